Source: an optimization exercise on an open RTL-to-GDS flow (aim: small area and a short achievable clock period). Production flows keep margins and buffers that such runs may drop. RTL that was checked went through simulation tests only; none was proved equivalent to the original. Runs are listed by start time; runs that overlapped did not see each other's results, and the first one shown may already differ from the original design. The series may have gaps, and a smaller design here may also do less where the tests do not look. Only the layout flow was run in run 3; the RTL was not checked for function there. Power figures rest on the tool's default switching activity, not on a simulated workload.

`flow/design.v`:
```
`timescale 1ns / 1ps
module full_adder
(
    input logic a,b,c,
    output logic cr, s
);
always_comb begin
    s= a^b^c;
    cr= (a&b)| c&(a^b);
end
endmodule
`timescale 1ns / 1ps
module MUX
(
    input logic a,b,s,
    output logic o
);
always_comb begin
    case(s)
        1'b0: o=a;
        1'b1: o=b;
    endcase
end
endmodule
`timescale 1ns / 1ps
module adder_module
(
    input logic [31:0] A_i,
    input logic [31:0] B_i,
    input logic Sel_i, 
    output logic [31:0] Sum_o,
    output logic C_o,
    output logic Overflow
);
logic [31:0] C_I;
logic [31:0] C_O;
integer i;
genvar j;
logic [31:0] n1;
logic [31:0] n2;
logic [31:0] B;
logic [32:0] full;
generate 
    for (j=0; j<=31; j=j+1) begin
        full_adder uut (.a(A_i[j]), .b(B[j]), .c(C_I[j]), .cr(n1[j]), .s(n2[j]));
    end
endgenerate
always_comb begin
    if(Sel_i == 0)
    C_I[0]= 0;
    else 
    C_I[0]=1;
    for(i=0;i<=31;i=i+1) begin
        B[i] = B_i[i] ^ Sel_i;
    end
    C_O = n1;
    for(i=0;i<=30;i=i+1) begin
        C_I[i+1] = C_O[i];
    end
    Sum_o = n2;
    C_o = C_O[31];
    Overflow = C_O[31] ^ C_O[30];
    full= {C_o, Sum_o};
end
endmodule
`timescale 1ns / 1ps
module core_adder
(
    input logic [31:0] a_i,b_i,
    output logic [31:0] sum 
);
genvar j;
logic [31:0] C_I;
logic [31:0] C_O;
integer i;
logic [31:0] n1;
logic [31:0] n2;
logic [31:0] B;
generate 
    for (j=0; j<=31; j=j+1)  begin
        full_adder uut (.a(a_i[j]), .b(b_i[j]), .c(C_I[j]), .cr(n1[j]), .s(n2[j]));
    end
endgenerate
always_comb begin
    C_I[0]=0;
    C_O = n1;
    for(i=0;i<=30;i=i+1) begin
        C_I[i+1] = C_O[i];
    end
    sum = n2;
end
endmodule
`timescale 1ns / 1ps
module logic_unit
(
    input logic [31:0] A,B, 
    input logic [1:0] logic_op, 
    output logic [31:0] o
);
integer i;
logic [31:0] o1,o2,o3;
always_comb begin
    for(i=0; i<32; i=i+1) begin
        o1[i] = A[i] ^ B[i];
        o2[i] = A[i] | B[i];
        o3[i] = A[i] & B[i];  
    end
    case(logic_op)
        2'b00: o=o3;
        2'b01: o=o2;
        2'b10: o=o1;
        default  : o=0;
    endcase
end
endmodule
`timescale 1ns / 1ps
module Comparison_Unit
(
    input logic [31:0] A,B,
    input logic [1:0] cmp_op,
    output logic [31:0] o 
);
logic [31:0] f0;
logic f1 ,f3,f4;
logic sign;
integer i,j;
logic t;
always_comb begin
    t=0;
    f1=0;
    f3=0;
    f4=0;
    for(i=0; i<=31; i=i+1) begin
        f0[i] = A[i] ^B[i];
    end
    if((A[31]==1 && B[31] ==1) || (A[31]==0 && B[31]==0))
    sign =1;  
    else
    sign =0; 
    if(sign==0) begin
        if(A[31])
        f3=0;  
        else
        f3=1; 
    end
    if(sign==1) begin
        if(A[31])
        f4=1;  
        else 
        f4=0; 
    end
    for(j=0;j<=31;j=j+1) begin
        if(f0[31-j]==1 && t==0) begin  
           if(A[31-j]) begin
               f1=1;  
               t=1;
           end
           else begin  
               f1=0;
               t=1;
           end 
        end
    end
    case (cmp_op)
        2'b11: o = !(|(f0));  
        2'b01: o =((!sign)&&(!f3) || (sign)&&(!f1)&&(!f4) || (sign)&&f4&&(!f1))  && (|(f0)) ;  
        2'b10: o = !f1 && (|(f0));  
        default: o = 0;
    endcase
end
endmodule
`timescale 1ns / 1ps
module Barrel_shift
(
    input logic [31:0] A,B,
    input logic [1:0] shifter_op,
    output logic [31:0] o
);
genvar i;
logic [31:0] A_16,B_16, A_8,B_8, A_4,B_4, A_2,B_2, A_1,B_1;
logic [31:0] n1,n2,n3,n4,n5;
logic sign_bit;
logic [15:0] sign_mem;
integer j;
logic [31:0] B0;
always_comb begin
    B0= { {27{1'b0}} , B[4:0]  };
    sign_bit=0; sign_mem=0; j=0;
    A_16=0; B_16=0; A_8=0; B_8=0; A_4=0; B_4=0; A_2=0; B_2=0; A_1=0; B_1=0;
    if(shifter_op == 2'b00) begin  
       A_16=  {16'b0,A[31:16]};
       B_16=  {16'b0,B0[31:16]};
       A_8=  {8'b0,n1[31:8]};
       B_8=  {8'b0,n1[31:8]};
       A_4=  {4'b0,n2[31:4]};
       B_4=  {4'b0,n2[31:4]};
       A_2=  {2'b0,n3[31:2]};
       B_2=  {2'b0,n3[31:2]};
       A_1=  {1'b0,n4[31:1]};
       B_1=  {1'b0,n4[31:1]};
    end
    if(shifter_op == 2'b10) begin  
        A_16=  {A[15:0],16'b0};
        B_16=  {B0[15:0],16'b0};
        A_8=  {n1[23:0],8'b0};
        B_8=  {n1[23:0],8'b0};
        A_4=  {n2[27:0],4'b0};
        B_4=  {n2[27:0],4'b0};
        A_2=  {n3[29:0],2'b0};
        B_2=  {n3[29:0],2'b0};
        A_1=  {n4[30:0],1'b0};
        B_1=  {n4[30:0],1'b0};
    end
    if(shifter_op == 2'b01) begin  
       sign_bit=A[31];
       for (j=0;j<16;j=j+1)
       sign_mem[j] = sign_bit;
       A_16=  {sign_mem,A[31:16]};
       B_16=  {sign_mem,B0[31:16]};
       A_8=  {sign_mem[7:0],n1[31:8]};
       B_8=  {sign_mem[7:0],n1[31:8]};
       A_4=  {sign_mem[3:0],n2[31:4]};
       B_4=  {sign_mem[3:0],n2[31:4]};
       A_2=  {sign_mem[1:0],n3[31:2]};
       B_2=  {sign_mem[1:0],n3[31:2]};
       A_1=  {sign_mem[0],n4[31:1]};
       B_1=  {sign_mem[0],n4[31:1]};
    end
    o=n5;
end
generate 
    for(i=0; i<32; i=i+1) begin
        MUX bit_16 (.a(A[31-i]), .b(A_16[31-i]),.s(B0[4]) , .o(n1[31-i]) );
        MUX bit_8 (.a(n1[31-i]), .b(A_8[31-i]), .s(B0[3]) , .o(n2[31-i]) );
        MUX bit_4 (.a(n2[31-i]), .b(A_4[31-i]), .s(B0[2]) , .o(n3[31-i]) );
        MUX bit_2 (.a(n3[31-i]), .b(A_2[31-i]), .s(B0[1]) , .o(n4[31-i]) );
        MUX bit_1 (.a(n4[31-i]), .b(A_1[31-i]), .s(B0[0]) , .o(n5[31-i]) );
    end
endgenerate
endmodule
`timescale 1ns / 1ps
module Count_Unit
(
    input logic [31:0] A,  
    input logic  [1:0] op,  
    output logic [31:0] out
);
logic [31:0] counter; 
logic stop;
always_comb begin
counter = 0; 
stop = 0;
    case(op)
        2'b00 : for (int i = 31; i>=0; i=i-1) begin
                    if(A[i] == 0 && !stop) counter = counter + 1;    
                    else stop = 1;
                end
        2'b01 : for (int i = 0; i<=31; i=i+1) begin                  
                    if(A[i] == 0 && !stop) counter = counter + 1;           
                    else stop = 1;
                end
        2'b10 : for (int i = 0; i<=31; i=i+1)                        
                if(A[i] == 1) counter = counter + 1;  
        default: counter = 0;
    endcase
    out = counter;
end
endmodule
`timescale 1ns / 1ps
module ALU
(
    input logic [31:0] A,B,
    input logic [3:0] op,
    output logic [31:0] F,
    output logic C,Ov, Zero 
);
logic [31:0] o1,o2,o3,o4,o5;
logic n2,n3;
logic [32:0] full;
adder_module u0 (.A_i(A), .B_i(B), .Sel_i(op[0]), .Sum_o(o1), .C_o(n2), .Overflow(n3));
logic_unit u1 (.A(A), .B(B), .logic_op({op[3],op[0]}), .o(o2));
Comparison_Unit u2 (.A(A), .B(B) , .cmp_op({op[3],op[0]}), .o(o3));
Barrel_shift u3 (.A(A), .B(B), .shifter_op({op[3],op[0]}), .o(o4));
Count_Unit u4 ( .A(A), .op(B[1:0]), .out(o5));
always_comb begin
    C=n2;
    Ov=n3;
    case(op[2:1]) 
        2'b00 : F=o1;
        2'b01 : F=o2;
        2'b10 : F=o3;
        2'b11 : if(op != 4'b1111) F=o4;
                else F=o5;  
    endcase
    Zero  = F[0];
    full ={C,F};
end
endmodule
`timescale 1ns / 1ps
module Extend
(
    input logic [31:7] Instr, 
    input logic [2:0] ImmSrc, 
    output logic [31:0] ImmExt
);
always_comb  begin
    case(ImmSrc)
        3'b000: ImmExt = {{20{Instr[31]}}, Instr[31:20]};   
        3'b001: ImmExt = {{20{Instr[31]}}, Instr[31:25], Instr[11:7]};  
        3'b010: ImmExt = {{20{Instr[31]}}, Instr[7], Instr[30:25], Instr[11:8], 1'b0};  
        3'b011: ImmExt = {{12{Instr[31]}}, Instr[19:12], Instr[20], Instr[30:21], 1'b0};  
        3'b100: ImmExt = {Instr[31:12], {12{1'b0}} };  
        default: ImmExt = 32'h0;
    endcase
end
endmodule
`timescale 1ns / 1ps
module PC
(
    input logic [31:0] PCNext,
    input logic  CLK, 
    input logic reset,
    output logic [31:0] PC
);
always_ff @(posedge CLK or negedge reset)
begin
    if(!reset) 
    PC<=32'h8000_0000;   
    else
    PC<=PCNext;
end    
endmodule
`timescale 1ns / 1ps
module Register_File
(
    input logic [4:0] A1,A2,A3,
    input logic clk, WE3,reset,
    input logic [31:0] WD3, 
    output logic [31:0] RD1,RD2
);
logic [31:1][31:0] file;  
always_ff @(posedge clk or negedge reset ) begin
    if(!reset) begin
        file <= '0;    
    end
    else
    if(WE3 && (A3 != 5'b00000))  file[A3] <= WD3;
end
always_comb  begin
    RD1= (A1 == 5'b00000) ? 32'd0 : file[A1];
    RD2= (A2 == 5'b00000) ? 32'd0 : file[A2];
end
endmodule
`timescale 1ns / 1ps
module Datapath
(
    input logic PCSrc,MemWrite, ALUSrc ,RegWrite, clk, rstn_i,
    input logic [3:0] ALUControl,
    input logic [1:0] ResultSrc, TargetSrc,
    input logic [2:0] ImmSrc,
    input logic [31:0] imem_rdata_i,
    input logic [31:0] dmem_rdata_i,
    output logic [31:0] Instr,
    output logic [31:0] pc_o,
    output logic [4:0] reg_addr_o,
    output logic [31:0] reg_data_o,
    output logic [31:0] mem_addr_o,
    output logic [31:0] mem_wdata_o,
    output logic [3:0]  mem_we_o,
    output logic Zero
);
logic [31:0] pc, instr, Result, SrcA, rd2, immext, PCTarget, four, PCPlus4, PCNext, SrcB, ALUResult, ReadData, Target;             
logic[31:0] srcb, pcnext, result,target;
logic [19:15] a1;
logic [24:20] a2;
logic [11:7] a3;
logic z;
assign four =32'h4;
assign a1 = instr[19:15];
assign a2 = instr[24:20];
assign a3 = instr[11:7];
assign pc_o = pc;
assign reg_addr_o = a3;
assign reg_data_o = Result;
assign mem_addr_o = ALUResult;
assign mem_wdata_o = rd2;
assign instr = imem_rdata_i;   
Register_File d1(.A1(a1) , .A2(a2), .A3(a3), .clk(clk), .WE3(RegWrite), .WD3(Result), .RD1(SrcA), .RD2(rd2), .reset(rstn_i));  
Extend d2 (.Instr(instr[31:7]), .ImmSrc(ImmSrc), .ImmExt(immext));      
PC d3 (.PCNext(PCNext), .CLK(clk), .PC(pc), .reset(rstn_i)); 
ALU d4 (.A(SrcA), .B(SrcB), .F(ALUResult), .Zero(z),.op(ALUControl)); 
always_comb begin
    case(instr[14:12])
        3'b000: ReadData = { {24{dmem_rdata_i[7]}} ,  dmem_rdata_i[7:0] };     
        3'b001: ReadData = { {16{dmem_rdata_i[15]}} , dmem_rdata_i[15:0] };    
        3'b010: ReadData = dmem_rdata_i;                                       
        3'b100: ReadData = { {24{1'b0}} , dmem_rdata_i[7:0] };                 
        3'b101: ReadData = { {16{1'b0}} , dmem_rdata_i[15:0] };                
        default: ReadData = 32'h0;
    endcase
    case(instr[14:12])
        3'b000: mem_we_o = {3'b000, MemWrite};    
        3'b001: mem_we_o = {2'b00, {2{MemWrite}}};  
        3'b010: mem_we_o = {4{MemWrite}};         
        default: mem_we_o = 4'b0000;
    endcase
end
core_adder adder0 (.a_i(Target), .b_i(immext), .sum(PCTarget));
core_adder adder1 (.a_i(pc), .b_i(four), .sum(PCPlus4));        
assign SrcB = srcb;        
assign PCNext = pcnext;
assign Result = result;        
assign Target = target;
always_comb begin 
    Instr = instr;      
    Zero = z;
    case(PCSrc) 
        1'b0 : pcnext = PCPlus4;
        1'b1 : pcnext = PCTarget; 
    endcase
    case(ALUSrc)
        1'b0 : srcb = rd2;
        1'b1 : srcb = immext;
    endcase             
    case(ResultSrc)
        2'b00: result = ALUResult;           
        2'b01: result = ReadData;
        2'b10: result = PCPlus4;    
        2'b11: result = PCTarget;                  
    endcase         
    case(TargetSrc)
        2'b00: target = 32'h0;
        2'b01: target = pc;
        2'b10: target =SrcA;
        default: target = 32'h0;
    endcase
end
endmodule
`timescale 1ns / 1ps
module Main_Decoder
(
    input logic [6:0] op ,
    output logic Branch,Jump,MemWrite,ALUSrc,RegWrite,
    output logic [1:0] ResultSrc,ALUOp,TargetSrc,
    output logic [2:0] ImmSrc
);
logic [13:0] controls;
always_comb begin
    case(op)
        7'b0000011: controls = 14'b1_000_1_0_01_0_00_0_01;  
        7'b0100011: controls = 14'b0_001_1_1_00_0_00_0_01;  
        7'b0110011: controls = 14'b1_000_0_0_00_0_10_0_01;  
        7'b1100011: controls = 14'b0_010_0_0_00_1_01_0_01;  
        7'b0010011: controls = 14'b1_000_1_0_00_0_10_0_01;  
        7'b0010111: controls = 14'b1_100_0_0_11_0_00_0_01;  
        7'b0110111: controls = 14'b1_100_0_0_11_0_00_0_00;  
        7'b1101111: controls = 14'b1_011_0_0_10_0_00_1_01;  
        7'b1100111: controls = 14'b1_000_1_0_10_0_00_1_10;  
        default:    controls = 14'b0_000_0_0_00_0_00_0_00;  
    endcase
    {RegWrite, ImmSrc, ALUSrc, MemWrite,
    ResultSrc, Branch, ALUOp, Jump , TargetSrc} = controls;
end
endmodule
`timescale 1ns / 1ps
module ALU_dec
(
    input logic opb5,
    input logic [2:0] funct3,
    input logic funct7b5,
    input logic [1:0] ALUOp,
    output logic [3:0] ALUControl
);
logic RtypeSub;
assign RtypeSub = funct7b5 & opb5;  
always_comb begin
    case(ALUOp)
        2'b00: ALUControl = 4'b0000;  
        2'b01: case(funct3)  
                   3'b000: ALUControl = 4'b1101;   
                   3'b001: ALUControl = 4'b1101;
                   3'b100: ALUControl = 4'b0101;   
                   3'b101: ALUControl = 4'b0101; 
                   3'b110: ALUControl = 4'b1100;   
                   3'b111: ALUControl = 4'b1100;
                   default: ALUControl = 4'b0000;
               endcase
        default: case(funct3)  
                     3'b000: if (RtypeSub) ALUControl = 4'b0001;  
                             else ALUControl = 4'b0000;  
                     3'b001: if (!funct7b5) ALUControl = 4'b1110;  
                             else ALUControl = 4'b1111;  
                     3'b010: ALUControl = 4'b0101;  
                     3'b011: ALUControl = 4'b1100;  
                     3'b100: ALUControl = 4'b1010;  
                     3'b110: ALUControl = 4'b0011;  
                     3'b111: ALUControl = 4'b0010;  
                     3'b101: if (funct7b5) ALUControl = 4'b0111;  
                             else ALUControl = 4'b0110;
                     default: ALUControl = 4'b0000;  
                 endcase
    endcase
end
endmodule
`timescale 1ns / 1ps
module Control_Unit
(
    input  logic [6:0] op,
    input  logic [14:12] funct3,
    input  logic funct7, Zero,
    output logic PCSrc, MemWrite, ALUSrc, RegWrite,
    output logic [1:0] ResultSrc, TargetSrc,
    output logic [2:0] ImmSrc,
    output logic [3:0] ALUControl
);
logic Branch0, Jump0,  MemWrite0, ALUSrc0, RegWrite0;
logic [1:0] ResultSrc0, ALUOp0,TargetSrc0;
logic [2:0] ImmSrc0;
logic [3:0] ALUControl0;
logic flag;
Main_Decoder m_dec (.op(op), .Branch(Branch0), .Jump(Jump0), .MemWrite(MemWrite0),
 .ALUSrc(ALUSrc0), .RegWrite(RegWrite0)
, .ResultSrc(ResultSrc0), .ImmSrc(ImmSrc0), .ALUOp(ALUOp0), .TargetSrc(TargetSrc0) );
ALU_dec alu_dec (.opb5(op[5]), .funct3(funct3), .funct7b5(funct7), .ALUOp(ALUOp0),
 .ALUControl(ALUControl0));
always_comb begin
    case (funct3[12])
        1'b0: flag = Zero;
        1'b1: flag = ~Zero;
    endcase
    PCSrc= (flag & Branch0) | Jump0;
    MemWrite= MemWrite0;
    ALUSrc= ALUSrc0;
    RegWrite= RegWrite0;
    ResultSrc= ResultSrc0; 
    ImmSrc= ImmSrc0;
    TargetSrc = TargetSrc0;
    ALUControl = ALUControl0;
end
endmodule
`timescale 1ns / 1ps
module riscv_singlecycle
(
    input  logic        clk_i,          
    input  logic        rstn_i,         
    output logic [31:0] imem_addr_o,    
    input  logic [31:0] imem_rdata_i,   
    output logic [31:0] dmem_addr_o,    
    output logic [31:0] dmem_wdata_o,   
    output logic [3:0]  dmem_we_o,      
    input  logic [31:0] dmem_rdata_i,   
    output logic        rd_we_o,        
    output logic [4:0]  rd_addr_o,      
    output logic [31:0] rd_data_o       
);
logic PCSrc1,MemWrite1, ALUSrc1 ,RegWrite1;
logic [3:0] ALUControl1;
logic [2:0] ImmSrc1;
logic [1:0] ResultSrc1, TargetSrc1;
logic zero1;
logic [31:0] Instr1;
Datapath datapath (.PCSrc(PCSrc1), .MemWrite(MemWrite1), .ALUSrc(ALUSrc1), .RegWrite(RegWrite1),
 .clk(clk_i), .TargetSrc(TargetSrc1), .ALUControl(ALUControl1)
, .ImmSrc(ImmSrc1), .ResultSrc(ResultSrc1), .Zero(zero1), .Instr(Instr1),
.imem_rdata_i(imem_rdata_i), .dmem_rdata_i(dmem_rdata_i), .rstn_i(rstn_i), .pc_o(imem_addr_o),
.reg_addr_o(rd_addr_o), .reg_data_o(rd_data_o), .mem_addr_o(dmem_addr_o),
.mem_wdata_o(dmem_wdata_o), .mem_we_o(dmem_we_o) );
Control_Unit ctrl (.op(Instr1[6:0]) , .funct3(Instr1[14:12]), .funct7(Instr1[30]), .Zero(zero1), .PCSrc(PCSrc1),
.MemWrite(MemWrite1), .ALUSrc(ALUSrc1), .RegWrite(RegWrite1), .ResultSrc(ResultSrc1),
 .ImmSrc(ImmSrc1), .ALUControl(ALUControl1),
 .TargetSrc(TargetSrc1) );
assign rd_we_o = RegWrite1;
endmodule
```
`flow/run.sh`:
```
#!/bin/bash
# synth_recipe.tcl (not shown) runs the flow's synth.tcl, then flattens the netlist and writes it again
# the make line also repeats each setting of config.mk as NAME=value (left out here)
make -C /OpenROAD-flow-scripts/flow DESIGN_CONFIG=/design/flow/config.mk WORK_HOME=/design/flow/orfs CLKGATE_MAP_FILE= SYNTH_SCRIPT=/design/flow/synth_recipe.tcl finish
```
`flow/config.mk`:
```
export PLATFORM = sky130hd
export DESIGN_NAME = riscv_singlecycle
export DESIGN_NICKNAME = riscv_singlecycle
export VERILOG_FILES = /design/flow/design.v
export SDC_FILE = /design/flow/constraint.sdc
export NUM_CORES = 4
export LEC_CHECK = 0
export CAP_MARGIN = 20
export CORE_MARGIN = 2
export CORE_UTILIZATION = 40
export SLEW_MARGIN = 20
```
`flow/constraint.sdc`:
```
create_clock -name core_clock -period 40.0 [get_ports {clk_i}]
set_input_delay 8.0000 -clock core_clock [delete_from_list [all_inputs] [get_ports {clk_i}]]
set_output_delay 8.0000 -clock core_clock [all_outputs]
set_load 0.01 [all_outputs]
```
==> flow_summary.ini, run 1 <==
[synthesis]
postSynth.asyncResetShare_pct = 100
synth.area.mux_share_pct = 18.1
synth-compound-area-share_pct = 18.6
yosysWarnings = 16
synth_ff_type = dfrtp_1
yosysUniqueCellTypes = 131
avgSynthCellArea_um2 = 9.15
ys_seq_elements = 1024
synth_nets = 9048
synth_xor_xnor_area_share_pct = 4.95
synthCells = 8714
netlist_area_um2 = 79800
synth-simple-area-share_pct = 15.9
synth_top_family_by_area = compound AO/OA/AOI/OAI gates
yosys.area_share.adder_pct = 4.88
yosysSeqAreaShare_pct = 32.1
synth-edff-count = 0

[power]
intPower_uw = 2390
ir_drop_mv = 0.0414
switchingPower_uw = 1650
pwr-share-clk_pct = 26.2
comb_power_share_pct = 45.3
powerDensity_nw_per_um2 = 45.3
switching_share_pct = 40.8
leakage_uw = 0.0366
share_seq_of_total_power_pct = 28.5
total_power_uw = 4030

[critical_path]
cp-start-kind = input port
r2r_start = datapath.d1.file[129]
path_max_fanout = 12
path_class = input port to primary output
critical_path.slowest_cell = nor4b_2
crit_top_cell = ha_1
r2r_slack_ns = 17.74
startpoint = imem_rdata_i[16]
worstPathRequired_ns = 32.00
reg2regPathDepth = 107
reg2reg_to = datapath.d1.file[168]
arrival_ns = 30.93
slowest_delay_ns = 0.75
end_kind = primary output

[floorplan]
fp-row-count = 163
design.core.area_um2 = 198000
ios = 204
die_w_um = 451
initial_utilization_pct = 40.3
die_area_um2 = 203000
die_h_um = 451

[place]
placed_cells = 11100
place_hpwl_um = 231000
numPortBuffers = 203
gp_congestion = 0.992

[global_routing]
antenna_found_initial = 17
track_usage_pct = 32.2
grt_max_degree = 170
overflow = 0
grt_pass1_vias = 69700
grt_pass1_wl_um = 487000

[layout]
drive_above_1_share_pct = 16.6
fin_cells = 11300
fill_cells = 19100
area_growth_pct = 11.6
layout.nets = 8933
utilization_pct = 45.0

[detailed_routing]
drtIter0Drc = 8527
antenna_left = 0
wl_um = 335000
remaining_drc_errors = 0
vias = 72500
wire_per_inst_um = 29.5
routed_via_density = 6.39
drt_first_pass_iters = 9

[status]
status = complete, no violations

[sta]
worstMarginPinSlew_ns = 1.29
finalHoldViolations = 0
slew_headroom_pct = 13.3
setup_tns_ns = 0
slew_violations = 0
hold_slack_ns = 0.495
max_freq_mhz = 25.7
setup_viol = 0
fin_worst_skew_ns = 0.0593
period_share_pct = 97.3
finalCriticalPeriod_ns = 38.93

[hold_path]
hold_depth = 2
hold_path_end = datapath.d1.file[20]
hold_path.startpoint = datapath.d1.file[20]
holdCritPathClass = flop to flop

[clocking]
cts_max_path_buffers = 3
clock_latency_ns = 0.76
cts_max_level = 3
ctsHoldBuffers = 0
cts_tree = built
path_clk_slew_ns = 0.06
cts_made_buffers = 111
root_buffer = clkbuf_16
clock-sinks = 1024

[flow_run]
cap_violations = 0
worst max-delay path by stage:
stage / cells after the start / to / slack (ns)
final: 109 / dmem_addr_o[6] / 1.07
after global routing: 112 / rd_data_o[5] / -0.04
after CTS: 113 / rd_data_o[8] / 0.003
after detailed placement: 114 / rd_data_o[8] / -0.24
after global placement: 114 / rd_data_o[8] / -0.07
after floorplan: 124 / rd_data_o[8] / 0.68
sequential cells by signal, indices dropped and copies added, names as in the netlist:
register          flops
datapath.d3.PC       32
datapath.d1.file    992
repair_timing:
| action | CTS | global route |
|---|---|---|
| setup buffers | 0 | 30 |
| cloned | 0 | 3 |
| pin swaps | 1 | 19 |
| setup endpoints to repair | 7 | 18 |
| resized for setup | 2 | 63 |
metrics by stage:
step	setup WS, ns	instance area (um2)
6_report	1.07	89000
5_1_grt	-0.0399	89000
4_1_cts	0.00342	88300
3_5_place_dp	-0.238	84600
3_3_place_gp	-0.0738	84600
2_1_floorplan	0.678	79800
cells in the mapped netlist (all sizes together) (60+ instances only):
library cell / number / area, um2
nor2: 513 / 1930
fa: 60 / 1200
and3: 69 / 432
mux2i: 163 / 1660
inv: 238 / 893
buf: 248 / 1550
o22ai: 70 / 438
xor2: 109 / 985
nand3: 177 / 911
ha: 208 / 2600
a21oi: 324 / 1650
mux2: 141 / 1590
nand2: 1549 / 5830
o21ai: 1220 / 6130
nor3: 170 / 886
a31oi: 80 / 519
clkbuf: 508 / 1910
xnor2: 216 / 2030
mux4: 494 / 11200
a211oi: 77 / 583
dfrtp: 1023 / 25600
cell usage in the layout (no fill, tap or decap), types with 56 or more instances in the layout:
cell type	instances
nand3_1	175
mux2i_1	154
xnor2_1	193
nor2_1	501
mux4_2	479
inv_1	223
xor2_1	102
a21o_1	57
a21oi_1	305
a31oi_1	69
nor3_1	145
buf_4	306
clkdlybuf4s50_1	196
o21ai_0	1135
dfrtp_1	1023
o211ai_1	56
mux2_2	139
and3_1	69
a211oi_1	74
nand2_1	1514
o21ai_1	64
ha_1	204
fa_1	60
clkbuf_16	115
logic make-up after synthesis:
| kind of cell | Yosys count |
|---|---|
| compound gates | 2388 |
| xor+xnor | 366 |
| fa+ha+maj | 277 |
| buf+inv | 1001 |
| flops | 1024 |
| mux | 798 |
| simple gates | 2860 |
power groups by stage:
stage          sequential [uW]  clock, uW  combinational (uW)
5_1_grt                   1160       1110                1960
3_3_place_gp              1160          0                1730
6_report                  1150       1060                1830
4_1_cts                   1150       1070                1760
3_5_place_dp              1170          0                1750
2_1_floorplan             1150          0                1190
area by class of cell:
cell class / instances / area, um2 / area share [%]
multi-input combinational: 6689 / 50700 / 57.0
inverter: 244 / 917 / 1.03
clock inverter: 33 / 377 / 0.423
antenna: 12 / 30.0 / 0.0337
tap: 2640 / 3300 / 3.71
clock buffer: 169 / 3300 / 3.70
timing repair buffer: 529 / 4750 / 5.34
sequential: 1024 / 25600 / 28.8
per-layer routing:
| layer | wire [um] | vias up | part of all wire [%] | GRT usage, % |
|---|---|---|---|---|
| met3 | 34700 | 910 | 10 | 7.88 |
| met5 | 123 | - | 0.037 | 0 |
| met1 | 129000 | 36200 | 38 | 41.4 |
| met4 | 21200 | 18 | 6.3 | 17.5 |
| met2 | 150000 | 3832 | 45 | 50.0 |
| li1 | - | 31500 | - | - |
critical path, delay by kind of cell:
kind | cells | cell delay, ns
simple gates | 29 | 4.57
mux | 8 | 2.03
compound gates | 29 | 4.78
fa+ha+maj | 30 | 9.06
buf+inv | 13 | 2.47
==> inputs of run 2 (changes only) <==
==> flow/design.v (replaced) <==
module aoi222
(
    input  logic a1, b1, a2, b2, a3, b3,
    output logic y
);
assign y = ~((a1 & b1) | (a2 & b2) | (a3 & b3));
endmodule
module nand2g
(
    input  logic a, b,
    output logic y
);
assign y = ~(a & b);
endmodule
module nand4g
(
    input  logic a, b, c, d,
    output logic y
);
assign y = ~(a & b & c & d);
endmodule
module nand3g
(
    input  logic a, b, c,
    output logic y
);
assign y = ~(a & b & c);
endmodule
module or3g
(
    input  logic a, b, c,
    output logic y
);
assign y = a | b | c;
endmodule
module aoi22
(
    input  logic a1, b1, a2, b2,
    output logic y
);
assign y = ~((a1 & b1) | (a2 & b2));
endmodule
module oai21
(
    input  logic a1, a2, b1,
    output logic y
);
assign y = ~((a1 | a2) & b1);
endmodule
module xor2g
(
    input  logic a, b,
    output logic y
);
assign y = a ^ b;
endmodule
module adder_module
(
    input  logic [31:0] pc,
    input  logic [12:1] off,
    output logic [31:0] target
);
logic [13:1] c;
logic [18:0] hi, hi_inc, hi_dec;
logic [19:0] ai, ad;
always_comb begin
    target[0] = pc[0];
    c[1] = 1'b0;
    for (int i = 1; i < 13; i++) begin
        target[i] = pc[i] ^ off[i] ^ c[i];
        c[i+1]    = (pc[i] & off[i]) | (c[i] & (pc[i] ^ off[i]));
    end
    hi = pc[31:13];
    ai[0] = 1'b1;
    ad[0] = 1'b1;
    for (int i = 0; i < 19; i++) begin
        hi_inc[i] = hi[i] ^ ai[i];
        hi_dec[i] = hi[i] ^ ad[i];
        ai[i+1] = ai[i] & hi[i];
        ad[i+1] = ad[i] & ~hi[i];
    end
    case ({c[13], off[12]})
        2'b10:   target[31:13] = hi_inc;
        2'b01:   target[31:13] = hi_dec;
        default: target[31:13] = hi;
    endcase
end
endmodule
module Barrel_shift
(
    input  logic [31:0] X,
    input  logic [4:0]  shamt,
    input  logic        fill,
    output logic [31:0] o
);
logic [31:0] s0, s1, s2, s3, s4;
always_comb begin
    s0 = shamt[0] ? {fill, X[31:1]}          : X;
    s1 = shamt[1] ? {{2{fill}}, s0[31:2]}    : s0;
    s2 = shamt[2] ? {{4{fill}}, s1[31:4]}    : s1;
    s3 = shamt[3] ? {{8{fill}}, s2[31:8]}    : s2;
    s4 = shamt[4] ? {{16{fill}}, s3[31:16]}  : s3;
    o  = s4;
end
endmodule
module Count_Unit
(
    input  logic [31:0] X,
    input  logic [31:0] A,
    input  logic        pop,
    output logic [5:0]  out
);
logic [15:0]      v1;  logic [15:0][0:0] p1;
logic [7:0]       v2;  logic [7:0][1:0]  p2;
logic [3:0]       v3;  logic [3:0][2:0]  p3;
logic [1:0]       v4;  logic [1:0][3:0]  p4;
logic             v5;  logic [4:0]       p5;
logic [5:0]       tz;
logic [7:0][2:0]  c1;
logic [3:0][3:0]  c2;
logic [1:0][4:0]  c3;
logic [5:0]       c4;
genvar k;
generate
    for (k = 0; k < 8; k++) begin : q4
        pop4 p (.x(A[4*k+3:4*k]), .c(c1[k]));
    end
    for (k = 0; k < 4; k++) begin : a3
        cla_add #(.N(3)) s (.a(c1[2*k]), .b(c1[2*k+1]), .s(c2[k]));
    end
    for (k = 0; k < 2; k++) begin : a4
        cla_add #(.N(4)) s (.a(c2[2*k]), .b(c2[2*k+1]), .s(c3[k]));
    end
endgenerate
cla_add #(.N(5)) a5 (.a(c3[0]), .b(c3[1]), .s(c4));
always_comb begin
    for (int i = 0; i < 16; i++) begin
        v1[i] = X[2*i] | X[2*i+1];
        p1[i] = ~X[2*i];
    end
    for (int i = 0; i < 8; i++) begin
        v2[i] = v1[2*i] | v1[2*i+1];
        p2[i] = v1[2*i] ? {1'b0, p1[2*i]} : {1'b1, p1[2*i+1]};
    end
    for (int i = 0; i < 4; i++) begin
        v3[i] = v2[2*i] | v2[2*i+1];
        p3[i] = v2[2*i] ? {1'b0, p2[2*i]} : {1'b1, p2[2*i+1]};
    end
    for (int i = 0; i < 2; i++) begin
        v4[i] = v3[2*i] | v3[2*i+1];
        p4[i] = v3[2*i] ? {1'b0, p3[2*i]} : {1'b1, p3[2*i+1]};
    end
    v5 = v4[0] | v4[1];
    p5 = v4[0] ? {1'b0, p4[0]} : {1'b1, p4[1]};
    tz = {~v5, p5 & {5{v5}}};
    out = pop ? c4 : tz;
end
endmodule
module pop4
(
    input  logic [3:0] x,
    output logic [2:0] c
);
logic x1, x2, n1, n2, nx;
xor2g e1 (.a(x[0]), .b(x[1]), .y(x1));
xor2g e2 (.a(x[2]), .b(x[3]), .y(x2));
xor2g e3 (.a(x1), .b(x2), .y(c[0]));
assign n1 = x[0] & x[1];
assign n2 = x[2] & x[3];
xor2g e4 (.a(n1), .b(n2), .y(nx));
assign c[1] = nx | (x1 & x2);
assign c[2] = n1 & n2;
endmodule
module cla_add
#(
    parameter N = 4
)
(
    input  logic [N-1:0] a, b,
    output logic [N:0]   s
);
logic [N-1:0] p, g;
logic [N:0]   c;
genvar i;
generate
    for (i = 0; i < N; i++) begin : bit_g
        xor2g hp (.a(a[i]), .b(b[i]), .y(p[i]));
        xor2g hs (.a(p[i]), .b(c[i]), .y(s[i]));
    end
endgenerate
assign g = a & b;
always_comb begin
    c[0] = 1'b0;
    for (int j = 0; j < N; j++) c[j+1] = g[j] | (p[j] & c[j]);
end
assign s[N] = c[N];
endmodule
module ALU
(
    input  logic [31:0] A, B,
    input  logic        sub,       
    input  logic        rev,       
    input  logic        arith,     
    input  logic        pop,       
    input  logic        s_sum, s_sl, s_sr, s_cnt, s_slt, s_sltu, s_xor, s_or, s_and,
    output logic [31:0] Sum,
    output logic        Ltu, Lt, Eq,
    output logic [31:0] F
);
logic [33:0] s;
logic [31:0] x, ar, sh;
logic [5:0]  cnt;
assign s   = {1'b0, A, 1'b1} + {1'b0, B ^ {32{sub}}, sub};
assign Sum = s[32:1];
assign Ltu = ~s[33];
assign Lt  = (A[31] ^ B[31]) ? A[31] : Ltu;
assign x   = A ^ B;
assign Eq  = ~|x;
always_comb for (int i = 0; i < 32; i++) ar[i] = rev ? A[31-i] : A[i];
Barrel_shift shifter (.X(ar), .shamt(B[4:0]), .fill(arith & A[31]), .o(sh));
Count_Unit   counter (.X(ar), .A(A), .pop(pop), .out(cnt));
always_comb begin
    for (int i = 0; i < 32; i++)
        F[i] = (s_sum & Sum[i]) | (s_sl & sh[31-i]) | (s_sr & sh[i]) |
               (s_xor & x[i]) | (s_or & (A[i] | B[i])) | (s_and & A[i] & B[i]);
    F[0]   = F[0] | (s_slt & Lt) | (s_sltu & Ltu);
    F[5:0] = F[5:0] | ({6{s_cnt}} & cnt);
end
endmodule
module Extend
(
    input  logic [31:0] Instr,
    output logic [31:0] ImmExt
);
logic b6, b5, b4, b3, b2;
assign {b6, b5, b4, b3, b2} = Instr[6:2];
always_comb begin
    if (b4 & b2 & ~b6)                            
        ImmExt = {Instr[31:12], 12'b0};
    else if (b3)                                  
        ImmExt = {{12{Instr[31]}}, Instr[19:12], Instr[20], Instr[30:21], 1'b0};
    else if (b5 & ~b4 & ~b6)                      
        ImmExt = {{20{Instr[31]}}, Instr[31:25], Instr[11:7]};
    else                                          
        ImmExt = {{20{Instr[31]}}, Instr[31:20]};
end
endmodule
module PC
(
    input  logic        CLK,
    input  logic        reset,
    input  logic [31:0] PCNext,
    output logic [31:0] PC
);
always_ff @(posedge CLK or negedge reset) begin
    if (!reset) PC <= 32'h8000_0000;
    else        PC <= PCNext;
end
endmodule
module Register_File
(
    input  logic        clk,
    input  logic        reset,
    input  logic [4:0]  A1, A2, A3,
    input  logic        WE3,
    input  logic [31:0] WD3,
    input  logic        use1,      
    input  logic        pcsel,     
    input  logic [31:0] PC,
    output logic [31:0] RD1, RD2
);
logic [31:1][31:0] file;
logic [31:1]       valid;
logic [31:1]       wsel, sel1, sel2;
logic [3:0] lo1, lo2, low;
logic [7:0] hi1, hi2, hiw;
always_comb begin
    for (int j = 0; j < 4; j++) begin
        lo1[j] = (A1[1:0] == 2'(j));
        lo2[j] = (A2[1:0] == 2'(j));
        low[j] = (A3[1:0] == 2'(j));
    end
    for (int k = 0; k < 8; k++) begin
        hi1[k] = use1 && (A1[4:2] == 3'(k));
        hi2[k] = (A2[4:2] == 3'(k));
        hiw[k] = WE3 && (A3[4:2] == 3'(k));
    end
    for (int i = 1; i < 32; i++) begin
        wsel[i] = hiw[i/4] && low[i%4];
        sel1[i] = valid[i] && hi1[i/4] && lo1[i%4];
        sel2[i] = valid[i] && hi2[i/4] && lo2[i%4];
    end
end
always_ff @(posedge clk or negedge reset) begin
    if (!reset) valid <= '0;
    else        valid <= valid | wsel;
end
logic [31:1][31:0] nxt, hold_n;
logic [31:1]       wsel_n;
logic [31:0]       wd_n;
assign wsel_n = ~wsel;
assign wd_n   = ~WD3;
genvar r, b;
generate
    for (r = 1; r < 32; r++) begin : wr
        for (b = 0; b < 32; b++) begin : wb
            nand2g h (.a(wsel_n[r]), .b(file[r][b]), .y(hold_n[r][b]));
            oai21  m (.a1(wsel_n[r]), .a2(wd_n[b]), .b1(hold_n[r][b]), .y(nxt[r][b]));
        end
    end
endgenerate
always_ff @(posedge clk) file <= nxt;
RF_read #(.EXTRA(1)) rp1 (.sel(sel1), .file(file), .xsel(pcsel), .x(PC), .rd(RD1));
RF_read #(.EXTRA(0)) rp2 (.sel(sel2), .file(file), .xsel(1'b0), .x(32'b0), .rd(RD2));
endmodule
module RF_read
#(
    parameter EXTRA = 0
)
(
    input  logic [31:1]       sel,
    input  logic [31:1][31:0] file,
    input  logic              xsel,
    input  logic [31:0]       x,
    output logic [31:0]       rd
);
genvar b, g;
generate
    for (b = 0; b < 32; b++) begin : bit_g
        logic [10:0] t;      
        logic [2:0]  u;
        for (g = 0; g < 10; g++) begin : grp
            aoi222 c (.a1(sel[3*g+1]), .b1(file[3*g+1][b]),
                      .a2(sel[3*g+2]), .b2(file[3*g+2][b]),
                      .a3(sel[3*g+3]), .b3(file[3*g+3][b]), .y(t[g]));
        end
        if (EXTRA) begin : gx
            aoi22 c31 (.a1(sel[31]), .b1(file[31][b]), .a2(xsel), .b2(x[b]), .y(t[10]));
        end else begin : g1
            nand2g c31 (.a(sel[31]), .b(file[31][b]), .y(t[10]));
        end
        nand4g n0 (.a(t[0]), .b(t[1]), .c(t[2]), .d(t[3]), .y(u[0]));
        nand4g n1 (.a(t[4]), .b(t[5]), .c(t[6]), .d(t[7]), .y(u[1]));
        nand3g n2 (.a(t[8]), .b(t[9]), .c(t[10]), .y(u[2]));
        or3g   o  (.a(u[0]), .b(u[1]), .c(u[2]), .y(rd[b]));
    end
endgenerate
endmodule
module riscv_singlecycle
(
    input  logic        clk_i,          
    input  logic        rstn_i,         
    output logic [31:0] imem_addr_o,    
    input  logic [31:0] imem_rdata_i,   
    output logic [31:0] dmem_addr_o,    
    output logic [31:0] dmem_wdata_o,   
    output logic [3:0]  dmem_we_o,      
    input  logic [31:0] dmem_rdata_i,   
    output logic        rd_we_o,        
    output logic [4:0]  rd_addr_o,      
    output logic [31:0] rd_data_o       
);
logic [31:0] instr, pc, pc_next, pc4, btgt, imm, rs1, rs2, srcb, sum, alu_f, ldata, result;
logic [2:0]  f3;
logic b6, b5, b4, b3, b2, i30;
logic is_alu, is_op, is_branch, is_jump, is_jal, is_store, is_load, is_upper, is_auipc;
logic reg_write, use_rs2, sub, ltu, lt, eq, taken, f3is0, f3is1;
assign instr = imem_rdata_i;
assign f3  = instr[14:12];
assign i30 = instr[30];
assign {b6, b5, b4, b3, b2} = instr[6:2];
assign is_alu    = ~b6 &  b4 & ~b2;             
assign is_op     = ~b6 &  b5 & b4 & ~b2;        
assign is_branch =  b6 & ~b2;
assign is_jump   =  b6 &  b2;                   
assign is_jal    =  b3;
assign is_store  = ~b6 &  b5 & ~b4;
assign is_load   = ~b6 & ~b5 & ~b4;
assign is_upper  = ~b6 &  b4 & b2;              
assign is_auipc  = is_upper & ~b5;
assign reg_write = ~(is_store | is_branch);
assign use_rs2   = is_op | is_branch;
assign f3is0     = (f3 == 3'b000);
assign f3is1     = (f3 == 3'b001);
assign sub = is_branch | (is_alu & ((f3[1] & ~f3[2]) | (f3is0 & i30 & b5)));
Extend imm_gen (.Instr(instr), .ImmExt(imm));
PC pc_reg (.CLK(clk_i), .reset(rstn_i), .PCNext(pc_next), .PC(pc));
Register_File rf (.clk(clk_i), .reset(rstn_i), .A1(instr[19:15]), .A2(instr[24:20]), .A3(instr[11:7]),
    .WE3(reg_write), .WD3(result), .use1(~(is_upper | is_jal)), .pcsel(is_auipc | is_jal), .PC(pc),
    .RD1(rs1), .RD2(rs2));
assign srcb = use_rs2 ? rs2 : imm;
ALU alu (.A(rs1), .B(srcb), .sub(sub),
    .rev(~f3[2] & ~(i30 & instr[20])), .arith(i30), .pop(instr[21]),
    .s_sum(is_upper | (is_alu & f3is0)),
    .s_sl(is_alu & f3is1 & ~i30), .s_sr(is_alu & (f3 == 3'b101)), .s_cnt(is_alu & f3is1 & i30),
    .s_slt(is_alu & (f3 == 3'b010)), .s_sltu(is_alu & (f3 == 3'b011)),
    .s_xor(is_alu & (f3 == 3'b100)), .s_or(is_alu & (f3 == 3'b110)), .s_and(is_alu & (f3 == 3'b111)),
    .Sum(sum), .Ltu(ltu), .Lt(lt), .Eq(eq), .F(alu_f));
adder_module btgt_add (.pc(pc), .off({instr[31], instr[7], instr[30:25], instr[11:8]}), .target(btgt));
assign pc4 = {pc[31:2] + 30'd1, pc[1:0]};
always_comb begin
    ldata[7:0]   = dmem_rdata_i[7:0];
    ldata[15:8]  = (f3[1:0] == 2'b00) ? {8{~f3[2] & dmem_rdata_i[7]}} : dmem_rdata_i[15:8];
    ldata[31:16] = f3[1] ? dmem_rdata_i[31:16] :
                   {16{~f3[2] & (f3[0] ? dmem_rdata_i[15] : dmem_rdata_i[7])}};
end
always_comb begin
    case (f3[2:1])
        2'b00:   taken = eq ^ f3[0];
        2'b10:   taken = lt ^ f3[0];
        default: taken = ltu ^ f3[0];
    endcase
end
assign result = alu_f | ({32{is_load}} & ldata) | ({32{is_jump}} & pc4);
always_comb begin
    if (is_jump)                  pc_next = sum;      
    else if (is_branch & taken)   pc_next = btgt;
    else                          pc_next = pc4;
end
assign imem_addr_o  = pc;
assign dmem_addr_o  = sum;
assign dmem_wdata_o = rs2;
assign dmem_we_o    = {{2{is_store & f3[1]}}, is_store & (f3[1] | f3[0]), is_store};
assign rd_we_o      = reg_write;
assign rd_addr_o    = instr[11:7];
assign rd_data_o    = result;
endmodule
--- a/flow/config.mk
+++ b/flow/config.mk
@@ -7,5 +7,7 @@
 export LEC_CHECK = 0
 export CAP_MARGIN = 20
 export CORE_MARGIN = 2
-export CORE_UTILIZATION = 40
+export CORE_UTILIZATION = 45
 export SLEW_MARGIN = 20
+export SYNTH_HIERARCHICAL = 1
+export SYNTH_MINIMUM_KEEP_SIZE = 0
==> flow_summary.ini, run 2 <==
[status]
status = complete, no violations

[clocking]
ctsHoldBuffers = 0
clock_latency_ns = 0.75
path_clk_slew_ns = 0.05
cts_max_path_buffers = 3
clock-sinks = 1055
cts_max_level = 3
cts_resized = 0
root_buffer = clkbuf_16
post_cts_buffers = 0
cts_tree = built
cts_made_buffers = 111

[synthesis]
yosysWarnings = 17
synthCells = 5952
synth_nets = 6099
avgSynthCellArea_um2 = 8.74
netlist_area_um2 = 52000

[sta]
slew_violations = 0
finalCriticalPeriod_ns = 25.97
setup_viol = 0
setup_tns_ns = 0
period_share_pct = 64.9
slew_headroom_pct = 17.1
worstMarginPinSlew_ns = 1.24
finalHoldViolations = 0
fin_worst_skew_ns = 0.0511
max_freq_mhz = 38.5
worst_slack_ns = 14.03
rsz0062_at_grt = no

[critical_path]
worstPathRequired_ns = 32.00
crit_family = simple AND/OR/NAND/NOR gates
critical_path.slowest_cell = and3_2
reg2regPathDepth = 21
r2r_slack_ns = 31.50
reg2reg_to = pc_reg.PC[22]
crit_buf_inv = 3
end_kind = primary output
slowest_delay_ns = 1.07
path_max_fanout = 32
crit_top_cell = xor2_1
cp-start-kind = input port
path_class = input port to primary output
r2r_start = rf.valid[22]
arrival_ns = 17.97

[power]
ir_drop_mv = 0.0799
switchingPower_uw = 1820
comb_power_share_pct = 38.7
intPower_uw = 2570
powerDensity_nw_per_um2 = 72.6
pwr-share-clk_pct = 23.7
total_power_uw = 4390
switching_share_pct = 41.5
leakage_uw = 0.0228
share_seq_of_total_power_pct = 37.7

[floorplan]
die_area_um2 = 118000
die_h_um = 344
design.core.area_um2 = 115000
ios = 204
die_w_um = 344
fp-row-count = 124
initial_utilization_pct = 45.4

[hold_path]
hold_path.startpoint = rf.file[422]
holdCritPathClass = flop to flop
hold_path_end = rf.file[422]
hold_depth = 2

[flow_run]
cap_violations = 0

[global_routing]
grt_pass1_wl_um = 354000
overflow = 0
antenna_found_initial = 36
track_usage_pct = 41.2
grt_max_degree = 65
grt_pass1_vias = 49100

[detailed_routing]
wl_um = 254000
routed_via_density = 6.91
antenna_left = 0
vias = 54600
remaining_drc_errors = 0
drt_first_pass_iters = 13
drtIter0Drc = 10300
wire_per_inst_um = 32.1

[layout]
top_regs = rf.file (992), pc_reg.PC (32), rf.valid (31)
fill_cells = 11100
multi_input_area_um2 = 29600
final_common_cell = nand2_1
drive_above_1_share_pct = 9.52
largest_reg_flops = 992
top_register = rf.file
layout.nets = 6443
layout_common_cells = nand2_1, o21ai_1, dfxtp_1
utilization_pct = 52.8
area_growth_pct = 16.2
seq_area_um2 = 21400

[place]
place_hpwl_um = 164000
pre_cts_ws_ns = 14.57
gp_congestion = 1.03
numPortBuffers = 201
-- run 2: final cells by class --
cell class	instances	area share, %
multi-input cells	4629	49.0
clock inverters	31	0.474
inverters	128	0.795
diodes	13	0.0538
clock buffers	173	5.62
well taps	1512	3.13
repair buffers	371	5.45
flip-flops and latches	1055	35.5
-- run 2: per-stage QoR --
stage	instance area, um2	hold WS (ns)	std cells
3_5_place_dp	56700	0.451	7694
3_3_place_gp	56700	0.444	7694
5_1_grt	60400	0.477	7899
2_1_floorplan	52000	0.433	5952
6_report	60400	0.462	7912
4_1_cts	60400	0.462	7898
-- run 2: power groups by stage --
stage | combinational [uW] | clock [uW] | sequential (uW)
after global routing | 1800 | 1090 | 1680
after global placement | 1620 | 0 | 1640
final | 1700 | 1040 | 1650
after floorplan | 1020 | 0 | 1580
after CTS | 1650 | 1040 | 1630
after detailed placement | 1640 | 0 | 1650
-- run 2: worst max path at each step --
stage	startpoint	to	slack, ns	depth (start not counted)
final	imem_rdata_i[2]	rd_data_o[4]	14.03	27
after global routing	imem_rdata_i[2]	rd_data_o[4]	13.98	27
after CTS	imem_rdata_i[2]	rd_data_o[4]	14.53	27
after detailed placement	imem_rdata_i[2]	rd_data_o[4]	14.57	27
after global placement	imem_rdata_i[2]	rd_data_o[4]	14.61	27
after floorplan	imem_rdata_i[2]	rd_data_o[4]	17.78	24
-- run 2: worst min-delay path: cells and delay by family (launching register included) --
kind / cells / cell delay (ns)
flops: 1 / 0.32
simple gates: 1 / 0.05
compound gates: 1 / 0.05
-- run 2: per-layer routing --
layer	share of wire, %	up-vias	global-route usage, %	routed length [um]
li1	-	24300	-	-
met5	0.060	-	0	151
met2	42	3641	61.3	107000
met4	8.0	18	28.7	20400
met3	12	902	10.5	31000
met1	38	25700	52.1	95300
==> inputs of run 3 (changes only) <==
--- a/flow/design.v
+++ b/flow/design.v
@@ -57,34 +57,10 @@
 module adder_module
 (
     input  logic [31:0] pc,
-    input  logic [12:1] off,
+    input  logic [31:0] off,
     output logic [31:0] target
 );
-logic [13:1] c;
-logic [18:0] hi, hi_inc, hi_dec;
-logic [19:0] ai, ad;
-always_comb begin
-    target[0] = pc[0];
-    c[1] = 1'b0;
-    for (int i = 1; i < 13; i++) begin
-        target[i] = pc[i] ^ off[i] ^ c[i];
-        c[i+1]    = (pc[i] & off[i]) | (c[i] & (pc[i] ^ off[i]));
-    end
-    hi = pc[31:13];
-    ai[0] = 1'b1;
-    ad[0] = 1'b1;
-    for (int i = 0; i < 19; i++) begin
-        hi_inc[i] = hi[i] ^ ai[i];
-        hi_dec[i] = hi[i] ^ ad[i];
-        ai[i+1] = ai[i] & hi[i];
-        ad[i+1] = ad[i] & ~hi[i];
-    end
-    case ({c[13], off[12]})
-        2'b10:   target[31:13] = hi_inc;
-        2'b01:   target[31:13] = hi_dec;
-        default: target[31:13] = hi;
-    endcase
-end
+assign target = pc + off;
 endmodule
 module Barrel_shift
 (
@@ -203,6 +179,7 @@
     input  logic        arith,     
     input  logic        pop,       
     input  logic        s_sum, s_sl, s_sr, s_cnt, s_slt, s_sltu, s_xor, s_or, s_and,
+    input  logic [31:0] E,         
     output logic [31:0] Sum,
     output logic        Ltu, Lt, Eq,
     output logic [31:0] F
@@ -222,7 +199,7 @@
 always_comb begin
     for (int i = 0; i < 32; i++)
         F[i] = (s_sum & Sum[i]) | (s_sl & sh[31-i]) | (s_sr & sh[i]) |
-               (s_xor & x[i]) | (s_or & (A[i] | B[i])) | (s_and & A[i] & B[i]);
+               (s_xor & x[i]) | (s_or & (A[i] | B[i])) | (s_and & A[i] & B[i]) | E[i];
     F[0]   = F[0] | (s_slt & Lt) | (s_sltu & Ltu);
     F[5:0] = F[5:0] | ({6{s_cnt}} & cnt);
 end
@@ -230,19 +207,22 @@
 module Extend
 (
     input  logic [31:0] Instr,
-    output logic [31:0] ImmExt
+    output logic [31:0] ImmExt,
+    output logic [31:0] PcImm
 );
 logic b6, b5, b4, b3, b2;
 assign {b6, b5, b4, b3, b2} = Instr[6:2];
 always_comb begin
-    if (b4 & b2 & ~b6)                            
-        ImmExt = {Instr[31:12], 12'b0};
-    else if (b3)                                  
-        ImmExt = {{12{Instr[31]}}, Instr[19:12], Instr[20], Instr[30:21], 1'b0};
-    else if (b5 & ~b4 & ~b6)                      
+    if (b5 & ~b4 & ~b6)                           
         ImmExt = {{20{Instr[31]}}, Instr[31:25], Instr[11:7]};
     else                                          
         ImmExt = {{20{Instr[31]}}, Instr[31:20]};
+    if (~b6)                                      
+        PcImm = {Instr[31:12], 12'b0};
+    else if (b3)                                  
+        PcImm = {{12{Instr[31]}}, Instr[19:12], Instr[20], Instr[30:21], 1'b0};
+    else                                          
+        PcImm = {{20{Instr[31]}}, Instr[7], Instr[30:25], Instr[11:8], 1'b0};
 end
 endmodule
 module PC
@@ -264,9 +244,6 @@
     input  logic [4:0]  A1, A2, A3,
     input  logic        WE3,
     input  logic [31:0] WD3,
-    input  logic        use1,      
-    input  logic        pcsel,     
-    input  logic [31:0] PC,
     output logic [31:0] RD1, RD2
 );
 logic [31:1][31:0] file;
@@ -281,7 +258,7 @@
         low[j] = (A3[1:0] == 2'(j));
     end
     for (int k = 0; k < 8; k++) begin
-        hi1[k] = use1 && (A1[4:2] == 3'(k));
+        hi1[k] = (A1[4:2] == 3'(k));
         hi2[k] = (A2[4:2] == 3'(k));
         hiw[k] = WE3 && (A3[4:2] == 3'(k));
     end
@@ -310,7 +287,7 @@
     end
 endgenerate
 always_ff @(posedge clk) file <= nxt;
-RF_read #(.EXTRA(1)) rp1 (.sel(sel1), .file(file), .xsel(pcsel), .x(PC), .rd(RD1));
+RF_read #(.EXTRA(0)) rp1 (.sel(sel1), .file(file), .xsel(1'b0), .x(32'b0), .rd(RD1));
 RF_read #(.EXTRA(0)) rp2 (.sel(sel2), .file(file), .xsel(1'b0), .x(32'b0), .rd(RD2));
 endmodule
 module RF_read
@@ -360,7 +337,7 @@
     output logic [4:0]  rd_addr_o,      
     output logic [31:0] rd_data_o       
 );
-logic [31:0] instr, pc, pc_next, pc4, btgt, imm, rs1, rs2, srcb, sum, alu_f, ldata, result;
+logic [31:0] instr, pc, pc_next, pc4, ptgt, pimm, early, imm, rs1, rs2, srcb, sum, alu_f, ldata, result;
 logic [2:0]  f3;
 logic b6, b5, b4, b3, b2, i30;
 logic is_alu, is_op, is_branch, is_jump, is_jal, is_store, is_load, is_upper, is_auipc;
@@ -383,20 +360,20 @@
 assign f3is0     = (f3 == 3'b000);
 assign f3is1     = (f3 == 3'b001);
 assign sub = is_branch | (is_alu & ((f3[1] & ~f3[2]) | (f3is0 & i30 & b5)));
-Extend imm_gen (.Instr(instr), .ImmExt(imm));
+Extend imm_gen (.Instr(instr), .ImmExt(imm), .PcImm(pimm));
 PC pc_reg (.CLK(clk_i), .reset(rstn_i), .PCNext(pc_next), .PC(pc));
 Register_File rf (.clk(clk_i), .reset(rstn_i), .A1(instr[19:15]), .A2(instr[24:20]), .A3(instr[11:7]),
-    .WE3(reg_write), .WD3(result), .use1(~(is_upper | is_jal)), .pcsel(is_auipc | is_jal), .PC(pc),
-    .RD1(rs1), .RD2(rs2));
+    .WE3(reg_write), .WD3(result), .RD1(rs1), .RD2(rs2));
 assign srcb = use_rs2 ? rs2 : imm;
 ALU alu (.A(rs1), .B(srcb), .sub(sub),
     .rev(~f3[2] & ~(i30 & instr[20])), .arith(i30), .pop(instr[21]),
-    .s_sum(is_upper | (is_alu & f3is0)),
+    .s_sum(is_alu & f3is0),
     .s_sl(is_alu & f3is1 & ~i30), .s_sr(is_alu & (f3 == 3'b101)), .s_cnt(is_alu & f3is1 & i30),
     .s_slt(is_alu & (f3 == 3'b010)), .s_sltu(is_alu & (f3 == 3'b011)),
     .s_xor(is_alu & (f3 == 3'b100)), .s_or(is_alu & (f3 == 3'b110)), .s_and(is_alu & (f3 == 3'b111)),
+    .E(early),
     .Sum(sum), .Ltu(ltu), .Lt(lt), .Eq(eq), .F(alu_f));
-adder_module btgt_add (.pc(pc), .off({instr[31], instr[7], instr[30:25], instr[11:8]}), .target(btgt));
+adder_module pc_add (.pc(pc), .off(pimm), .target(ptgt));
 assign pc4 = {pc[31:2] + 30'd1, pc[1:0]};
 always_comb begin
     ldata[7:0]   = dmem_rdata_i[7:0];
@@ -411,10 +388,12 @@
         default: taken = ltu ^ f3[0];
     endcase
 end
-assign result = alu_f | ({32{is_load}} & ldata) | ({32{is_jump}} & pc4);
+assign early  = ({32{is_load}} & ldata) | ({32{is_jump}} & pc4) |
+                ({32{is_upper}} & (is_auipc ? ptgt : pimm));
+assign result = alu_f;
 always_comb begin
-    if (is_jump)                  pc_next = sum;      
-    else if (is_branch & taken)   pc_next = btgt;
+    if (is_jump & ~is_jal)                 pc_next = sum;      
+    else if (is_jal | (is_branch & taken)) pc_next = ptgt;     
     else                          pc_next = pc4;
 end
 assign imem_addr_o  = pc;
==> flow/flow/run.sh (new file) <==
#!/bin/bash
# Layout flow: the standard ORFS flow (standard.sh, all steps) with
# these changes to how the layout is built:
#  - the port buffers are buf_2 cells rather than the default pick, a slow
#    delay cell (timing repair may size them up);
#  - timing repair (floorplan, CTS and global-route steps) aims at a setup
#    slack margin, so the critical paths get sized and buffered although the
#    40 ns clock is met by a wide margin;
#  - clock tree: larger sink clusters and no dummy loads, which needs far
#    fewer clock buffers (flip-flop clock slew stays under the limit).
# Each tool's full output is in orfs/logs/...; this script's in standard.log.
set -euo pipefail
MARGIN=$(cat flow/margin.txt)
bash standard.sh \
    "BUFFER_PORTS_ARGS=-buffer_cell sky130_fd_sc_hd__buf_2" \
    "SETUP_SLACK_MARGIN=${MARGIN}" \
    "CTS_ARGS=-sink_clustering_enable -repair_clock_nets -dont_use_dummy_load -sink_clustering_size 30 -sink_clustering_max_diameter 80" \
    finish > standard.log 2>&1
==> flow/flow/margin.txt (new file) <==
18.5
==> flow/standard.sh (new file) <==
#!/bin/bash
# synth_recipe.tcl (not shown) runs the flow's synth.tcl, then flattens the netlist and writes it again
# the make line also repeats each setting of config.mk as NAME=value (left out here)
make -C /OpenROAD-flow-scripts/flow DESIGN_CONFIG=/design/flow/config.mk WORK_HOME=/design/flow/orfs CLKGATE_MAP_FILE= SYNTH_SCRIPT=/design/flow/synth_recipe.tcl "${@:-finish}"
--- a/flow/config.mk
+++ b/flow/config.mk
@@ -7,7 +7,8 @@
 export LEC_CHECK = 0
 export CAP_MARGIN = 20
 export CORE_MARGIN = 2
-export CORE_UTILIZATION = 45
+export CORE_UTILIZATION = 40
+export PLACE_DENSITY = 0.5
 export SLEW_MARGIN = 20
 export SYNTH_HIERARCHICAL = 1
 export SYNTH_MINIMUM_KEEP_SIZE = 0
removed: flow/run.sh
==> flow_summary.ini, run 3 <==
[status]
status = complete, no violations

[layout]
top_regs = rf.file (992), pc_reg.PC (32), rf.valid (31)
area_growth_pct = 16.3
top_register = rf.file
layout_common_cells = nand2_1, o21ai_1, dfxtp_1
final_common_cell = nand2_1
layout.nets = 6711
fin_area_um2 = 61600
drive_above_1_share_pct = 15.6
largest_reg_flops = 992

[global_routing]
grt_max_degree = 65
grt_pass1_wl_um = 377000
grt_pass1_vias = 49700
track_usage_pct = 38.5
overflow = 0
antenna_found_initial = 12

[floorplan]
die_h_um = 368
design.core.area_um2 = 131000
fp-row-count = 133
initial_utilization_pct = 40.3
die_area_um2 = 135000
ios = 204
die_w_um = 368

[place]
dpl_cell_area_um2 = 56700
gp_congestion = 1.04
place_hpwl_um = 169000
numPortBuffers = 201

[synthesis]
synth_nets = 6312
netlist_area_um2 = 53000
synthCells = 6146
yosysWarnings = 16
avgSynthCellArea_um2 = 8.62

[clocking]
clock-sinks = 1055
root_buffer = clkbuf_16
cts_made_buffers = 56
cts_tree = built
cts_max_level = 2
ctsHoldBuffers = 0
clock_latency_ns = 0.74
cts_max_path_buffers = 3
path_clk_slew_ns = 0.07

[critical_path]
slowest_delay_ns = 0.85
cp-start-kind = input port
arrival_ns = 13.85
path_max_fanout = 9
startpoint = imem_rdata_i[19]
critical_path.slowest_cell = a222oi_1
worstPathRequired_ns = 32.00
path_cells = buf_12, and3b_2, and3_4, buf_12, buf_16, a222oi_1, nand4_1, or3_4, buf_4, buf_6, nand2_1, o21ai_1, buf_4, mux4_2, a32o_2, a221oi_4, o221ai_4, a222oi_1, o2111ai_2, a21oi_2, nand3_4, buf_6
r2r_start = rf.valid[10]
crit_path_end = rd_data_o[28]
r2r_slack_ns = 32.74
reg2reg_to = pc_reg.PC[28]
end_kind = primary output
reg2regPathDepth = 23
path_class = input port to primary output

[power]
total_power_uw = 3680
comb_power_share_pct = 41.2
intPower_uw = 2150
powerDensity_nw_per_um2 = 59.7
leakage_uw = 0.0236
switchingPower_uw = 1530
pwr-share-clk_pct = 16.5
ir_drop_mv = 0.0489
share_seq_of_total_power_pct = 42.3
switching_share_pct = 41.6

[hold_path]
holdCritPathClass = flop to flop

[detailed_routing]
drt_first_pass_iters = 11
wire_per_inst_um = 33.4
drtIter0Drc = 10000
antenna_left = 0
vias = 55500
remaining_drc_errors = 0
wl_um = 277000
routed_via_density = 6.69

[sta]
finalHoldViolations = 0
setup_tns_ns = 0
slew_headroom_pct = 23.7
setup_viol = 0
slew_violations = 0
finalCriticalPeriod_ns = 21.85
max_freq_mhz = 45.8
period_share_pct = 54.6
worstMarginPinSlew_ns = 1.13
rsz0062_at_grt = yes
fin_worst_skew_ns = 0.113

[flow_run]
cap_violations = 0
[run 3: routing by layer]
layer | routed length, um | share of wire, % | track usage, %
met5 | 11 | 0.0040 | 0
met2 | 117000 | 42 | 57.5
met1 | 108000 | 39 | 49.8
met3 | 30100 | 11 | 8.98
met4 | 21800 | 7.9 | 24.9
[run 3: final cells by class]
class | count | area, um2
flip-flops and latches | 1055 | 21400
repair buffers | 509 | 4310
multi-input cells | 4761 | 31700
diodes | 6 | 15.0
fillers | 13200 | 69800
well taps | 1755 | 2200
clock buffers | 56 | 1400
inverters | 162 | 617
[run 3: power by group through the flow]
stage	logic [uW]	clock network, uW	registers (uW)
global placement	1260	0	1550
detailed placement	1270	0	1560
global route	1620	654	1590
floorplan	809	0	1510
CTS	1390	620	1540
finish	1510	608	1560
[run 3: worst min path at each step]
stage	startpoint	endpoint	slack (ns)	cells after the start
3_3_place_gp	rf.valid[19]	rf.valid[19]	0.44	1
6_report	rf.file[433]	rf.file[433]	0.46	2
2_1_floorplan	rf.valid[10]	rf.valid[10]	0.43	1
3_5_place_dp	rf.valid[21]	rf.valid[21]	0.45	1
4_1_cts	rf.file[530]	rf.file[530]	0.46	2
5_1_grt	rf.valid[19]	rf.valid[19]	0.48	1
[run 3: worst max-delay path, delay by kind of cell]
family	cells	cell delay (ns)
compound gates	8	2.65
buf+inv	7	1.03
mux	1	0.49
simple gates	6	1.65
[run 3: through the flow]
step                setup WS (ns)  util [%]  hold WS, ns  cells
floorplan                   19.35         -        0.433   6146
global placement            16.48      43.1        0.444   8082
detailed placement          16.43      43.1        0.449   8084
CTS                         18.42      46.0        0.464   8250
global route                18.23      46.9        0.480   8298
finish                      18.15      46.9        0.462   8304
[run 3: what timing repair did]
item	in CTS	in global routing
buffers inserted	96	39
cloned	14	8
pin swaps	208	133
gates resized for setup	299	141
setup endpoints to repair	59	33
==> inputs of run 4 (changes only) <==
--- a/flow/design.v
+++ b/flow/design.v
@@ -54,6 +54,13 @@
 );
 assign y = a ^ b;
 endmodule
+module and2g
+(
+    input  logic a, b,
+    output logic y
+);
+assign y = a & b;
+endmodule
 module adder_module
 (
     input  logic [31:0] pc,
@@ -83,15 +90,14 @@
 (
     input  logic [31:0] X,
     input  logic [31:0] A,
-    input  logic        pop,
-    output logic [5:0]  out
+    output logic [5:0]  pop,       
+    output logic [5:0]  tz         
 );
 logic [15:0]      v1;  logic [15:0][0:0] p1;
 logic [7:0]       v2;  logic [7:0][1:0]  p2;
 logic [3:0]       v3;  logic [3:0][2:0]  p3;
 logic [1:0]       v4;  logic [1:0][3:0]  p4;
 logic             v5;  logic [4:0]       p5;
-logic [5:0]       tz;
 logic [7:0][2:0]  c1;
 logic [3:0][3:0]  c2;
 logic [1:0][4:0]  c3;
@@ -109,6 +115,7 @@
     end
 endgenerate
 cla_add #(.N(5)) a5 (.a(c3[0]), .b(c3[1]), .s(c4));
+assign pop = c4;
 always_comb begin
     for (int i = 0; i < 16; i++) begin
         v1[i] = X[2*i] | X[2*i+1];
@@ -129,7 +136,6 @@
     v5 = v4[0] | v4[1];
     p5 = v4[0] ? {1'b0, p4[0]} : {1'b1, p4[1]};
     tz = {~v5, p5 & {5{v5}}};
-    out = pop ? c4 : tz;
 end
 endmodule
 module pop4
@@ -161,7 +167,11 @@
 generate
     for (i = 0; i < N; i++) begin : bit_g
         xor2g hp (.a(a[i]), .b(b[i]), .y(p[i]));
-        xor2g hs (.a(p[i]), .b(c[i]), .y(s[i]));
+        if (i == 0) begin : l
+            assign s[i] = p[i];
+        end else begin : h
+            xor2g hs (.a(p[i]), .b(c[i]), .y(s[i]));
+        end
     end
 endgenerate
 assign g = a & b;
@@ -177,8 +187,7 @@
     input  logic        sub,       
     input  logic        rev,       
     input  logic        arith,     
-    input  logic        pop,       
-    input  logic        s_sum, s_sl, s_sr, s_cnt, s_slt, s_sltu, s_xor, s_or, s_and,
+    input  logic        s_sum, s_sl, s_sr, s_pop, s_tz, s_slt, s_sltu, s_xor, s_or, s_and,
     input  logic [31:0] E,         
     output logic [31:0] Sum,
     output logic        Ltu, Lt, Eq,
@@ -186,7 +195,9 @@
 );
 logic [33:0] s;
 logic [31:0] x, ar, sh;
-logic [5:0]  cnt;
+logic [5:0]  pc, tz;
+logic [31:0] En, t1, t2, t3;
+logic        t4, t5;
 assign s   = {1'b0, A, 1'b1} + {1'b0, B ^ {32{sub}}, sub};
 assign Sum = s[32:1];
 assign Ltu = ~s[33];
@@ -195,14 +206,30 @@
 assign Eq  = ~|x;
 always_comb for (int i = 0; i < 32; i++) ar[i] = rev ? A[31-i] : A[i];
 Barrel_shift shifter (.X(ar), .shamt(B[4:0]), .fill(arith & A[31]), .o(sh));
-Count_Unit   counter (.X(ar), .A(A), .pop(pop), .out(cnt));
-always_comb begin
-    for (int i = 0; i < 32; i++)
-        F[i] = (s_sum & Sum[i]) | (s_sl & sh[31-i]) | (s_sr & sh[i]) |
-               (s_xor & x[i]) | (s_or & (A[i] | B[i])) | (s_and & A[i] & B[i]) | E[i];
-    F[0]   = F[0] | (s_slt & Lt) | (s_sltu & Ltu);
-    F[5:0] = F[5:0] | ({6{s_cnt}} & cnt);
-end
+Count_Unit   counter (.X(ar), .A(A), .pop(pc), .tz(tz));
+assign En = ~E;
+genvar i;
+generate
+    for (i = 0; i < 32; i++) begin : f
+        logic o, n;
+        assign o = A[i] | B[i];
+        assign n = A[i] & B[i];
+        aoi222 g1 (.a1(s_sum), .b1(Sum[i]), .a2(s_sl), .b2(sh[31-i]), .a3(s_sr), .b3(sh[i]), .y(t1[i]));
+        aoi222 g2 (.a1(s_xor), .b1(x[i]), .a2(s_or), .b2(o), .a3(s_and), .b3(n), .y(t2[i]));
+        if (i == 0) begin : b0
+            aoi22 g3 (.a1(s_pop), .b1(pc[i]), .a2(s_tz), .b2(tz[i]), .y(t3[i]));
+            aoi22 g4 (.a1(s_slt), .b1(Lt), .a2(s_sltu), .b2(Ltu), .y(t4));
+            and2g g5 (.a(t4), .b(En[i]), .y(t5));
+            nand4g g (.a(t1[i]), .b(t2[i]), .c(t3[i]), .d(t5), .y(F[i]));
+        end else if (i < 6) begin : bc
+            aoi22 g3 (.a1(s_pop), .b1(pc[i]), .a2(s_tz), .b2(tz[i]), .y(t3[i]));
+            nand4g g (.a(t1[i]), .b(t2[i]), .c(t3[i]), .d(En[i]), .y(F[i]));
+        end else begin : bo
+            assign t3[i] = 1'b1;
+            nand3g g (.a(t1[i]), .b(t2[i]), .c(En[i]), .y(F[i]));
+        end
+    end
+endgenerate
 endmodule
 module Extend
 (
@@ -366,9 +393,9 @@
     .WE3(reg_write), .WD3(result), .RD1(rs1), .RD2(rs2));
 assign srcb = use_rs2 ? rs2 : imm;
 ALU alu (.A(rs1), .B(srcb), .sub(sub),
-    .rev(~f3[2] & ~(i30 & instr[20])), .arith(i30), .pop(instr[21]),
+    .rev(~f3[2] & ~(i30 & instr[20])), .arith(i30),
     .s_sum(is_alu & f3is0),
-    .s_sl(is_alu & f3is1 & ~i30), .s_sr(is_alu & (f3 == 3'b101)), .s_cnt(is_alu & f3is1 & i30),
+    .s_sl(is_alu & f3is1 & ~i30), .s_sr(is_alu & (f3 == 3'b101)), .s_pop(is_alu & f3is1 & i30 & instr[21]), .s_tz(is_alu & f3is1 & i30 & ~instr[21]),
     .s_slt(is_alu & (f3 == 3'b010)), .s_sltu(is_alu & (f3 == 3'b011)),
     .s_xor(is_alu & (f3 == 3'b100)), .s_or(is_alu & (f3 == 3'b110)), .s_and(is_alu & (f3 == 3'b111)),
     .E(early),
==> flow_summary.ini, run 4 <==
[global_routing]
grt_pass1_vias = 49100
overflow = 0
track_usage_pct = 38.5
grt_max_degree = 65
grt_pass1_wl_um = 377000
antenna_found_initial = 8

[sta]
fin_worst_skew_ns = 0.128
setup_tns_ns = 0
finalCriticalPeriod_ns = 21.83
max_freq_mhz = 45.8
slew_violations = 0
worstMarginPinSlew_ns = 1.06
slew_headroom_pct = 28.5
period_share_pct = 54.6
worst_slack_ns = 18.17
finalHoldViolations = 0
rsz0062_at_grt = yes
setup_viol = 0

[clocking]
clock_latency_ns = 0.74
path_clk_slew_ns = 0.08
clock-sinks = 1055
cts_max_path_buffers = 3
cts_made_buffers = 58
cts_max_level = 2
cts_tree = built
ctsHoldBuffers = 0
root_buffer = clkbuf_16

[synthesis]
yosysWarnings = 16
synthCells = 6080
avgSynthCellArea_um2 = 8.75
synth_nets = 6275
netlist_area_um2 = 53200

[layout]
area_growth_pct = 18.8
drive_above_1_share_pct = 16.7
top_register = rf.file
largest_reg_flops = 992
layout_common_cells = nand2_1, o21ai_1, dfxtp_1
final_common_cell = nand2_1
layout.nets = 6748
top_regs = rf.file (992), pc_reg.PC (32), rf.valid (31)

[floorplan]
design.core.area_um2 = 132000
initial_utilization_pct = 40.4
ios = 204
die_h_um = 369
die_area_um2 = 136000
fp-row-count = 133
die_w_um = 369

[place]
place_hpwl_um = 167000
gp_congestion = 1.00
numPortBuffers = 201
pre_cts_ws_ns = 16.43

[critical_path]
path_max_fanout = 16
path_class = input port to primary output
worstPathRequired_ns = 32.00
cp-start-kind = input port
end_kind = primary output
arrival_ns = 13.83

[power]
powerDensity_nw_per_um2 = 58.9
leakage_uw = 0.0246
ir_drop_mv = 0.0544

[detailed_routing]
wl_um = 280000
routed_via_density = 6.72
drtIter0Drc = 11200
drt_first_pass_iters = 12
vias = 55800
antenna_left = 0
wire_per_inst_um = 33.6
remaining_drc_errors = 0

[status]
status = complete, no violations

[flow_run]
cap_violations = 0

[hold_path]
holdCritPathClass = flop to flop
run 4: through the flow:
stage	area [um2]	power, uW	util, %	hold slack, ns	cells
finish	63200	3720	47.9	0.465	8312
global route	63200	3890	47.9	0.478	8306
CTS	61600	3610	46.7	0.466	8227
floorplan	53200	2400	-	0.433	6080
global placement	56900	2880	43.2	0.443	8038
detailed placement	56900	2900	43.2	0.449	8038
run 4: worst paths after layout:
check / slack (ns) / start / cells past startpoint / end
max: 18.17 / imem_rdata_i[24] / 22 / rd_data_o[20]
min: 0.47 / rf.valid[31] / 1 / rf.valid[31]
max reg2reg: 33.00 / rf.valid[19] / 22 / pc_reg.PC[20]
min reg2reg: 0.47 / rf.valid[31] / 1 / rf.valid[31]
max in group asynchronous: 31.52 / rstn_i / 2 / rf.valid[2]
min in group asynchronous: 7.26 / rstn_i / 1 / pc_reg.PC[11]
run 4: area by class of cell:
type,instances,area (um2)
clock buffer,58,1450
sequential,1055,21400
timing repair buffer,567,5430
multi-input combinational,4656,31900
fill,13100,68600
tap,1755,2200
antenna,6,15.0
inverter,215,807
run 4: report_power, final:
part / internal [uW] / leakage, uW / switching [uW]
Sequential: 1340 / 0.00888 / 234
Combinational: 566 / 0.0150 / 966
Clock: 257 / 0.000715 / 363
Total: 2160 / 0.0246 / 1560
run 4: repair_timing:
item	CTS	global route
setup endpoints to repair	60	26
buffers inserted	104	67
gates resized for setup	357	152
pin swaps	212	190
gates cloned	27	12
run 4: worst max-delay path, cell delays in order:
cell	delay, ns
buf_16	0.13
nor3b_4	0.21
and3_4	0.26
buf_12	0.19
a222oi_1	0.34
nand4_1	0.31
or3_4	0.54
mux2_4	0.32
buf_12	0.14
xor2_1	0.13
ha_1	0.38
a21oi_4	0.22
o221ai_4	0.16
a21oi_4	0.28
o31a_1	0.30
o211ai_1	0.16
a221oi_2	0.33
xnor2_2	0.15
a222oi_1	0.74
nand3_2	0.17
buf_8	0.20
buf_6	0.13
run 4: metal layers:
metal | wire length (um) | vias up | GRT usage [%]
met3 | 29900 | 618 | 6.62
met5 | 25 | - | 0
met2 | 119000 | 3339 | 58.0
met4 | 20600 | 6 | 24.3
li1 | - | 25000 | -
met1 | 110000 | 26900 | 51.1
==> inputs of run 5 (changes only) <==
--- a/flow/design.v
+++ b/flow/design.v
@@ -67,7 +67,26 @@
     input  logic [31:0] off,
     output logic [31:0] target
 );
-assign target = pc + off;
+logic [31:0] p, g, gg, pp;
+assign p = pc ^ off;
+assign g = pc & off;
+always_comb begin
+    gg = g;
+    pp = p;
+    for (int l = 0; l < 5; l++)
+        for (int i = 0; i < 32; i++)
+            if (((i + 1) % (2 << l)) == 0) begin
+                gg[i] = gg[i] | (pp[i] & gg[i - (1 << l)]);
+                pp[i] = pp[i] & pp[i - (1 << l)];
+            end
+    for (int l = 3; l >= 0; l--)
+        for (int i = 0; i < 32; i++)
+            if (((i + 1) % (2 << l)) == (1 << l) && i >= (2 << l)) begin
+                gg[i] = gg[i] | (pp[i] & gg[i - (1 << l)]);
+                pp[i] = pp[i] & pp[i - (1 << l)];
+            end
+end
+assign target = p ^ {gg[30:0], 1'b0};
 endmodule
 module Barrel_shift
 (
@@ -190,43 +209,61 @@
     input  logic        s_sum, s_sl, s_sr, s_pop, s_tz, s_slt, s_sltu, s_xor, s_or, s_and,
     input  logic [31:0] E,         
     output logic [31:0] Sum,
-    output logic        Ltu, Lt, Eq,
+    output logic        Ltu, Lt, Eq,     
     output logic [31:0] F
 );
-logic [33:0] s;
-logic [31:0] x, ar, sh;
+logic [31:0] bx, p, g, c, x, o, n, ar, sh;
+logic [31:0] gs, ps;      
 logic [5:0]  pc, tz;
-logic [31:0] En, t1, t2, t3;
-logic        t4, t5;
-assign s   = {1'b0, A, 1'b1} + {1'b0, B ^ {32{sub}}, sub};
-assign Sum = s[32:1];
-assign Ltu = ~s[33];
+logic [31:0] En;
+assign bx = B ^ {32{sub}};
+assign p  = A ^ bx;
+assign g  = A & bx;
+always_comb begin
+    logic [31:0] gg, pp;
+    gg = g;
+    pp = p;
+    gg[0] = g[0] | (p[0] & sub);
+    for (int l = 0; l < 5; l++)
+        for (int i = 0; i < 32; i++)
+            if (((i >> l) & 1) == 1) begin
+                gg[i] = gg[i] | (pp[i] & gg[((i >> l) << l) - 1]);
+                pp[i] = pp[i] & pp[((i >> l) << l) - 1];
+            end
+    gs = gg;
+    ps = pp;
+end
+assign c   = {gs[30:0], sub};
+assign Sum = p ^ c;
+assign Ltu = ~gs[31];
 assign Lt  = (A[31] ^ B[31]) ? A[31] : Ltu;
-assign x   = A ^ B;
-assign Eq  = ~|x;
+assign x   = p;                  
+assign o   = p | g;              
+assign n   = g;                  
+assign Eq  = &p;                 
 always_comb for (int i = 0; i < 32; i++) ar[i] = rev ? A[31-i] : A[i];
 Barrel_shift shifter (.X(ar), .shamt(B[4:0]), .fill(arith & A[31]), .o(sh));
 Count_Unit   counter (.X(ar), .A(A), .pop(pc), .tz(tz));
+logic [31:0] u1, u2, u3, u4, tl;
 assign En = ~E;
 genvar i;
 generate
     for (i = 0; i < 32; i++) begin : f
-        logic o, n;
-        assign o = A[i] | B[i];
-        assign n = A[i] & B[i];
-        aoi222 g1 (.a1(s_sum), .b1(Sum[i]), .a2(s_sl), .b2(sh[31-i]), .a3(s_sr), .b3(sh[i]), .y(t1[i]));
-        aoi222 g2 (.a1(s_xor), .b1(x[i]), .a2(s_or), .b2(o), .a3(s_and), .b3(n), .y(t2[i]));
+        assign tl[i] = ~((s_xor & x[i]) | (s_or & o[i]) | (s_and & n[i]));
+        assign u4[i] = tl[i] & En[i];
+        aoi22 g1 (.a1(s_sum), .b1(Sum[i]), .a2(s_sl), .b2(sh[31-i]), .y(u1[i]));
         if (i == 0) begin : b0
-            aoi22 g3 (.a1(s_pop), .b1(pc[i]), .a2(s_tz), .b2(tz[i]), .y(t3[i]));
-            aoi22 g4 (.a1(s_slt), .b1(Lt), .a2(s_sltu), .b2(Ltu), .y(t4));
-            and2g g5 (.a(t4), .b(En[i]), .y(t5));
-            nand4g g (.a(t1[i]), .b(t2[i]), .c(t3[i]), .d(t5), .y(F[i]));
+            aoi22  g2 (.a1(s_sr), .b1(sh[i]), .a2(s_pop), .b2(pc[i]), .y(u2[i]));
+            aoi222 g3 (.a1(s_tz), .b1(tz[i]), .a2(s_slt), .b2(Lt), .a3(s_sltu), .b3(Ltu), .y(u3[i]));
+            nand4g g  (.a(u1[i]), .b(u2[i]), .c(u3[i]), .d(u4[i]), .y(F[i]));
         end else if (i < 6) begin : bc
-            aoi22 g3 (.a1(s_pop), .b1(pc[i]), .a2(s_tz), .b2(tz[i]), .y(t3[i]));
-            nand4g g (.a(t1[i]), .b(t2[i]), .c(t3[i]), .d(En[i]), .y(F[i]));
+            aoi22  g2 (.a1(s_sr), .b1(sh[i]), .a2(s_pop), .b2(pc[i]), .y(u2[i]));
+            nand2g g3 (.a(s_tz), .b(tz[i]), .y(u3[i]));
+            nand4g g  (.a(u1[i]), .b(u2[i]), .c(u3[i]), .d(u4[i]), .y(F[i]));
         end else begin : bo
-            assign t3[i] = 1'b1;
-            nand3g g (.a(t1[i]), .b(t2[i]), .c(En[i]), .y(F[i]));
+            nand2g g2 (.a(s_sr), .b(sh[i]), .y(u2[i]));
+            assign u3[i] = 1'b1;
+            nand3g g  (.a(u1[i]), .b(u2[i]), .c(u4[i]), .y(F[i]));
         end
     end
 endgenerate
--- a/flow/flow/run.sh
+++ b/flow/flow/run.sh
@@ -14,5 +14,5 @@
 bash standard.sh \
     "BUFFER_PORTS_ARGS=-buffer_cell sky130_fd_sc_hd__buf_2" \
     "SETUP_SLACK_MARGIN=${MARGIN}" \
-    "CTS_ARGS=-sink_clustering_enable -repair_clock_nets -dont_use_dummy_load -sink_clustering_size 30 -sink_clustering_max_diameter 80" \
+    "CTS_ARGS=-sink_clustering_enable -repair_clock_nets -dont_use_dummy_load -sink_clustering_size 30 -sink_clustering_max_diameter 70" \
     finish > standard.log 2>&1
--- a/flow/config.mk
+++ b/flow/config.mk
@@ -5,10 +5,10 @@
 export SDC_FILE = /design/flow/constraint.sdc
 export NUM_CORES = 4
 export LEC_CHECK = 0
-export CAP_MARGIN = 20
+export CAP_MARGIN = 0
 export CORE_MARGIN = 2
 export CORE_UTILIZATION = 40
 export PLACE_DENSITY = 0.5
-export SLEW_MARGIN = 20
+export SLEW_MARGIN = 0
 export SYNTH_HIERARCHICAL = 1
 export SYNTH_MINIMUM_KEEP_SIZE = 0
==> flow_summary.ini, run 5 <==
[clocking]
cts_tree = built
root_buffer = clkbuf_16
cts_max_level = 3
clock-sinks = 1055
clock_latency_ns = 0.72
cts_max_path_buffers = 3
path_clk_slew_ns = 0.07
cts_made_buffers = 83

[critical_path]
cp-start-kind = input port
r2r_start = rf.valid[22]
path_class = input port to primary output
end_kind = primary output
reg2reg_to = pc_reg.PC[22]
arrival_ns = 13.57
r2r_slack_ns = 32.87
path_max_fanout = 32
reg2regPathDepth = 22
worstPathRequired_ns = 32.00

[floorplan]
die_w_um = 364
initial_utilization_pct = 40.2
die_h_um = 364
die_area_um2 = 133000
ios = 204
design.core.area_um2 = 129000
fp-row-count = 132

[detailed_routing]
wire_per_inst_um = 32.3
vias = 53000
drt_first_pass_iters = 9
antenna_left = 0
wl_um = 259000
routed_via_density = 6.62
drtIter0Drc = 9222
remaining_drc_errors = 0

[power]
comb_power_share_pct = 37.1
intPower_uw = 2190
switching_share_pct = 40.7
pwr-share-clk_pct = 20.4
ir_drop_mv = 0.0373
powerDensity_nw_per_um2 = 61.3
switchingPower_uw = 1500
share_seq_of_total_power_pct = 42.6
leakage_uw = 0.0229

[layout]
drive_above_1_share_pct = 15.3
area_growth_pct = 15.7
fill_cells = 13000
multi_input_area_um2 = 30500
utilization_pct = 46.5
top_regs = rf.file (992), pc_reg.PC (32), rf.valid (31)
largest_reg_flops = 992
fin_cells = 8008
layout.nets = 6441
seq_area_um2 = 21400
top_register = rf.file
final_common_cell = nand2_1
layout_common_cells = nand2_1, o21ai_1, dfxtp_1

[global_routing]
grt_max_degree = 65
antenna_found_initial = 6
track_usage_pct = 37.2
grt_pass1_wl_um = 355000
overflow = 0
grt_pass1_vias = 47500

[place]
numPortBuffers = 201
place_hpwl_um = 160000
placed_cells = 7835
gp_congestion = 0.995

[hold_path]
hold_path_end = rf.file[909]
hold_depth = 2
hold_path.startpoint = rf.file[909]
holdCritPathClass = flop to flop

[sta]
setup_viol = 0
setup_tns_ns = 0
fin_worst_skew_ns = 0.0759
rsz0062_at_grt = yes
period_share_pct = 53.9
finalCriticalPeriod_ns = 21.57
max_freq_mhz = 46.4
worstMarginPinSlew_ns = 1.40
slew_violations = 0
slew_headroom_pct = 6.60
finalHoldViolations = 0

[flow_run]
cap_violations = 0

[status]
status = complete, no violations

[synthesis]
netlist_area_um2 = 52000
synthCells = 5881
yosysWarnings = 17
synth_nets = 6062
avgSynthCellArea_um2 = 8.84
## run 5: changes by cell type in the layout (fill, tap and decap cells not counted), moves of 20 or more
cell and delta:
buf_4 -69, a21o_1 -22, and3_4 -24, and3_2 +20
a211oi_1 +35, a21oi_1 -26, a222oi_1 -63, inv_1 -37
a22oi_2 +31, nand2_1 +31, buf_12 -39, ha_1 -25
o21ai_0 +38
## run 5: power by group through the flow
stage          logic, uW  registers (uW)  clock network (uW)
6_report            1360            1570                 750
5_1_grt             1450            1600                 805
4_1_cts             1290            1560                 768
3_5_place_dp        1230            1580                   0
3_3_place_gp        1210            1570                   0
2_1_floorplan        784            1530                   0
## run 5: layout make-up
type / count / area share [%]
antenna: 8 / 0.0333
clock buffer: 83 / 3.45
inverter: 166 / 1.04
multi-input combinational: 4510 / 50.7
sequential: 1055 / 35.7
tap: 1742 / 3.63
timing repair buffer: 444 / 5.53
## run 5: layer usage
layer  global-route usage, %  vias to the layer above  share of wire, %  wire [um]
met4                    25.8                        0               7.9      20400
met2                    55.7                     3120                42     109000
li1                        -                    23900                 -          -
met5                       0                        -                 0          0
met3                    8.12                      672                11      27900
met1                    47.8                    25300                39     101000
## run 5: what timing repair did
item,CTS,global route
hold buffers,0,0
gates cloned,1,4
buffers inserted,39,37
pin swaps,82,122
endpoints found under the setup margin,61,34
resized for setup,210,125
## run 5: metrics by stage
step	instance area [um2]	worst slack (ns)	power (uW)	hold slack (ns)
CTS	59100	18.45	3620	0.461
floorplan	52000	19.35	2310	0.433
detailed placement	55700	16.30	2810	0.449
finish	60100	18.43	3680	0.462
global route	60100	18.34	3860	0.477
global placement	55700	16.35	2780	0.443
## run 5: worst max-delay path, stage by stage
cell and delay, ns:
buf_6 0.17, and3b_1 0.25, and3_2 0.23, buf_6 0.22
a222oi_1 0.42, nand4_1 0.43, or3_4 0.54, mux2_2 0.30
xor2_2 0.17, inv_1 0.07, ha_2 0.43, a21oi_1 0.11
o21ai_1 0.27, a221oi_4 0.15, buf_4 0.18, buf_4 0.14
a211oi_2 0.37, nor2_4 0.12, a311o_2 0.45, a22oi_2 0.23
nand3_4 0.10, buf_2 0.16
## run 5: how the worst max path moves through the flow
stage / depth (start not counted) / endpoint / slack (ns) / from
after detailed placement: 21 / rd_data_o[21] / 16.30 / imem_rdata_i[21]
after global placement: 21 / rd_data_o[21] / 16.35 / imem_rdata_i[20]
after global routing: 20 / rd_data_o[0] / 18.34 / imem_rdata_i[21]
after floorplan: 18 / rd_data_o[25] / 19.35 / imem_rdata_i[21]
final: 22 / rd_data_o[27] / 18.43 / imem_rdata_i[24]
after CTS: 20 / rd_data_o[0] / 18.45 / imem_rdata_i[24]
==> inputs of run 6 (changes only) <==
--- a/flow/config.mk
+++ b/flow/config.mk
@@ -7,8 +7,8 @@
 export LEC_CHECK = 0
 export CAP_MARGIN = 0
 export CORE_MARGIN = 2
-export CORE_UTILIZATION = 40
-export PLACE_DENSITY = 0.5
+export CORE_UTILIZATION = 50
+export PLACE_DENSITY = 0.75
 export SLEW_MARGIN = 0
 export SYNTH_HIERARCHICAL = 1
 export SYNTH_MINIMUM_KEEP_SIZE = 0
==> flow_summary.ini, run 6 <==
[sta]
max_freq_mhz = 46.0
slew_violations = 0
slew_headroom_pct = 8.86
hold_slack_ns = 0.466
fin_worst_skew_ns = 0.157
finalCriticalPeriod_ns = 21.73
finalHoldViolations = 0
setup_tns_ns = 0
setup_viol = 0
rsz0062_at_grt = yes
worstMarginPinSlew_ns = 1.37
period_share_pct = 54.3

[floorplan]
die_area_um2 = 107000
ios = 204
initial_utilization_pct = 50.3
die_w_um = 326
design.core.area_um2 = 103000
die_h_um = 326
fp-row-count = 118

[place]
numPortBuffers = 201
place_hpwl_um = 147000
gp_congestion = 1.03

[critical_path]
path_class = input port to primary output
worstPathRequired_ns = 32.00
arrival_ns = 13.73
cp-start-kind = input port
end_kind = primary output
path_max_fanout = 16

[hold_path]
holdCritPathClass = flop to flop

[global_routing]
grt_max_degree = 65
overflow = 0
antenna_found_initial = 14
grt_pass1_wl_um = 329000
grt_pass1_vias = 48800
track_usage_pct = 41.3

[clocking]
cts_made_buffers = 55
cts_max_path_buffers = 3
root_buffer = clkbuf_16
clock_latency_ns = 0.76
ctsHoldBuffers = 0
cts_max_level = 2
cts_tree = built
path_clk_slew_ns = 0.07
clock-sinks = 1055

[status]
status = complete, no violations

[layout]
largest_reg_flops = 992
top_register = rf.file
drive_above_1_share_pct = 14.3
layout.nets = 6416
area_growth_pct = 13.6
layout_common_cells = nand2_1, o21ai_1, dfxtp_1
final_common_cell = nand2_1
fill_cells = 9409
utilization_pct = 57.1
top_regs = rf.file (992), pc_reg.PC (32), rf.valid (31)

[detailed_routing]
wl_met3_um = 37100
vias = 55100
drtIter0Drc = 12400
antenna_left = 0
routed_via_density = 7.23
wl_um = 243000
drt_first_pass_iters = 13
wl_met2_um = 98200
wire_per_inst_um = 31.9
met1Wirelength_um = 83700
remaining_drc_errors = 0
topRoutingLayerUsed = met5

[flow_run]
cap_violations = 0

[power]
total_power_uw = 3510
leakage_uw = 0.0226
ir_drop_mv = 0.0405
powerDensity_nw_per_um2 = 59.4

[synthesis]
yosysWarnings = 17
synthCells = 5881
avgSynthCellArea_um2 = 8.84
synth_nets = 6062
netlist_area_um2 = 52000
-- run 6: critical path, cell delays in order --
cell	delay, ns
buf_6	0.13
nor2b_4	0.17
buf_4	0.18
and3_2	0.46
a222oi_1	0.44
nand4_1	0.46
or3_4	0.57
and2_1	0.16
xor2_1	0.13
a21o_1	0.17
xor2_1	0.23
a32o_1	0.27
xor2_2	0.28
xor2_2	0.27
a22o_1	0.22
xor2_2	0.32
xor2_2	0.18
a22o_1	0.22
xor2_1	0.20
a22oi_2	0.14
nand4_1	0.25
buf_2	0.26
-- run 6: repair_timing --
| action | CTS | global route |
|---|---|---|
| gates resized for setup | 189 | 153 |
| gates cloned | 1 | 20 |
| setup endpoints to repair | 60 | 29 |
| pin swaps | 94 | 137 |
| buffers inserted | 35 | 54 |
-- run 6: final timing paths --
| path | slack, ns | depth (start not counted) | startpoint | end |
|---|---|---|---|---|
| worst min-delay path | 0.47 | 2 | rf.file[523] | rf.file[523] |
| min in group asynchronous | 7.60 | 2 | rstn_i | rf.valid[7] |
| max in group asynchronous | 31.63 | 2 | rstn_i | rf.valid[28] |
| worst max register to register | 32.54 | 24 | rf.valid[11] | pc_reg.PC[22] |
| worst max-delay path | 18.27 | 22 | imem_rdata_i[18] | rd_data_o[4] |
| worst min register to register | 0.47 | 2 | rf.file[523] | rf.file[523] |
-- run 6: metal layers --
| layer | vias up | GRT usage (%) |
|---|---|---|
| met5 | - | 0 |
| met4 | 6 | 31.9 |
| met3 | 1151 | 11.7 |
| met2 | 4742 | 60.4 |
| met1 | 25400 | 51.3 |
| li1 | 23800 | - |
-- run 6: through the flow --
step	setup WS, ns	area (um2)	instances
after global placement	16.60	55100	7448
after detailed placement	16.58	55100	7448
after global routing	18.23	59000	7615
after CTS	18.48	57600	7539
final	18.27	59100	7621
after floorplan	19.35	52000	5881
-- run 6: cell type report --
class | count | area, um2 | area share, %
Antenna cell | 8 | 20.0 | 0.0339
Timing Repair Buffer | 437 | 3400 | 5.76
Sequential cell | 1055 | 21400 | 36.3
Multi-Input combinational cell | 4520 | 30500 | 51.6
Tap cell | 1380 | 1730 | 2.92
Inverter | 166 | 623 | 1.06
Clock buffer | 55 | 1380 | 2.33
-- run 6: report_power, final --
part           total, uW  switching (uW)  leakage (uW)  internal (uW)
logic               1340             867        0.0131            469
clock network        595             352      0.000678            243
registers           1570             238       0.00888           1340
==> inputs of run 7 (changes only) <==
==> flow/flow/margin.txt (replaced) <==
18.3
--- a/flow/config.mk
+++ b/flow/config.mk
@@ -7,8 +7,8 @@
 export LEC_CHECK = 0
 export CAP_MARGIN = 0
 export CORE_MARGIN = 2
-export CORE_UTILIZATION = 50
-export PLACE_DENSITY = 0.75
+export CORE_UTILIZATION = 45
+export PLACE_DENSITY = 0.65
 export SLEW_MARGIN = 0
 export SYNTH_HIERARCHICAL = 1
 export SYNTH_MINIMUM_KEEP_SIZE = 0
==> flow_summary.ini, run 7 <==
[hold_path]
hold_depth = 2
holdCritPathClass = flop to flop

[critical_path]
arrival_ns = 13.82
path_class = input port to primary output
worstPathRequired_ns = 32.00
critical_path.slowest_cell = o21ai_0
path_cells = clkbuf_4, nor2_2, and3_4, a222oi_1, nand4_1, or3_4, buf_4, inv_1, o21ai_0, mux2i_1, mux4_2, o21ai_0, nand2_1, nand3_2, buf_2
r2r_start = rf.valid[4]
startpoint = imem_rdata_i[15]
cp-start-kind = input port
end_kind = primary output
reg2regPathDepth = 21
crit_buf_inv = 4
path_max_fanout = 32
crit_top_cell = o21ai_0
crit_family = simple AND/OR/NAND/NOR gates
crit_path_end = rd_data_o[25]
slowest_delay_ns = 0.86
reg2reg_to = pc_reg.PC[24]
critical_path_cell_count = 15
r2r_slack_ns = 32.91

[detailed_routing]
vias = 54200
topRoutingLayerUsed = met5
met1Wirelength_um = 89700
wl_um = 248000
drtIter0Drc = 11100
antenna_left = 0
routed_via_density = 7.04
wl_met2_um = 101000
wire_per_inst_um = 32.2
remaining_drc_errors = 0
wl_met3_um = 36100
drt_first_pass_iters = 11

[synthesis]
avgSynthCellArea_um2 = 8.84
synth_nets = 6062
netlist_area_um2 = 52000
yosysWarnings = 17
synthCells = 5881

[layout]
layout.nets = 6357
seq_area_um2 = 21400
drive_above_1_share_pct = 13.7
largest_reg_flops = 992
layout_common_cells = nand2_1, o21ai_1, dfxtp_1
fill_cells = 11100
top_regs = rf.file (992), pc_reg.PC (32), rf.valid (31)
top_register = rf.file
multi_input_area_um2 = 30500
area_growth_pct = 12.7
final_common_cell = nand2_1

[global_routing]
grt_max_degree = 65
grt_pass1_vias = 48200
track_usage_pct = 38.8
grt_pass1_wl_um = 336000
overflow = 0
antenna_found_initial = 20

[clocking]
clock_latency_ns = 0.70
root_buffer = clkbuf_16
cts_made_buffers = 66
path_clk_slew_ns = 0.06
cts_max_level = 3
cts_tree = built
ctsHoldBuffers = 0
cts_max_path_buffers = 3
clock-sinks = 1055

[floorplan]
fp-row-count = 124
ios = 204
initial_utilization_pct = 45.4
die_area_um2 = 118000
design.core.area_um2 = 115000
die_w_um = 344
die_h_um = 344

[sta]
finalHoldViolations = 0
setup_viol = 0
period_share_pct = 54.5
slew_headroom_pct = 12.0
fin_worst_skew_ns = 0.0971
worst_slack_ns = 18.18
worstMarginPinSlew_ns = 1.32
rsz0062_at_grt = no
max_freq_mhz = 45.8
slew_violations = 0
setup_tns_ns = 0
finalCriticalPeriod_ns = 21.82

[place]
gp_congestion = 1.04
pre_cts_ws_ns = 16.56
place_hpwl_um = 150000
numPortBuffers = 201

[power]
leakage_uw = 0.0222
switching_share_pct = 41.2
intPower_uw = 2080
switchingPower_uw = 1460
ir_drop_mv = 0.0421
share_seq_of_total_power_pct = 44.6
comb_power_share_pct = 36.7
powerDensity_nw_per_um2 = 60.4
pwr-share-clk_pct = 18.7

[flow_run]
cap_violations = 0

[status]
status = complete, no violations
## run 7: repair_timing
item	4_1_cts	5_1_grt
setup buffers	7	26
setup endpoints to repair	59	30
resized for setup	167	117
gates cloned	2	18
pin swaps	25	78
## run 7: worst min-delay path, cell delays in order (launching register included)
cell     delay, ns
dfxtp_1       0.32
nand2_1       0.05
o21ai_1       0.05
## run 7: layout make-up
class | instances | share of cell area, %
multi-input combinational | 4526 | 52.1
sequential | 1055 | 36.6
timing repair buffer | 361 | 4.19
tap | 1512 | 3.23
clock buffer | 66 | 2.82
inverter | 166 | 1.06
antenna | 6 | 0.0256
## run 7: per-layer routing
metal / GRT usage [%] / vias up
met5: 0.321 / -
met1: 48.6 / 25300
li1: - / 23700
met4: 27.9 / 12
met2: 56.4 / 4141
met3: 12.0 / 966
## run 7: worst min path at each step
stage                 start            to  slack [ns]
4_1_cts         rf.file[32]   rf.file[32]        0.46
3_3_place_gp    rf.valid[3]   rf.valid[3]        0.44
2_1_floorplan  rf.valid[10]  rf.valid[10]        0.43
5_1_grt          rf.file[0]    rf.file[0]        0.48
6_report       rf.file[813]  rf.file[813]        0.46
3_5_place_dp   rf.valid[10]  rf.valid[10]        0.45
## run 7: power by group through the flow
| stage | Clock, uW | Combinational, uW | Sequential (uW) |
|---|---|---|---|
| floorplan | 0 | 784 | 1530 |
| global placement | 0 | 1170 | 1560 |
| detailed placement | 0 | 1190 | 1580 |
| CTS | 663 | 1220 | 1560 |
| global route | 699 | 1390 | 1610 |
| finish | 661 | 1300 | 1580 |
## run 7: through the flow
step	area, um2	total power (uW)	utilization, %	hold WS (ns)	cells
after floorplan	52000	2310	-	0.433	5881
after global placement	55100	2730	48.2	0.442	7567
after detailed placement	55100	2770	48.2	0.449	7567
after CTS	57600	3440	50.3	0.465	7642
after global routing	58600	3690	51.2	0.482	7687
final	58600	3540	51.2	0.465	7692
==> inputs of run 8 (changes only) <==
==> flow/flow/run.sh (replaced) <==
#!/bin/bash
# Layout flow: the standard ORFS flow (standard.sh, all steps) with
# these changes to how the layout is built:
#  - the port buffers are buf_2 cells rather than the default pick, a slow
#    delay cell (timing repair may size them up);
#  - timing repair aims at a setup slack margin, so the critical paths get
#    sized and buffered although the 40 ns clock is met by a wide margin:
#    margin.txt holds the margin for the steps up to CTS and the one for
#    the global-route step (where repair buys less per unit of area);
#  - clock tree: larger sink clusters and no dummy loads, which needs far
#    fewer clock buffers (flip-flop clock slew stays under the limit).
# Each tool's full output is in orfs/logs/...; this script's in
# standard_cts.log and standard_finish.log.
set -euo pipefail
read -r M_CTS M_GRT < flow/margin.txt
ARGS=(
    "BUFFER_PORTS_ARGS=-buffer_cell sky130_fd_sc_hd__buf_2"
    "CTS_ARGS=-sink_clustering_enable -repair_clock_nets -dont_use_dummy_load -sink_clustering_size 28 -sink_clustering_max_diameter 70"
)
bash standard.sh "${ARGS[@]}" "SETUP_SLACK_MARGIN=${M_CTS}" cts > standard_cts.log 2>&1
bash standard.sh "${ARGS[@]}" "SETUP_SLACK_MARGIN=${M_GRT}" finish > standard_finish.log 2>&1
==> flow/flow/margin.txt (replaced) <==
18.45 18.25
--- a/flow/config.mk
+++ b/flow/config.mk
@@ -7,8 +7,8 @@
 export LEC_CHECK = 0
 export CAP_MARGIN = 0
 export CORE_MARGIN = 2
-export CORE_UTILIZATION = 45
-export PLACE_DENSITY = 0.65
+export CORE_UTILIZATION = 50
+export PLACE_DENSITY = 0.75
 export SLEW_MARGIN = 0
 export SYNTH_HIERARCHICAL = 1
 export SYNTH_MINIMUM_KEEP_SIZE = 0
==> flow_summary.ini, run 8 <==
[detailed_routing]
drtIter0Drc = 11400
drt_first_pass_iters = 17
remaining_drc_errors = 0
routed_via_density = 7.17
vias = 54200
antenna_left = 0
wire_per_inst_um = 31.0
wl_um = 235000

[floorplan]
initial_utilization_pct = 50.3
die_w_um = 326
die_h_um = 326
ios = 204
die_area_um2 = 107000
design.core.area_um2 = 103000
fp-row-count = 118

[clocking]
cts_made_buffers = 55
root_buffer = clkbuf_16
cts_max_level = 2
path_clk_slew_ns = 0.09
cts_max_path_buffers = 3
clock-sinks = 1055
ctsHoldBuffers = 0
cts_tree = built
clock_latency_ns = 0.73

[place]
gp_congestion = 1.03
place_hpwl_um = 147000
numPortBuffers = 201

[power]
share_seq_of_total_power_pct = 45.4
pwr-share-clk_pct = 17.1
comb_power_share_pct = 37.5
powerDensity_nw_per_um2 = 59.7
switching_share_pct = 41.3
intPower_uw = 2030
switchingPower_uw = 1430
ir_drop_mv = 0.0399
leakage_uw = 0.0222

[layout]
multi_input_area_um2 = 30100
utilization_pct = 56.0
layout.nets = 6358
top_regs = rf.file (992), pc_reg.PC (32), rf.valid (31)
layout_common_cells = nand2_1, o21ai_1, dfxtp_1
largest_reg_flops = 992
seq_area_um2 = 21400
area_growth_pct = 11.4
final_common_cell = nand2_1
top_register = rf.file
fill_cells = 9574
drive_above_1_share_pct = 12.9

[critical_path]
path_cells = clkbuf_4, nor2_1, and3_4, a222oi_1, nand4_1, or3_4, and2_2, xor2_1, a21o_1, xor2_2, xor2_1, xor2_1, xor2_1, xor2_1, a32o_1, a22o_1, a22o_1, xor2_1, a22oi_2, nand4_1, buf_2
end_kind = primary output
cp-start-kind = input port
crit_family = simple AND/OR/NAND/NOR gates
path_max_fanout = 32
slowest_delay_ns = 0.79
worstPathRequired_ns = 32.00
arrival_ns = 14.04
crit_buf_inv = 2
critical_path.slowest_cell = nor2_1
path_class = input port to primary output
r2r_slack_ns = 32.69
r2r_start = rf.valid[12]
crit_top_cell = xor2_1
startpoint = imem_rdata_i[19]

[hold_path]
hold_path.startpoint = rf.file[512]
holdCritPathClass = flop to flop

[sta]
fin_worst_skew_ns = 0.143
finalCriticalPeriod_ns = 22.04
finalHoldViolations = 0
rsz0062_at_grt = yes
slew_headroom_pct = 10.4
max_freq_mhz = 45.4
worstMarginPinSlew_ns = 1.34
slew_violations = 0
period_share_pct = 55.1
setup_viol = 0
setup_tns_ns = 0

[global_routing]
grt_max_degree = 65
overflow = 0
grt_pass1_wl_um = 329000
antenna_found_initial = 21
track_usage_pct = 41.2
grt_pass1_vias = 48900

[flow_run]
cap_violations = 0

[synthesis]
netlist_area_um2 = 52000
yosysWarnings = 17
synthCells = 5881
avgSynthCellArea_um2 = 8.84
synth_nets = 6062

[status]
status = complete, no violations
==> run 8: cell count changes in the layout (fill, tap and decap cells not counted), sizes merged <==
cell / previous run / this run
buf: 355 / 380
and3: 89 / 77
clkbuf: 72 / 60
diode: 6 / 11
==> run 8: metal layers <==
layer  global-route usage, %  wire [um]
met1                    50.7      81800
met4                    32.1      22600
met3                    12.3      34800
met2                    60.3      95700
met5                       0          5
==> run 8: final timing paths <==
path                            depth (start not counted)       endpoint
worst min register to register                          2   rf.file[512]
worst min-delay path                                    2   rf.file[512]
worst max register to register                         23  pc_reg.PC[22]
min in group asynchronous                               2   pc_reg.PC[6]
max in group asynchronous                               2   rf.valid[28]
worst max-delay path                                   21   rd_data_o[4]
==> run 8: per-stage QoR <==
step / cells / setup slack [ns] / hold WS (ns) / cell area (um2) / total power [uW]
4_1_cts: 7532 / 18.45 / 0.466 / 57500 / 3370
2_1_floorplan: 5881 / 19.35 / 0.433 / 52000 / 2310
5_1_grt: 7557 / 18.07 / 0.480 / 57900 / 3600
3_5_place_dp: 7448 / 16.58 / 0.453 / 55100 / 2760
3_3_place_gp: 7448 / 16.60 / 0.443 / 55100 / 2720
6_report: 7566 / 17.96 / 0.466 / 57900 / 3460
==> run 8: repair_timing <==
| action | in CTS | in global routing |
|---|---|---|
| pin swaps | 77 | 56 |
| endpoints found under the setup margin | 60 | 28 |
| setup buffers | 29 | 18 |
| hold endpoints to repair | 0 | 0 |
| cloned | 0 | 5 |
| gates resized for setup | 172 | 48 |
==> run 8: cell type report <==
class	instances	area share, %
sequential	1055	37.0
tap	1380	2.98
antenna	11	0.0475
timing repair buffer	385	4.44
clock buffer	55	2.38
inverter	166	1.08
multi-input combinational	4514	52.1
==> run 8: tightest hold or removal path: stages, from the launching register on <==
cell and delay, ns:
dfxtp_1 0.33, nand2_1 0.05, o21ai_1 0.05
==> run 8: power groups by stage <==
stage                     clock, uW  combinational [uW]  sequential [uW]
after floorplan                   0                 784             1530
after global placement            0                1160             1560
after detailed placement          0                1180             1580
after CTS                       590                1230             1560
after global routing            625                1380             1600
final                           591                1300             1570
==> inputs of run 9 (changes only) <==
==> flow/flow/margin.txt (replaced) <==
18.3 18.1
--- a/flow/config.mk
+++ b/flow/config.mk
@@ -7,8 +7,8 @@
 export LEC_CHECK = 0
 export CAP_MARGIN = 0
 export CORE_MARGIN = 2
-export CORE_UTILIZATION = 50
-export PLACE_DENSITY = 0.75
+export CORE_UTILIZATION = 45
+export PLACE_DENSITY = 0.65
 export SLEW_MARGIN = 0
 export SYNTH_HIERARCHICAL = 1
 export SYNTH_MINIMUM_KEEP_SIZE = 0
==> flow_summary.ini, run 9 <==
[status]
status = complete, no violations

[detailed_routing]
routed_via_density = 6.96
vias = 53400
drtIter0Drc = 10600
wl_um = 243000
drt_first_pass_iters = 15
remaining_drc_errors = 0
antenna_left = 0
wire_per_inst_um = 31.7

[clocking]
cts_max_level = 3
clock-sinks = 1055
path_clk_slew_ns = 0.06
ctsHoldBuffers = 0
cts_made_buffers = 67
cts_tree = built
clock_latency_ns = 0.71
cts_max_path_buffers = 3
root_buffer = clkbuf_16

[place]
placed_cells = 7567
numPortBuffers = 201
gp_congestion = 1.04
place_hpwl_um = 150000

[power]
ir_drop_mv = 0.0444
switching_share_pct = 41.0
pwr-share-clk_pct = 19.0
switchingPower_uw = 1440
powerDensity_nw_per_um2 = 60.7
intPower_uw = 2080
comb_power_share_pct = 36.3
share_seq_of_total_power_pct = 44.7
leakage_uw = 0.0220

[synthesis]
avgSynthCellArea_um2 = 8.84
netlist_area_um2 = 52000
synth_nets = 6062
yosysWarnings = 17
synthCells = 5881

[global_routing]
antenna_found_initial = 24
track_usage_pct = 38.9
grt_pass1_vias = 48200
overflow = 0
grt_max_degree = 65
grt_pass1_wl_um = 336000

[layout]
fin_cells = 7669
final_common_cell = nand2_1
drive_above_1_share_pct = 12.8
top_register = rf.file
top_regs = rf.file (992), pc_reg.PC (32), rf.valid (31)
layout_common_cells = nand2_1, o21ai_1, dfxtp_1
layout.nets = 6328
fill_cells = 11100
largest_reg_flops = 992
area_growth_pct = 11.7

[flow_run]
cap_violations = 0

[sta]
fin_worst_skew_ns = 0.0951
finalCriticalPeriod_ns = 22.04
setup_viol = 0
slew_violations = 0
max_freq_mhz = 45.4
worstMarginPinSlew_ns = 1.27
finalHoldViolations = 0
rsz0062_at_grt = no
setup_tns_ns = 0
slew_headroom_pct = 15.4
period_share_pct = 55.1

[critical_path]
arrival_ns = 14.04
slowest_delay_ns = 0.94
cp-start-kind = input port
critical_path.slowest_cell = o21ai_0
path_cells = buf_2, nor3b_4, and3_2, a222oi_1, nand4_1, or3_4, inv_1, o21ai_0, mux2i_1, mux2_2, mux2_2, o221ai_1, nand2_1, nand3_1, buf_2
path_class = input port to primary output
reg2regPathDepth = 21
r2r_start = rf.valid[9]
worstPathRequired_ns = 32.00
end_kind = primary output
r2r_slack_ns = 32.76
reg2reg_to = pc_reg.PC[24]
path_max_fanout = 16

[hold_path]
holdCritPathClass = flop to flop
hold_path_end = rf.file[189]
hold_depth = 2
hold_path.startpoint = rf.file[189]

[floorplan]
fp-row-count = 124
die_area_um2 = 118000
die_h_um = 344
die_w_um = 344
initial_utilization_pct = 45.4
ios = 204
design.core.area_um2 = 115000
run 9: cell types whose count changed in the layout (fill, tap and decap cells not counted), sizes merged:
cell | before | now
buf | 380 | 339
clkbuf | 60 | 69
and3 | 77 | 79
diode | 11 | 12
run 9: timing repair:
item | 4_1_cts | 5_1_grt
setup endpoints to repair | 59 | 22
pin swaps | 26 | 28
resized for setup | 166 | 45
gates cloned | 3 | 4
buffers inserted | 8 | 8
run 9: how the worst max path moves through the flow:
stage	slack [ns]	from	to
6_report	17.96	imem_rdata_i[15]	rd_data_o[18]
5_1_grt	18.06	imem_rdata_i[19]	rd_data_o[4]
4_1_cts	18.29	imem_rdata_i[23]	rd_data_o[0]
3_5_place_dp	16.56	imem_rdata_i[20]	rd_data_o[23]
3_3_place_gp	16.51	imem_rdata_i[20]	rd_data_o[23]
2_1_floorplan	19.35	imem_rdata_i[21]	rd_data_o[25]
run 9: worst max-delay path: cells and delay by family:
family | cells | cell delay (ns)
and+or+nand+nor | 6 | 2.68
AOI/OAI and AO/OA | 3 | 1.87
buffers and inverters | 3 | 0.58
muxes | 3 | 0.88
run 9: cell type report:
type | instances | area (um2) | area share (%)
Clock buffer | 67 | 1680 | 2.89
Timing Repair Buffer | 341 | 2200 | 3.79
Inverter | 166 | 623 | 1.07
Tap cell | 1512 | 1890 | 3.26
Antenna cell | 12 | 30.0 | 0.0517
Sequential cell | 1055 | 21400 | 36.9
Multi-Input combinational cell | 4516 | 30200 | 52.0
run 9: layer usage:
metal | vias up | wire length, um | track usage (%)
met1 | 24900 | 88100 | 48.7
li1 | 23700 | - | -
met3 | 879 | 35300 | 12.0
met4 | 16 | 20100 | 27.4
met5 | - | 131 | 0.321
met2 | 3974 | 99100 | 56.8
run 9: through the flow:
step / cell area, um2 / hold WS (ns) / setup slack [ns] / util (%) / total power (uW)
6_report: 58000 / 0.463 / 17.96 / 50.7 / 3520
5_1_grt: 58000 / 0.482 / 18.06 / 50.7 / 3680
4_1_cts: 57700 / 0.465 / 18.29 / 50.4 / 3440
3_5_place_dp: 55100 / 0.449 / 16.56 / 48.2 / 2770
3_3_place_gp: 55100 / 0.442 / 16.51 / 48.2 / 2730
2_1_floorplan: 52000 / 0.433 / 19.35 / - / 2310
run 9: power by group through the flow:
stage / Clock (uW) / Sequential [uW] / Combinational (uW)
3_3_place_gp: 0 / 1560 / 1170
2_1_floorplan: 0 / 1530 / 784
3_5_place_dp: 0 / 1580 / 1190
5_1_grt: 706 / 1600 / 1370
4_1_cts: 670 / 1560 / 1220
6_report: 667 / 1570 / 1280
==> inputs of run 10 (changes only) <==
==> flow/flow/margin.txt (replaced) <==
18.2 18.0
==> flow_summary.ini, run 10 <==
[status]
status = complete, no violations

[synthesis]
avgSynthCellArea_um2 = 8.84
yosysWarnings = 17
synthCells = 5881
synth_nets = 6062
netlist_area_um2 = 52000

[clocking]
cts_max_path_buffers = 3
cts_made_buffers = 67
clock-sinks = 1055
cts_tree = built
root_buffer = clkbuf_16
path_clk_slew_ns = 0.06
cts_max_level = 3
ctsHoldBuffers = 0
clock_latency_ns = 0.70

[floorplan]
initial_utilization_pct = 45.4
fp-row-count = 124
design.core.area_um2 = 115000
ios = 204
die_h_um = 344
die_w_um = 344
die_area_um2 = 118000

[critical_path]
path_class = input port to primary output
r2r_start = rf.valid[4]
arrival_ns = 13.99
startpoint = imem_rdata_i[23]
reg2regPathDepth = 21
slowest_delay_ns = 0.66
worstPathRequired_ns = 32.00
path_max_fanout = 32
path_cells = buf_4, and3b_1, and3_2, buf_4, a222oi_1, nand4_1, or3_1, mux2_2, xor2_1, inv_1, ha_1, a21o_1, a21o_1, a221oi_4, buf_12, a21oi_2, nor2_1, xnor2_2, a22oi_2, nand3_1, buf_2
end_kind = primary output
crit_buf_inv = 5
cp-start-kind = input port
critical_path_cell_count = 21
crit_family = simple AND/OR/NAND/NOR gates
critical_path.slowest_cell = or3_1

[detailed_routing]
met1Wirelength_um = 88100
wl_met2_um = 99400
antenna_left = 0
routed_via_density = 6.98
topRoutingLayerUsed = met5
vias = 53500
drtIter0Drc = 10300
wl_met3_um = 34200
remaining_drc_errors = 0
wl_um = 242000
drt_first_pass_iters = 13
wire_per_inst_um = 31.6

[global_routing]
grt_pass1_wl_um = 334000
grt_max_degree = 65
antenna_found_initial = 24
overflow = 0
grt_pass1_vias = 48100
track_usage_pct = 38.5

[layout]
layout_common_cells = nand2_1, o21ai_1, dfxtp_1
fin_cells = 7669
final_common_cell = nand2_1
fin_area_um2 = 57800
top_register = rf.file
largest_reg_flops = 992
layout.nets = 6322
drive_above_1_share_pct = 12.4
top_regs = rf.file (992), pc_reg.PC (32), rf.valid (31)
area_growth_pct = 11.3

[sta]
slew_violations = 0
finalCriticalPeriod_ns = 21.99
finalHoldViolations = 0
max_freq_mhz = 45.5
period_share_pct = 55.0
hold_slack_ns = 0.465
slew_headroom_pct = 14.3
rsz0062_at_grt = yes
setup_tns_ns = 0
setup_viol = 0
fin_worst_skew_ns = 0.0920
worstMarginPinSlew_ns = 1.28

[flow_run]
cap_violations = 0

[power]
powerDensity_nw_per_um2 = 60.6
leakage_uw = 0.0220
ir_drop_mv = 0.0438

[place]
dpl_cell_area_um2 = 55100
place_hpwl_um = 150000
numPortBuffers = 201
gp_congestion = 1.04
placed_cells = 7567

[hold_path]
hold_path.startpoint = rf.file[813]
holdCritPathClass = flop to flop
hold_depth = 2
run 10: area by class of cell:
type	instances	area, um2
Multi-Input combinational cell	4516	30000
Sequential cell	1055	21400
Antenna cell	18	45.0
Clock buffer	67	1680
Fill cell	11100	56700
Timing Repair Buffer	335	2140
Tap cell	1512	1890
Inverter	166	623
run 10: per-layer routing:
layer | vias to the layer above | GRT usage [%]
li1 | 23700 | -
met1 | 25000 | 48.1
met2 | 4006 | 56.4
met3 | 877 | 12.0
met4 | 18 | 27.2
met5 | - | 0
run 10: path summary, 6_finish.rpt:
kind | end | slack (ns)
min in group asynchronous | pc_reg.PC[27] | 7.61
max in group asynchronous | rf.valid[2] | 31.65
hold / removal | rf.file[813] | 0.47
setup / recovery | rd_data_o[18] | 18.01
setup reg to reg | pc_reg.PC[19] | 32.63
hold reg to reg | rf.file[813] | 0.47
run 10: repair_timing:
action / in CTS / in global routing
resized for setup: 138 / 40
pin swaps: 21 / 18
gates cloned: 0 / 7
setup endpoints to repair: 57 / 24
setup buffers: 5 / 5
run 10: stage by stage:
stage	setup slack, ns	util (%)	power [uW]
floorplan	19.35	-	2310
global placement	16.51	48.2	2730
detailed placement	16.56	48.2	2770
CTS	18.20	50.2	3440
global route	17.94	50.5	3670
finish	18.01	50.5	3510
run 10: power breakdown:
| part | internal (uW) | switching, uW | leakage, uW | total, uW |
|---|---|---|---|---|
| sequential | 1340 | 236 | 0.00888 | 1570 |
| clock | 298 | 367 | 0.000826 | 666 |
| combinational | 433 | 835 | 0.0123 | 1270 |
| total | 2070 | 1440 | 0.0220 | 3510 |
run 10: worst min-delay path, cell delays in order, from the launching register on:
cell	delay, ns
dfxtp_1	0.32
nand2_1	0.05
o21ai_1	0.05

[afterwards: timing with drivers on the ports]
No port has a modelled driver above. Below, the same layouts with a new extraction and two added sets of constraints.
Step 1, drivers: a clkbuf_16 drives clk_i and a buf_2 each remaining input, both assumed.
Step 2 moves the port delays by t, midway between the first and last clock arrival at a register: inputs arrive t later, outputs are due t later. That takes back most of the time a late clock gives input paths.
Three values: no drivers, after step 1, after step 2; two values: the first two.
| run | shift t [ns] | setup WS [ns] | worst setup path at the end | latest minus earliest clock arrival (ns) | pins driven straight from the clock port |
|---|---|---|---|---|---|
| run 1 | 0.811 | 1.071 / 1.027 / 1.027 | input to output | 0.059 / 0.059 | 1 |
| run 2 | 0.794 | 14.026 / 13.995 / 13.995 | input to output | 0.051 / 0.051 | 1 |
| run 3 | 0.768 | 18.154 / 18.027 / 18.027 | input to output | 0.114 / 0.113 | 1 |
| run 4 | 0.752 | 18.170 / 17.992 / 17.992 | input to output | 0.128 / 0.129 | 1 |
| run 5 | 0.761 | 18.427 / 18.387 / 18.387 | input to output | 0.076 / 0.076 | 1 |
| run 6 | 0.759 | 18.266 / 18.201 / 18.201 | input to output | 0.157 / 0.158 | 1 |
| run 7 | 0.719 | 18.184 / 18.149 / 18.149 | input to output | 0.097 / 0.097 | 1 |
| run 8 | 0.735 | 17.961 / 17.932 / 17.932 | input to output | 0.142 / 0.143 | 1 |
| run 9 | 0.731 | 17.962 / 17.917 / 17.917 | input to output | 0.095 / 0.095 | 1 |
| run 10 | 0.722 | 18.007 / 17.980 / 17.980 | input to output | 0.092 / 0.092 | 1 |
After both steps setup and hold are still met in every run listed. For run 4, which loses most, drivers alone change the setup slack by -0.178 ns; drivers and shift together by -0.178 ns.
